This design comes from an exercise in tuning for a short achievable clock period and few clock cycles on the open sky130 flow, not from production work.
In this exercise RTL edits were held to simulation tests only and were not proved equivalent to the original.
Runs are listed by start time; runs that overlapped did not see each other's results, and the first one shown may already differ from the original design.
The series may have gaps, and a smaller design here may also do less where the tests do not look.
Power and IR drop assume default switching activity.

## run.sh

```bash
#!/bin/bash
# synth_recipe.tcl (not shown) runs the flow's synth.tcl, then flattens the netlist and writes it again
# the make line also repeats each setting of config.mk as NAME=value (left out here)
make -C /OpenROAD-flow-scripts/flow DESIGN_CONFIG=/design/flow/config.mk WORK_HOME=/design/flow/orfs CLKGATE_MAP_FILE= SYNTH_SCRIPT=/design/flow/synth_recipe.tcl finish
```

## config.mk

```make
export PLATFORM = sky130hd
export DESIGN_NAME = mips
export DESIGN_NICKNAME = mips
export VERILOG_FILES = /design/flow/design.v
export SDC_FILE = /design/flow/constraint.sdc
export NUM_CORES = 4
export LEC_CHECK = 0
export CAP_MARGIN = 20
export CORE_MARGIN = 2
export CORE_UTILIZATION = 35
export PLACE_DENSITY = 0.45
export SLEW_MARGIN = 20
```

## constraint.sdc

```tcl
create_clock -name core_clock -period 8.5 [get_ports {clk}]
set_input_delay 1.7000 -clock core_clock [delete_from_list [all_inputs] [get_ports {clk}]]
set_output_delay 1.7000 -clock core_clock [all_outputs]
set_load 0.01 [all_outputs]
```

## design.v

```verilog
`timescale 1ns / 1ps
module IFU(
    input [31:0] NPC,
	 input clk,
    input reset,
	 input PCWR,
	 input branch,
	 output [31:0] PCout,
	 output [31:0] PC4,
	 output [31:0] PC8,
    output [31:0] Instr,
	 output [11:2] IM_A,
	 input [31:0] IM_D
    );
	 reg [31:0] PC;
	 assign IM_A = PC[11:2];
	 assign Instr = IM_D;
	 assign PCout = PC;
	 assign PC4 = PC + 4;
	 assign PC8 = PC + 8;
	 always @(posedge clk) begin
		if (reset) begin
			PC <= 32'h00003000;
		end
		else begin
		   if (PCWR) begin
				PC <= branch ? NPC : PC+4;
			end
		end
	 end
endmodule
`timescale 1ns / 1ps
module D(
    input WR,
	 input clk,
	 input reset,
	 input [31:0] PC,
    input [31:0] PC8,
    input [31:0] IR,
    output reg [31:0] PC_D,
    output reg [31:0] PC8_D,
    output reg [31:0] IR_D
    );
	 always @(posedge clk) begin
		if (reset) begin
			PC_D <= 0;
			PC8_D <= 0;
			IR_D <= 0;
		end
		else begin
			if (WR) begin
				PC_D <= PC;
				PC8_D <= PC8;
				IR_D <= IR;
			end
		end
	 end
endmodule
`timescale 1ns / 1ps
module GRF(
    input clk,
    input reset,
    input WE,
    input [4:0] A1,
    input [4:0] A2,
    input [4:0] A3,
    input [31:0] WD,
    output [31:0] RD1,
    output [31:0] RD2
    );
	 reg [31:0] regs [31:0];
	 integer i;
	 assign RD1 = (A1 == A3 && WE && A1 != 0) ? WD : regs[A1];
	 assign RD2 = (A2 == A3 && WE && A2 != 0) ? WD : regs[A2];
	 always @(posedge clk) begin
		if (reset) begin
			for ( i = 0; i < 32; i = i + 1 )
				regs[i] <= 0;
		end
		else begin
			if (WE && A3 != 0) begin
				regs[A3] <= WD;
			end
		end
	 end
endmodule
`timescale 1ns / 1ps
module EXT(
    input [15:0] A,
    input [1:0] EXTOp,
    output reg [31:0] B
    );
	 always @(*) begin
		B = 32'b0;
		if (EXTOp == 2'b00) begin
			B = {16'b0,A};
		end
		if (EXTOp == 2'b01) begin
			B = {A,16'b0};
		end
		if (EXTOp == 2'b10) begin
			B = {{16{A[15]}},A};
		end
	 end
endmodule
`timescale 1ns / 1ps
module CMP(
    input [31:0] A,
    input [31:0] B,
    output C
    );
	 assign C = (A == B);
endmodule
`timescale 1ns / 1ps
module NPC(
    input [31:0] Instr,
    input [31:0] rs,
    input [1:0] Br,
    input [31:0] PC,
    output reg [31:0] NPC
    );
	 wire [15:0] Imm;
	 wire [25:0] Jal;
	 assign Imm = Instr[15:0];
	 assign Jal = Instr[25:0];
	 always @(*) begin
		NPC = 32'b0;
		if (Br == 2'b00) begin
			NPC = PC + 4 + {{14{Imm[15]}},Imm,2'b0};
		end
		if (Br == 2'b01) begin
			NPC = {PC[31:28] ,Jal,2'b0};
		end
		if (Br == 2'b10) begin
			NPC = rs;
		end
	 end
endmodule
`timescale 1ns / 1ps
module Dpipe(
    input clk,
	 input reset,
	 input RegWr,
	 input [1:0] Br,
	 input [1:0] EXTOp,
	 input [31:0] PC_D,
    input [31:0] IR_D,
    input [31:0] PC8_D,
	 input [4:0] A3_W,
	 input [31:0] M_WD_src,
	 input [31:0] MF_RD1_D,
	 input [31:0] MF_RD2_D,
    output [31:0] RD1,
    output [31:0] RD2,
    output [31:0] EXTout,
    output CMPout,
    output [31:0] NPCout
    );
	 wire [31:0] NPC;
	 GRF grf(.clk(clk),.reset(reset),.WE(RegWr),.A1(IR_D[25:21]),.A2(IR_D[20:16]),.A3(A3_W),.WD(M_WD_src),.RD1(RD1),.RD2(RD2));
	 EXT ext(.A(IR_D[15:0]),.EXTOp(EXTOp),.B(EXTout));
	 CMP cmp(.A(MF_RD1_D),.B(MF_RD2_D),.C(CMPout));
	 NPC npc(.Instr(IR_D),.rs(MF_RD1_D),.Br(Br),.PC(PC_D),.NPC(NPCout));
endmodule
`timescale 1ns / 1ps
module E(
    input clk,
	 input reset,
	 input clr,
	 input [31:0] IR_D,
    input [31:0] PC8_D,
    input [31:0] MF_RD1_D,
    input [31:0] MF_RD2_D,
    input [31:0] EXT,
	 input [4:0] M_RF_A3,
	 input [2:0] RES,
    output reg [31:0] IR_E,
    output reg [31:0] PC8_E,
    output reg [4:0] A1_E,
    output reg [4:0] A2_E,
    output reg [4:0] A3_E,
    output reg [31:0] RD1_E,
    output reg [31:0] RD2_E,
    output reg [31:0] EXT_E,
	 output reg [2:0] RES_E
    );
	 always @(posedge clk) begin
		if (reset || clr) begin
			IR_E <= 0;
			PC8_E <= 0;
			A1_E <= 0;
			A2_E <= 0;
			A3_E <= 0;
			RD1_E <= 0;
			RD2_E <= 0;
			EXT_E <= 0;
			RES_E <= 0;
		end
		else begin
			IR_E <= IR_D;
			PC8_E <= PC8_D;
			A1_E <= IR_D[25:21];
			A2_E <= IR_D[20:16];
			A3_E <= M_RF_A3;
			RD1_E <= MF_RD1_D;
			RD2_E <= MF_RD2_D;
			EXT_E <= EXT;
			RES_E <= RES;
		end
	 end
endmodule
`timescale 1ns / 1ps
module ALU(
    input [31:0] A,
    input [31:0] B,
    input [2:0] ALUOp,
    output reg [31:0] C
    );
	 always @(*) begin
		C = 32'b0;
		if (ALUOp == 3'b000) begin
			C = A + B;
		end
		if (ALUOp == 3'b001) begin
			C = A - B;
		end
		if (ALUOp == 3'b010) begin
			C = A | B;
		end
	 end
endmodule
`timescale 1ns / 1ps
module M(
    input clk,
	 input reset,
	 input [31:0] IR_E,
    input [31:0] PC8_E,
    input [4:0] A2_E,
    input [4:0] A3_E,
    input [31:0] RD2_E,
    input [31:0] ALUout,
	 input [2:0] RES_E,
    output reg [31:0] IR_M,
    output reg [31:0] PC8_M,
    output reg [4:0] A2_M,
    output reg [4:0] A3_M,
    output reg [31:0] RD2_M,
    output reg [31:0] AO_M,
	 output reg [2:0] RES_M
    );
	 always @(posedge clk) begin
		if (reset) begin
			IR_M <= 0;
			PC8_M <= 0;
			A2_M <= 0;
			A3_M <= 0;
			RD2_M <= 0;
			AO_M <= 0;
			RES_M <= 0;
		end
		else begin
			IR_M <= IR_E;
			PC8_M <= PC8_E;
			A2_M <= A2_E;
			A3_M <= A3_E;
			RD2_M <= RD2_E;
			AO_M <= ALUout;
			RES_M <= RES_E;
		end
	 end
endmodule
`timescale 1ns / 1ps
module W(
    input clk,
	 input reset,
	 input [31:0] IR_M,
    input [31:0] PC8_M,
    input [4:0] A3_M,
    input [31:0] AO_M,
    input [31:0] DMout,
	 input [2:0] RES_M,
    output reg [31:0] IR_W,
    output reg [31:0] PC8_W,
    output reg [4:0] A3_W,
    output reg [31:0] AO_W,
    output reg [31:0] DR_W,
	 output reg [2:0] RES_W
    );
	 always @(posedge clk) begin
		if (reset) begin
			IR_W <= 0;
			PC8_W <= 0;
			A3_W <= 0;
			AO_W <= 0;
			DR_W <= 0;
			RES_W <= 0;
		end
		else begin
			IR_W <= IR_M;
			PC8_W <= PC8_M;
			A3_W <= A3_M;
			AO_W <= AO_M;
			DR_W <= DMout;
			RES_W <= RES_M;
		end
	 end
endmodule
`timescale 1ns / 1ps
module datapath(
    input clk,
    input reset,
	 input [1:0] Br,
	 input branch,
	 input RegWr,
	 input [1:0] RegIn,
	 input [1:0] EXTOp,
	 input ALUsrc,
	 input [2:0] ALUOp,
	 input MemWr,
	 input [1:0] ToReg,
	 input [2:0] RES,
	 input stall,
	 input [2:0] MRD1_D,
	 input [2:0] MRD2_D,
	 input [2:0] MRD1_E,
	 input [2:0] MRD2_E,
	 input [2:0] MRD2_M,
	 output [31:0] IR_D,
	 output [31:0] IR_E,
	 output [31:0] IR_M,
	 output [31:0] IR_W,
	 output [2:0] RES_E,
	 output [2:0] RES_M,
	 output [2:0] RES_W,
	 output [4:0] A1_E,
	 output [4:0] A2_E,
	 output [4:0] A2_M,
	 output [4:0] A3_E,
	 output [4:0] A3_M,
	 output [4:0] A3_W,
	 output [11:2] IM_A,
	 input [31:0] IM_D,
	 output [11:2] DM_A,
	 output [31:0] DM_WD,
	 output DM_WE,
	 input [31:0] DM_RD,
	 output W_EN,
	 output [4:0] W_REG,
	 output [31:0] W_DATA,
	 output [31:0] W_PC
    );
	 wire [31:0] PC,PC4,PC8,IR,GRFout1,GRFout2,EXTout,NPCout,ALUout,DMout;
	 wire [31:0] M_WD_src,MF_RD1_D,MF_RD2_D,MF_RD1_E,MF_RD2_E,MF_RD2_M,M_ALU_B;
	 wire [31:0] PC_D,PC8_D,RD1_E,RD2_E,PC8_E,EXT_E,PC8_M,AO_M,PC8_W,AO_W,DR_W,RD2_M;
	 wire [4:0] M_RF_A3;
	 IFU ifu(.NPC(NPCout),.clk(clk),.reset(reset),.PCWR(!stall),.branch(branchPC),.PCout(PC),.PC4(PC4),.PC8(PC8),.Instr(IR),.IM_A(IM_A),.IM_D(IM_D));
	 D d(.WR(!stall),.clk(clk),.reset(reset),.PC(PC),.PC8(PC8),.IR(IR),.PC_D(PC_D),.PC8_D(PC8_D),.IR_D(IR_D));
	 Dpipe dpiple(.clk(clk),.reset(reset),.RegWr(RegWr),.Br(Br),.EXTOp(EXTOp),.PC_D(PC_D),.IR_D(IR_D),.PC8_D(PC8_D),.A3_W(A3_W),.M_WD_src(M_WD_src),
					  .MF_RD1_D(MF_RD1_D),.MF_RD2_D(MF_RD2_D),.RD1(GRFout1),.RD2(GRFout2),.EXTout(EXTout),.CMPout(CMPout),.NPCout(NPCout));
	 E e(.clk(clk),.reset(reset),.clr(stall),.IR_D(IR_D),.PC8_D(PC8_D),.MF_RD1_D(MF_RD1_D),.MF_RD2_D(MF_RD2_D),.EXT(EXTout),.M_RF_A3(M_RF_A3),.RES(RES),
		  .IR_E(IR_E),.PC8_E(PC8_E),.A1_E(A1_E),.A2_E(A2_E),.A3_E(A3_E),.RD1_E(RD1_E),.RD2_E(RD2_E),.EXT_E(EXT_E),.RES_E(RES_E));
	 ALU epipe(.A(MF_RD1_E),.B(M_ALU_B),.ALUOp(ALUOp),.C(ALUout));
	 M m(.clk(clk),.reset(reset),.IR_E(IR_E),.PC8_E(PC8_E),.A2_E(A2_E),.A3_E(A3_E),.RD2_E(MF_RD2_E),.ALUout(ALUout),.RES_E(RES_E),
		  .IR_M(IR_M),.PC8_M(PC8_M),.A2_M(A2_M),.A3_M(A3_M),.RD2_M(RD2_M),.AO_M(AO_M),.RES_M(RES_M));
	 assign DM_A = AO_M[11:2];
	 assign DM_WD = MF_RD2_M;
	 assign DM_WE = MemWr;
	 assign DMout = DM_RD;
	 assign W_EN = RegWr && (A3_W != 0);
	 assign W_REG = A3_W;
	 assign W_DATA = M_WD_src;
	 assign W_PC = PC8_W - 8;
	 W w(.clk(clk),.reset(reset),.IR_M(IR_M),.PC8_M(PC8_M),.A3_M(A3_M),.AO_M(AO_M),.DMout(DMout),.RES_M(RES_M),
		  .IR_W(IR_W),.PC8_W(PC8_W),.A3_W(A3_W),.AO_W(AO_W),.DR_W(DR_W),.RES_W(RES_W));
	 assign branchPC = (Br == 2'b00) ? (CMPout ? branch : 0) : branch;
	 assign M_WD_src = (ToReg == 2'b00) ? AO_W :
							 (ToReg == 2'b01)  ? DR_W :
							 (ToReg == 2'b10) ? PC8_W : 32'b0 ;
	 assign M_ALU_B = ALUsrc ? EXT_E : MF_RD2_E;
	 assign M_RF_A3 = (RegIn == 2'b00) ? IR_D[20:16] :
							(RegIn == 2'b01) ? IR_D[15:11] :
							(RegIn == 2'b10) ? 5'b11111 : 5'b00000;
	 assign MF_RD1_D = (MRD1_D == 3'b000) ? PC8_E :
							 (MRD1_D == 3'b001) ? PC8_M :
							 (MRD1_D == 3'b010) ? AO_M : GRFout1;
	 assign MF_RD2_D = (MRD2_D == 3'b000) ? PC8_E :
							 (MRD2_D == 3'b001) ? PC8_M :
							 (MRD2_D == 3'b010) ? AO_M : GRFout2;
	 assign MF_RD1_E = (MRD1_E == 3'b001) ? PC8_M :
							 (MRD1_E == 3'b010) ? AO_M :
							 (MRD1_E == 3'b011) ? M_WD_src : RD1_E;
	 assign MF_RD2_E = (MRD2_E == 3'b001) ? PC8_M :
							 (MRD2_E == 3'b010) ? AO_M :
							 (MRD2_E == 3'b011) ? M_WD_src : RD2_E;
	 assign MF_RD2_M = (MRD2_M == 3'b011) ? M_WD_src : RD2_M;
endmodule
`timescale 1ns / 1ps
module control(
    input [31:0] Instr,
    output branch,
    output [1:0] Br,
    output [1:0] RegIn,
    output RegWr,
    output [1:0] EXTOp,
    output ALUsrc,
    output [2:0] ALUOp,
    output MemWr,
    output [1:0] ToReg
    );
	 wire [5:0] op = Instr[31:26];
	 wire [5:0] fun = Instr[5:0];
	 assign branch = (op == 6'b000100 || op == 6'b000010 || op == 6'b000011 || (op == 6'b000000 && fun == 6'b001000)) ? 1 : 0;
	 assign Br = (op == 6'b000010 || op == 6'b000011) ? 2'b01 :
					 (op == 6'b000000 && fun == 6'b001000) ? 2'b10 : 2'b00;
	 assign RegIn = (op == 6'b000000) ? 2'b01 :
						 (op == 6'b000011) ? 2'b10 : 2'b00;
	 assign RegWr = (op == 6'b000000) ?
											(fun == 6'b001000 || fun == 6'b000000) ? 0 : 1 :
						 (op == 6'b001101 || op == 6'b100011 || op == 6'b001111 || op == 6'b000011) ? 1 : 0;
	 assign EXTOp = (op == 6'b001111) ? 2'b01 :
						 (op == 6'b100011 || op == 6'b101011) ? 2'b10 : 2'b00;
	 assign ALUsrc = (op == 6'b001101 || op == 6'b100011 || op == 6'b001111 || op == 6'b101011) ? 1 : 0;
	 assign ALUOp = (op == 6'b000000 && fun == 6'b100011) ? 3'b001 :
						 (op == 6'b001101) ? 3'b010 : 3'b000;
	 assign MemWr = (op == 6'b101011) ? 1 : 0;
	 assign ToReg = (op == 6'b100011) ? 2'b01 :
						 (op == 6'b000011) ? 2'b10 : 2'b00;							
endmodule
`timescale 1ns / 1ps
module AT(
    input [31:0] Instr,
    output [1:0] Tuse_rs,
	 output [1:0] Tuse_rt,
    output [2:0] RES
    );
	 wire [5:0] op = Instr[31:26];
	 wire [5:0] fun = Instr[5:0];
	 assign Tuse_rs = (op == 6'b000000) ?
												(fun == 6'b001000) ? 2'b00 :
												(fun == 6'b000000) ? 2'b11 :2'b01 :
							(op == 6'b001101 || op == 6'b100011 || op == 6'b101011) ? 2'b01 :
							(op == 6'b000100) ? 2'b00 : 2'b11;
	 assign Tuse_rt = (op == 6'b000000 && (fun == 6'b100001 || fun == 6'b100011)) ? 2'b01 :
						   (op == 6'b101011) ? 2'b10 :
							(op == 6'b000100) ? 2'b00 : 2'b11;
	 assign RES = (op == 6'b000000 && (fun == 6'b100001 || fun == 6'b100011)) ? 3'b001 :
					  (op == 6'b001101 || op == 6'b001111) ? 3'b001 :
					  (op == 6'b100011) ? 3'b010 :
					  (op == 6'b000011) ? 3'b011 : 3'b000;
endmodule
`timescale 1ns / 1ps
module STALL(
    input [31:0] Instr,
	 input [1:0] Tuse_rs,
	 input [1:0] Tuse_rt,
	 input [2:0] RES_E,
	 input [2:0] RES_M,
	 input [2:0] RES_W,
	 input [4:0] A3_E,
	 input [4:0] A3_M,
	 input [4:0] A3_W,
    output stall
    );
	 wire [4:0] A1 = Instr[25:21];
	 wire [4:0] A2 = Instr[20:16];
	 wire stall_rs0_E1 = ((Tuse_rs == 2'b00) && (RES_E == 3'b001) && (A1 == A3_E) && (A1 != 0));
	 wire stall_rs0_E2 = ((Tuse_rs == 2'b00) && (RES_E == 3'b010) && (A1 == A3_E) && (A1 != 0));
	 wire stall_rs0_M2 = ((Tuse_rs == 2'b00) && (RES_M == 3'b010) && (A1 == A3_M) && (A1 != 0));
	 wire stall_rs1_E2 = ((Tuse_rs == 2'b01) && (RES_E == 3'b010) && (A1 == A3_E) && (A1 != 0));
	 wire stall_rt0_E1 = ((Tuse_rt == 2'b00) && (RES_E == 3'b001) && (A2 == A3_E) && (A2 != 0));
	 wire stall_rt0_E2 = ((Tuse_rt == 2'b00) && (RES_E == 3'b010) && (A2 == A3_E) && (A2 != 0));
	 wire stall_rt0_M2 = ((Tuse_rt == 2'b00) && (RES_M == 3'b010) && (A2 == A3_M) && (A2 != 0));
	 wire stall_rt1_E2 = ((Tuse_rt == 2'b01) && (RES_E == 3'b010) && (A2 == A3_E) && (A2 != 0));
	 wire stall_rs = (stall_rs0_E1 || stall_rs0_E2 || stall_rs0_M2 || stall_rs1_E2);
	 wire stall_rt = (stall_rt0_E1 || stall_rt0_E2 || stall_rt0_M2 || stall_rt1_E2);
	 assign stall = (stall_rs || stall_rt);
endmodule
`timescale 1ns / 1ps
module FORWARD(
	 input [31:0] Instr,
	 input [2:0] RES_E,
	 input [2:0] RES_M,
	 input [2:0] RES_W,
	 input [4:0] A1_E,
	 input [4:0] A2_E,
	 input [4:0] A2_M,
	 input [4:0] A3_E,
	 input [4:0] A3_M,
	 input [4:0] A3_W,
    output [2:0] RD1_D,
	 output [2:0] RD2_D,
	 output [2:0] RD1_E,
	 output [2:0] RD2_E,
	 output [2:0] RD2_M
    );
	 wire [4:0] A1_D = Instr[25:21];
	 wire [4:0] A2_D = Instr[20:16]; 
	 assign RD1_D = (A1_D == A3_E && RES_E == 3'b011 && A1_D != 0) ? 3'b000 :
						 (A1_D == A3_M && RES_M == 3'b011 && A1_D != 0) ? 3'b001 :
						 (A1_D == A3_M && RES_M == 3'b001 && A1_D != 0) ? 3'b010 : 3'b100;
	 assign RD2_D = (A2_D == A3_E && RES_E == 3'b011 && A2_D != 0) ? 3'b000 :
						 (A2_D == A3_M && RES_M == 3'b011 && A2_D != 0) ? 3'b001 :
						 (A2_D == A3_M && RES_M == 3'b001 && A2_D != 0) ? 3'b010 : 3'b100;
	 assign RD1_E = (A1_E == A3_M && RES_M == 3'b011 && A1_E != 0) ? 3'b001 :
						 (A1_E == A3_M && RES_M == 3'b001 && A1_E != 0) ? 3'b010 :
						 (A1_E == A3_W && RES_W != 3'b000 && A1_E != 0) ? 3'b011 :3'b100;
	 assign RD2_E = (A2_E == A3_M && RES_M == 3'b011 && A2_E != 0) ? 3'b001 :
						 (A2_E == A3_M && RES_M == 3'b001 && A2_E != 0) ? 3'b010 :
						 (A2_E == A3_W && RES_W != 3'b000 && A2_E != 0) ? 3'b011 :3'b100;
	 assign RD2_M = (A2_M == A3_W && RES_W != 3'b000 && A2_M != 0) ? 3'b011 :3'b100;
endmodule
`timescale 1ns / 1ps
module CPUUUUU(
    input clk,
    input reset,
	 output [11:2] IM_A,
	 input [31:0] IM_D,
	 output [11:2] DM_A,
	 output [31:0] DM_WD,
	 output DM_WE,
	 input [31:0] DM_RD,
	 output W_EN,
	 output [4:0] W_REG,
	 output [31:0] W_DATA,
	 output [31:0] W_PC
    );
	 wire [1:0] Br,RegIn,EXTOp,ToReg,Tuse_rs,Tuse_rt;
	 wire [2:0] ALUOp,RES,MRD1_D,MRD2_D,MRD1_E,MRD2_E,MRD2_M,RES_E,RES_M,RES_W;
	 wire [4:0] A3_E,A3_M,A3_W,A1_E,A2_E,A2_M;
	 wire [31:0] IR_D,IR_E,IR_M,IR_W;
	 datapath path(.clk(clk),.reset(reset),.Br(Br),.branch(branch),.RegWr(RegWr),.RegIn(RegIn),.EXTOp(EXTOp),
						.ALUsrc(ALUsrc),.ALUOp(ALUOp),.MemWr(MemWr),.ToReg(ToReg),.RES(RES),.stall(stall),
						.MRD1_D(MRD1_D),.MRD2_D(MRD2_D),.MRD1_E(MRD1_E),.MRD2_E(MRD2_E),.MRD2_M(MRD2_M),.IR_D(IR_D),.IR_E(IR_E),
						.IR_M(IR_M),.IR_W(IR_W),.RES_E(RES_E),.RES_M(RES_M),.RES_W(RES_W),.A1_E(A1_E),.A2_E(A2_E),
						.A2_M(A2_M),.A3_E(A3_E),.A3_M(A3_M),.A3_W(A3_W),
						.IM_A(IM_A),.IM_D(IM_D),.DM_A(DM_A),.DM_WD(DM_WD),.DM_WE(DM_WE),.DM_RD(DM_RD),
						.W_EN(W_EN),.W_REG(W_REG),.W_DATA(W_DATA),.W_PC(W_PC));
	 control ctrlD(.Instr(IR_D),.branch(branch),.Br(Br),.RegIn(RegIn),.EXTOp(EXTOp));
	 control ctrlE(.Instr(IR_E),.ALUsrc(ALUsrc),.ALUOp(ALUOp));
	 control ctrlM(.Instr(IR_M),.MemWr(MemWr));
	 control ctrlW(.Instr(IR_W),.RegWr(RegWr),.ToReg(ToReg));
	 AT at(.Instr(IR_D),.Tuse_rs(Tuse_rs),.Tuse_rt(Tuse_rt),.RES(RES));
	 STALL Stall(.Instr(IR_D),.Tuse_rs(Tuse_rs),.Tuse_rt(Tuse_rt),.RES_E(RES_E),.RES_M(RES_M),.RES_W(RES_W),.A3_E(A3_E),.A3_M(A3_M),.A3_W(A3_W),.stall(stall));
	 FORWARD forward(.Instr(IR_D),.RES_E(RES_E),.RES_M(RES_M),.RES_W(RES_W),.A1_E(A1_E),.A2_E(A2_E),.A2_M(A2_M),.A3_E(A3_E),.A3_M(A3_M),.A3_W(A3_W),
						  .RD1_D(MRD1_D),.RD2_D(MRD2_D),.RD1_E(MRD1_E),.RD2_E(MRD2_E),.RD2_M(MRD2_M));
endmodule
`timescale 1ns / 1ps
module mips(
    input clk,
    input reset,
    output [11:2] im_addr,
    input [31:0] im_rdata,
    output [11:2] dm_addr,
    output [31:0] dm_wdata,
    output dm_we,
    input [31:0] dm_rdata,
    output wb_en,
    output [4:0] wb_reg,
    output [31:0] wb_data,
    output [31:0] wb_pc
    );
	 CPUUUUU cpu(.clk(clk),.reset(reset),
	             .IM_A(im_addr),.IM_D(im_rdata),
	             .DM_A(dm_addr),.DM_WD(dm_wdata),.DM_WE(dm_we),.DM_RD(dm_rdata),
	             .W_EN(wb_en),.W_REG(wb_reg),.W_DATA(wb_data),.W_PC(wb_pc));
endmodule
```

==> results.cfg, run 1 <==
[floorplan]
die_w_um = 489
io_pins = 189
die-area_um2 = 239000
rows = 178
design.core.area_um2 = 235000
die_y_um = 489
start_util_pct = 35.1

[timing]
layout_min_cycle_time_ps = 7330
tightest_slew_ps = 1280
finalHoldViolations = 0
relSlewSlack_pct = 14.6
slew_viol_final = 0
timing.hold.ws_ps = 435
fin_skew_ps = 34.3
rsz0062_at_grt = no
setup_tns_ps = 0
setup_viol = 0
fmax_ghz = 0.136
timing.final.crit_share_pct = 86.2

[yosys]
synthMuxAreaShare_pct = 17.6
ys.flop_type = edfxtp_1
synth_compound_area_share_pct = 9.30
syn-instance-count = 7409
syn_area_per_cell_um2 = 11.1
synth-xor-area-share_pct = 1.83
yosysWarningCount = 16
ys_async_sr_fraction_pct = 0
syn-cell-area_um2 = 82400
synth-simple-area-share_pct = 14.5
synth_top_family_by_area = multiplexers
yosysSeqAreaShare_pct = 50.1
synth_edf_count = 1024
synth_fa_ha_area_share_pct = 2.41
synth_cell_types = 101
ys_ff_latch = 1549

[power]
p_leak_nw = 33.7
p_sw_share_pct = 29.5
vdd_drop_max_mv = 0.194
power-per-cell-area_nw_per_um2 = 207
p_comb_share_pct = 15.6
p_sw_w = 0.00575
pwr-share-seq_pct = 44.4
clkPwrFrac_pct = 40.0
internal_power_w = 0.0138

[critical_path]
timing.critical_path.slowest_stage_cell = a21oi_1
critPathArrivalTime_ps = 8140
endpoint_kind = flop
path_class = reg -> reg
r2r_end = cpu.path.ifu.PC[24]
reg2reg_from = cpu.path.d.IR_D[23]
crit_chain = xor2_1, nor3_1, nand2_1, a21oi_1, a221oi_1, a222oi_1, buf_4, xnor2_1, or4_1, or4_4, or3_1, buf_4, o41ai_1, a31oi_1, a21oi_1
regToRegSetupSlack_ps = 1170
cp.required_ps = 9310
cp_slowest_stage_delay_ps = 1210
worst-path-max-fanout = 17
start_kind = flop
r2r_cells = 15

[global_route]
grtUsageTotal_pct = 33.2
grt_pass1_wl_um = 546000
grt_max_degree = 197
grt_pass1_vias = 63100
antenna_found_initial = 42
grt_overflow = 0

[finish]
layout-drive-gt1-share_pct = 16.7
largest_reg_flops = 1024
final_area_um2 = 94300
layout_common_cells = nor2_1, edfxtp_1, dfxtp_1
fillers = 22600
top_register = cpu.path.dpiple.grf.regs
final_common_cell = nor2_1
final_nets = 7654
syn_to_final_growth_pct = 14.5

[detailed_routing]
via_count = 67100
drt-total-wl_um = 405000
ant_nets = 0
dr.first_iter.drc_count = 10100
vias_per_cell = 6.24
first_pass_iters = 8
wl_per_cell_um = 37.7
drc = 0

[clock_network]
cts_tree = built
clock_latency_ps = 880
ctsResizeCount = 0
cts_root_buffer = clkbuf_16
cts_max_path_buffers = 3
htree_levels = 4
post_cts_buffers = 0
cts.sinks = 1549
numCtsBuffers = 180
cts_hold_repair.buffers = 0
clkTransAtPathRegs_ps = 60

[placement]
dp_hpwl_um = 268000
port_buffers = 188
place_area_um2 = 88500
gp_congestion = 0.976

[worst_hold_path]
hold_path_depth = 1
min_to = cpu.path.w.IR_W[0]
hold_class = reg -> reg
min-delay-start = cpu.path.m.IR_M[0]

[flow_run]
max-cap-violations = 0

[run_status]
status = finished clean
stage by stage:
| step | worst slack [ps] | std cells | total power, W | util (%) |
|---|---|---|---|---|
| 6_report | 1170 | 10800 | 0.0195 | 40.2 |
| 5_1_grt | 978 | 10700 | 0.0200 | 40.2 |
| 4_1_cts | 1490 | 10700 | 0.0195 | 40.2 |
| 3_5_place_dp | 1540 | 10400 | 0.0118 | 37.7 |
| 3_3_place_gp | 781 | 10400 | 0.0118 | 37.7 |
| 2_1_floorplan | 2700 | 7440 | 0.0103 | - |
worst max-delay path by stage:
stage / end / from / slack (ps)
floorplan: cpu.path.m.AO_M[30] / cpu.path.m.A3_M[0] / 2700
detailed placement: cpu.path.m.AO_M[28] / cpu.path.w.A3_W[2] / 1540
CTS: cpu.path.m.AO_M[28] / cpu.path.w.A3_W[2] / 1490
global placement: cpu.path.ifu.PC[24] / cpu.path.d.IR_D[23] / 780
global route: cpu.path.ifu.PC[24] / cpu.path.d.IR_D[23] / 980
finish: cpu.path.ifu.PC[24] / cpu.path.d.IR_D[23] / 1170
worst max-delay path, delay by kind of cell (launching register included):
family                    cells  cell delay, ps
AOI/OAI and AO/OA             6            2360
DFF                           1             650
and+or+nand+nor               5            3340
xor gates and xnor gates      2             230
buffers and inverters         2             640
layout make-up:
type	count	area (um2)	share of cell area [%]
clock buffer	233	4870	5.16
antenna	20	50.0	0.0531
inverter	175	659	0.699
clock inverter	100	937	0.993
tap	3150	3940	4.18
timing repair buffer	473	4230	4.49
sequential	1549	41300	43.8
multi-input combinational	5052	38400	40.7
synth_stat cells, types with 14 or more instances:
| cell | instances | area (um2) |
|---|---|---|
| a21o_1 | 42 | 315 |
| a221oi_1 | 43 | 377 |
| edfxtp_1 | 1024 | 30700 |
| o221ai_1 | 30 | 263 |
| xnor2_1 | 89 | 780 |
| xor2_1 | 83 | 727 |
| nand2_1 | 525 | 1970 |
| mux2_2 | 71 | 800 |
| nor4_1 | 25 | 156 |
| nand2b_1 | 26 | 163 |
| and3_1 | 111 | 694 |
| mux2i_1 | 267 | 2670 |
| a211oi_1 | 78 | 586 |
| nor2b_1 | 196 | 1230 |
| mux4_2 | 477 | 10700 |
| and2_1 | 19 | 119 |
| nor2_1 | 1473 | 5530 |
| o22ai_1 | 62 | 388 |
| or3_1 | 46 | 288 |
| a221o_1 | 14 | 140 |
| o31ai_1 | 21 | 158 |
| buf_6 | 15 | 169 |
| buf_1 | 48 | 180 |
| o21ai_0 | 154 | 771 |
| a22o_1 | 14 | 123 |
| o21a_1 | 46 | 345 |
| buf_4 | 43 | 323 |
| nor3_1 | 79 | 395 |
| o32ai_1 | 19 | 166 |
| ha_1 | 154 | 1930 |
| a21oi_1 | 351 | 1760 |
| inv_1 | 171 | 642 |
| a22oi_1 | 87 | 653 |
| clkbuf_1 | 482 | 1810 |
| buf_2 | 74 | 370 |
| o21bai_1 | 20 | 150 |
| dfxtp_1 | 525 | 10500 |
| nand4_1 | 34 | 213 |
| nand3_1 | 90 | 450 |
| a31oi_1 | 31 | 194 |
cells by family (layout without fill, tap and decap cells):
| logic type | count (synthesis) | count (layout) |
|---|---|---|
| multiplexers | 828 | 828 |
| AO/OA/AOI/OAI | 1155 | 1155 |
| other | 1 | 52 |
| AND/OR/NAND/NOR | 2708 | 2708 |
| XOR/XNOR | 172 | 172 |
| flip-flops | 1549 | 1549 |
| buffers and inverters | 839 | 981 |
| adder cells (fa/ha/maj) | 157 | 157 |
power by group through the flow:
| stage | Clock [W] | Sequential (W) | Combinational (W) |
|---|---|---|---|
| floorplan | 0 | 0.00858 | 0.00172 |
| global placement | 0 | 0.00880 | 0.00296 |
| detailed placement | 0 | 0.00880 | 0.00296 |
| CTS | 0.00789 | 0.00864 | 0.00298 |
| global route | 0.00816 | 0.00867 | 0.00315 |
| finish | 0.00781 | 0.00866 | 0.00305 |
routing by layer:
metal / vias to the layer above / part of all wire (%) / track usage [%]
li1: 27200 / - / -
met1: 34600 / 41 / 46.4
met2: 4442 / 42 / 48.5
met3: 824 / 11 / 8.01
met4: 34 / 5.2 / 14.8
met5: - / 0.090 / 0
Testbench counts, summed over its fixed seeds: cycles 65,723.
==> run 2, diff against run 1 <==
==> design.v (replaced) <==
`timescale 1ns / 1ps
module mips(
    input clk,
    input reset,
    output [11:2] im_addr,
    input [31:0] im_rdata,
    output [11:2] dm_addr,
    output [31:0] dm_wdata,
    output dm_we,
    input [31:0] dm_rdata,
    output wb_en,
    output [4:0] wb_reg,
    output [31:0] wb_data,
    output [31:0] wb_pc
    );
    reg [31:0] pc_f;
    reg        v_d;
    reg [31:0] pc_d;
    reg [4:0]  rs_d, rt_d;
    reg [15:0] imm_d;
    reg [25:0] jidx_d;
    reg [31:1] srs_d, srt_d;         
    reg        addu_d, subu_d, jr_d, j_d, jal_d, beq_d, ori_d, lui_d, lw_d, sw_d;
    reg [4:0]  dst_d;
    reg        wr_d, urs_d, urt_d, bpt_d, early_d;
    reg        v_e;
    reg [31:0] pc_e, a_e, b_e, sd_e, ev_e, alt_e;
    reg [4:0]  dst_e;
    reg        wr_e, early_e, lw_e, sw_e, mem_e, beq_e, sub_e, or_e, predt_e;
    reg        fa_e, fb_e, fs_alu_e, fs_lw_e;
    reg [31:0] pc_m, ao_m, sd_m;
    reg [11:2] da_m;
    reg [4:0]  dst_m;
    reg        wr_m, lw_m, we_m;
    reg [31:0] pc_w, wd_w;
    reg [4:0]  dst_w;
    reg        wr_w;
    reg [31:0] regs [1:31];
    wire [5:0]  f_op = im_rdata[31:26];
    wire [5:0]  f_fn = im_rdata[5:0];
    wire [4:0]  f_rs = im_rdata[25:21];
    wire [4:0]  f_rt = im_rdata[20:16];
    wire [4:0]  f_rd = im_rdata[15:11];
    wire f_isR  = (f_op == 6'h00);
    wire f_addu = f_isR && (f_fn == 6'h21);
    wire f_subu = f_isR && (f_fn == 6'h23);
    wire f_jr   = f_isR && (f_fn == 6'h08);
    wire f_j    = (f_op == 6'h02);
    wire f_jal  = (f_op == 6'h03);
    wire f_beq  = (f_op == 6'h04);
    wire f_ori  = (f_op == 6'h0d);
    wire f_lui  = (f_op == 6'h0f);
    wire f_lw   = (f_op == 6'h23);
    wire f_sw   = (f_op == 6'h2b);
    wire [4:0] f_dst = (f_addu || f_subu) ? f_rd :
                       (f_ori || f_lui || f_lw) ? f_rt :
                       f_jal ? 5'd31 : 5'd0;
    wire f_urs = f_addu || f_subu || f_ori || f_lw || f_sw || f_beq || f_jr;
    wire f_urt = f_addu || f_subu || f_beq;
    wire [31:1] f_srs, f_srt;
    genvar g;
    generate
        for (g = 1; g < 32; g = g + 1) begin : sel
            assign f_srs[g] = (f_rs == g);
            assign f_srt[g] = (f_rt == g);
        end
    endgenerate
    wire d_addu = v_d && addu_d;
    wire d_subu = v_d && subu_d;
    wire d_jr   = v_d && jr_d;
    wire d_j    = v_d && j_d;
    wire d_jal  = v_d && jal_d;
    wire d_beq  = v_d && beq_d;
    wire d_ori  = ori_d;
    wire d_lui  = lui_d;
    wire d_lw   = v_d && lw_d;
    wire d_sw   = v_d && sw_d;
    wire d_wr   = v_d && wr_d;
    wire d_urs  = v_d && urs_d;
    wire d_urt  = v_d && urt_d;
    reg [31:0] grf_rs, grf_rt;
    integer k;
    always @(*) begin
        grf_rs = 32'd0;
        grf_rt = 32'd0;
        for (k = 1; k < 32; k = k + 1) begin
            grf_rs = grf_rs | ({32{srs_d[k]}} & regs[k]);
            grf_rt = grf_rt | ({32{srt_d[k]}} & regs[k]);
        end
    end
    wire e_rs = v_e && wr_e && (dst_e == rs_d);
    wire m_rs = wr_m && (dst_m == rs_d);
    wire e_rt = v_e && wr_e && (dst_e == rt_d);
    wire m_rt = wr_m && (dst_m == rt_d);
    wire [31:0] res_m = lw_m ? dm_rdata : ao_m;
    wire [31:0] fv_rs = e_rs ? ev_e : m_rs ? res_m : grf_rs;
    wire [31:0] fv_rt = e_rt ? ev_e : m_rt ? res_m : grf_rt;
    wire [31:0] pc8_d = pc_d + 32'd8;
    wire [31:0] d_ev = jal_d ? pc8_d : lui_d ? {imm_d, 16'd0} : {16'd0, imm_d};
    wire stall = (v_e && lw_e && wr_e &&
                  ((dst_e == rs_d && d_urs) || (dst_e == rt_d && d_urt))) ||
                 (d_jr && e_rs && !early_e) ||
                 (d_jr && m_rs && lw_m);
    wire [31:0] btarget = pc_d + 32'd4 + {{14{imm_d[15]}}, imm_d, 2'b00};
    wire d_predt = d_j || d_jal || d_jr || (d_beq && bpt_d);
    wire [31:0] d_target = (j_d || jal_d) ? {pc_d[31:28], jidx_d, 2'b00} :
                           jr_d ? fv_rs : btarget;
    wire [31:0] d_alt = bpt_d ? pc8_d : btarget;
    wire [31:0] ea = fa_e ? ao_m : a_e;
    wire [31:0] eb = fb_e ? ao_m : b_e;
    wire [31:0] esum = ea + (sub_e ? ~eb : eb) + {31'd0, sub_e};
    wire [31:0] eres = or_e ? (ea | eb) : esum;
    wire eeq = (ea == eb);
    wire mispredict = v_e && beq_e && (eeq != predt_e);
    always @(posedge clk) begin
        if (reset)
            pc_f <= 32'h00003000;
        else if (mispredict)
            pc_f <= alt_e;
        else if (!stall)
            pc_f <= (d_predt) ? d_target : pc_f + 32'd4;
        if (reset)
            v_d <= 1'b0;
        else if (!stall)
            v_d <= !mispredict;
        if (!stall) begin
            pc_d    <= pc_f;
            rs_d    <= f_rs;
            rt_d    <= f_rt;
            imm_d   <= im_rdata[15:0];
            jidx_d  <= im_rdata[25:0];
            srs_d   <= f_srs;
            srt_d   <= f_srt;
            addu_d  <= f_addu;
            subu_d  <= f_subu;
            jr_d    <= f_jr;
            j_d     <= f_j;
            jal_d   <= f_jal;
            beq_d   <= f_beq;
            ori_d   <= f_ori;
            lui_d   <= f_lui;
            lw_d    <= f_lw;
            sw_d    <= f_sw;
            dst_d   <= f_dst;
            wr_d    <= (f_dst != 5'd0);
            urs_d   <= f_urs;
            urt_d   <= f_urt;
            bpt_d   <= (f_rs == f_rt) || im_rdata[15];
            early_d <= f_jal || f_lui || (f_ori && f_rs == 5'd0);
        end
        if (reset)
            v_e <= 1'b0;
        else
            v_e <= !stall && v_d;
        pc_e    <= pc_d;
        a_e     <= jal_d ? pc8_d : fv_rs;
        b_e     <= (addu_d || subu_d || beq_d) ? fv_rt :
                   lui_d ? {imm_d, 16'd0} :
                   ori_d ? {16'd0, imm_d} :
                   jal_d ? 32'd0 : {{16{imm_d[15]}}, imm_d};
        sd_e    <= fv_rt;
        ev_e    <= d_ev;
        alt_e   <= d_alt;
        dst_e   <= dst_d;
        wr_e    <= d_wr;
        early_e <= early_d;
        lw_e    <= lw_d;
        sw_e    <= sw_d;
        mem_e   <= d_lw || d_sw;
        beq_e   <= beq_d;
        sub_e   <= subu_d;
        or_e    <= ori_d;
        predt_e <= bpt_d;
        fa_e    <= e_rs && d_urs && !lw_e && !early_e;
        fb_e    <= e_rt && d_urt && !lw_e && !early_e;
        fs_alu_e <= e_rt && d_sw && !lw_e && !early_e;
        fs_lw_e  <= e_rt && d_sw && lw_e;
        if (reset) begin
            wr_m <= 1'b0;
            we_m <= 1'b0;
        end else begin
            wr_m <= v_e && wr_e;
            we_m <= v_e && sw_e;
        end
        pc_m  <= pc_e;
        ao_m  <= eres;
        if (v_e && mem_e)
            da_m <= esum[11:2];
        sd_m  <= fs_lw_e ? dm_rdata : fs_alu_e ? ao_m : sd_e;
        dst_m <= dst_e;
        lw_m  <= lw_e;
        if (reset)
            wr_w <= 1'b0;
        else
            wr_w <= wr_m;
        if (wr_m) begin
            pc_w  <= pc_m;
            wd_w  <= res_m;
            dst_w <= dst_m;
        end
    end
    integer i;
    always @(posedge clk) begin
        if (reset) begin
            for (i = 1; i < 32; i = i + 1)
                regs[i] <= 32'd0;
        end else if (wr_m) begin
            regs[dst_m] <= res_m;
        end
    end
    assign im_addr  = pc_f[11:2];
    assign dm_addr  = da_m;
    assign dm_wdata = sd_m;
    assign dm_we    = we_m;
    assign wb_en    = wr_w;
    assign wb_reg   = dst_w;
    assign wb_data  = wd_w;
    assign wb_pc    = pc_w;
endmodule
--- a/config.mk
+++ b/config.mk
@@ -10,3 +10,4 @@
 export CORE_UTILIZATION = 35
 export PLACE_DENSITY = 0.45
+export SETUP_SLACK_MARGIN = 5
 export SLEW_MARGIN = 20
==> results.cfg, run 2 <==
[critical_path]
path_class = reg -> reg
critPathArrivalTime_ps = 4540
cp.required_ps = 9260
worst-path-max-fanout = 8
start_kind = flop
endpoint_kind = flop

[yosys]
synth_top_area_cell = edfxtp_1
synth_fa_ha_area_share_pct = 2.18
yosysWarningCount = 1
synth_edf_count = 1211
ys_ff_latch = 1558
ys.flop_type = edfxtp_1
netlist_top_cells_count = edfxtp_1, nor2_1, a22o_1, clkbuf_1, a221oi_1
synth_cell_types = 84
synth_compound_area_share_pct = 17.1
synth-simple-area-share_pct = 11.6
synth_top_family_by_area = compound AO/OA/AOI/OAI gates
ys_async_sr_fraction_pct = 0
synth.area.top_cells = edfxtp_1, dfxtp_1, nor2_1, a22o_1, a221oi_1
synth-xor-area-share_pct = 1.66
syn_area_per_cell_um2 = 11.6
synth_top_area_share_pct = 51.1
yosysMostFrequentCell = edfxtp_1
syn-cell-area_um2 = 71200
syn-instance-count = 6131
synthMuxAreaShare_pct = 3.22
yosysSeqAreaShare_pct = 60.8

[run_status]
status = finished clean

[floorplan]
die-area_um2 = 207000
die_w_um = 455
die_y_um = 455
start_util_pct = 35.2
design.core.area_um2 = 202000
rows = 165
io_pins = 189

[placement]
port_buffers = 188
place_area_um2 = 77100
dp_hpwl_um = 250000
gp_congestion = 0.999

[finish]
final_nets = 6546
largest_reg_flops = 992
layout_common_cells = edfxtp_1, nor2_1, a22o_1
utilization_pct = 42.7
final_common_cell = edfxtp_1
syn_to_final_growth_pct = 21.4
layout-drive-gt1-share_pct = 15.5
top_register = regs
fillers = 18900
final_area_um2 = 86500

[timing]
layout_min_cycle_time_ps = 3780
setup_viol = 0
timing.final.crit_share_pct = 44.4
slew_viol_final = 0
tightest_slew_ps = 1270
timing.hold.ws_ps = 324
fmax_ghz = 0.265
fin_skew_ps = 54.0
rsz0062_at_grt = yes
setup_tns_ps = 0
finalHoldViolations = 0
relSlewSlack_pct = 14.5

[clock_network]
cts_max_path_buffers = 3
cts_root_buffer = clkbuf_16
numCtsBuffers = 176
cts_tree = built
clkTransAtPathRegs_ps = 70
cts.sinks = 1558
htree_levels = 4
clock_latency_ps = 880

[detailed_routing]
dr.first_iter.drc_count = 12600
via_count = 62900
ant_nets = 0
wl_per_cell_um = 43.4
drc = 0
vias_per_cell = 6.84
first_pass_iters = 17
drt-total-wl_um = 399000

[global_route]
grt_pass1_vias = 58200
grtUsageTotal_pct = 37.3
grt_max_degree = 91
grt_overflow = 0
antenna_found_initial = 22
grt_pass1_wl_um = 523000

[power]
vdd_drop_max_mv = 0.241
p_leak_nw = 32.1
power-per-cell-area_nw_per_um2 = 233
p_total_w = 0.0201

[flow_run]
max-cap-violations = 0

[worst_hold_path]
hold_class = reg -> reg
-- run 2: cell types whose count changed after synthesis, moves of 190 or more --
cell / previous run / this run
nor2_1: 1473 / 1203
mux4_2: 477 / 0
nor2b_1: 196 / 6
a221oi_1: 43 / 452
nand2_1: 525 / 250
a22o_1: 14 / 466
-- run 2: worst paths after layout --
path             from        to  slack (ps)  cells after the start
max reg2reg      fb_e  pc_f[20]        4720                     16
min          pc_e[23]  pc_m[23]         320                      0
max              fb_e  pc_f[20]        4720                     16
min reg2reg  pc_e[23]  pc_m[23]         320                      0
-- run 2: timing repair --
| item | 4_1_cts | 5_1_grt |
|---|---|---|
| cloned | 9 | 4 |
| hold buffers | 0 | 0 |
| pin swaps | 44 | 55 |
| setup endpoints to repair | 1857 | 465 |
| setup buffers | 78 | 36 |
| resized for setup | 303 | 146 |
-- run 2: kinds of logic after synthesis --
group           after synthesis
mux                         224
xor+xnor                    135
flops                      1558
fa+ha+maj                   123
compound gates             1544
buf+inv                     629
simple gates               1918
-- run 2: routing by layer --
layer  wire, um  vias up  share of wire [%]  global-route usage, %
li1           -    24100                  -                      -
met4      37000       33                9.3                   26.1
met5        470        -               0.12                   1.29
met1     146000    31100                 36                   45.8
met3      54500     1882                 14                   14.8
met2     162000     5832                 40                   53.1
-- run 2: final cells by class --
| type | instances | area [um2] | area share [%] |
|---|---|---|---|
| diodes | 20 | 50.0 | 0.0579 |
| well taps | 2672 | 3340 | 3.87 |
| flip-flops and latches | 1558 | 43400 | 50.2 |
| multi-input cells | 3951 | 27800 | 32.2 |
| clock inverters | 97 | 1230 | 1.42 |
| inverters | 103 | 397 | 0.459 |
| repair buffers | 567 | 5470 | 6.33 |
| clock buffers | 232 | 4800 | 5.55 |
-- run 2: metrics by stage --
stage,setup WS (ps),std cells
floorplan,4580,6131
global placement,2460,8722
detailed placement,2520,8723
CTS,4730,9139
global route,4590,9187
finish,4720,9200
-- run 2: worst max-delay path: stages (launching register included) --
cell and delay (ps):
dfxtp_4 430, buf_12 150, buf_12 100, buf_12 100
buf_12 140, mux2i_4 270, ha_4 240, nor4_4 310
nand4_1 350, nor2_4 310, xor2_4 230, nand2_2 100
buf_12 150, nand2_8 120, o31ai_1 100, a311o_1 320
o32ai_1 230
-- run 2: where the power goes --
part	total, W	switching [W]	leakage (nW)	internal (W)
clock network	0.00812	0.00344	2.93	0.00468
registers	0.00900	0.000421	15.5	0.00858
logic	0.00302	0.00222	13.7	0.000797
Testbench counts for the RTL of run 2, summed over its fixed seeds: cycles 61,848.
==> run 3, diff against run 2 <==
==> design.v (replaced) <==
`timescale 1ns / 1ps
module mips(
    input clk,
    input reset,
    output [11:2] im_addr,
    input [31:0] im_rdata,
    output [11:2] dm_addr,
    output [31:0] dm_wdata,
    output dm_we,
    input [31:0] dm_rdata,
    output wb_en,
    output [4:0] wb_reg,
    output [31:0] wb_data,
    output [31:0] wb_pc
    );
    function [32:0] kadd;
        input [31:0] a;
        input [31:0] b;
        input        cin;
        reg [31:0] p, g, pp, gg;
        integer lv, i;
        begin
            p = a ^ b;
            g = a & b;
            pp = p;
            gg = g;
            for (lv = 1; lv < 32; lv = lv * 2)
                for (i = 31; i >= 0; i = i - 1)
                    if (i & lv) begin
                        gg[i] = gg[i] | (pp[i] & gg[(i & ~(lv - 1)) - 1]);
                        pp[i] = pp[i] & pp[(i & ~(lv - 1)) - 1];
                    end
            gg = gg | (pp & {32{cin}});
            kadd = {gg[31], p ^ {gg[30:0], cin}};
        end
    endfunction
    reg [31:0] pc_f;
    reg        v_d;
    reg [31:0] pc_d, pc8_d;
    reg [15:0] blo_d;
    reg        bc_d;
    reg [15:0] imm_d;
    reg [25:0] jidx_d;
    reg [31:0] rsv_d, rtv_d;         
    reg        addu_d, subu_d, jr_d, j_d, jal_d, beq_d, ori_d, lui_d, lw_d, sw_d;
    reg [4:0]  dst_d;
    reg        wr_d, urs_d, urt_d, bpt_d, early_d;
    reg        em_rs, em_rt;         
    reg        mm_rs, mm_rt;         
    reg        v_e;
    reg [31:0] pc_e, a_e, b_e, sd_e, ev_e, alt_e;
    reg [4:0]  dst_e;
    reg        wr_e, early_e, lw_e, sw_e, mem_e, sub_e;
    reg        chk_t_e, chk_n_e;
    reg        fs_lw_e;
    reg [31:0] ao_m, sd_m, pc_m;
    reg [31:1] wen_m;
    reg [11:2] da_m;
    reg [4:0]  dst_m;
    reg        wr_m, lw_m, we_m;
    reg [31:0] pc_w, wd_w;
    reg [4:0]  dst_w;
    reg        wr_w;
    reg [31:0] regs [1:31];
    integer i;
    wire [31:0] res_m = lw_m ? dm_rdata : ao_m;
    wire [5:0]  f_op = im_rdata[31:26];
    wire [5:0]  f_fn = im_rdata[5:0];
    wire [4:0]  f_rs = im_rdata[25:21];
    wire [4:0]  f_rt = im_rdata[20:16];
    wire [4:0]  f_rd = im_rdata[15:11];
    wire [15:0] f_imm = im_rdata[15:0];
    wire f_isR  = (f_op == 6'h00);
    wire f_addu = f_isR && (f_fn == 6'h21);
    wire f_subu = f_isR && (f_fn == 6'h23);
    wire f_jr   = f_isR && (f_fn == 6'h08);
    wire f_j    = (f_op == 6'h02);
    wire f_jal  = (f_op == 6'h03);
    wire f_beq  = (f_op == 6'h04);
    wire f_ori  = (f_op == 6'h0d);
    wire f_lui  = (f_op == 6'h0f);
    wire f_lw   = (f_op == 6'h23);
    wire f_sw   = (f_op == 6'h2b);
    wire [4:0] f_dst = (f_addu || f_subu) ? f_rd :
                       (f_ori || f_lui || f_lw) ? f_rt :
                       f_jal ? 5'd31 : 5'd0;
    wire f_urs = f_addu || f_subu || f_ori || f_lw || f_sw || f_beq || f_jr;
    wire f_urt = f_addu || f_subu || f_beq;
    wire [31:0] f_grs = (f_rs == 5'd0) ? 32'd0 : regs[f_rs];
    wire [31:0] f_grt = (f_rt == 5'd0) ? 32'd0 : regs[f_rt];
    wire [31:0] f_vrs = (wr_m && dst_m == f_rs) ? res_m : f_grs;
    wire [31:0] f_vrt = (wr_m && dst_m == f_rt) ? res_m : f_grt;
    wire [32:0] pc4_s = kadd({2'b00, pc_f[31:2]}, 32'd0, 1'b1);
    wire [32:0] pc8_s = kadd({3'b000, pc_f[31:3]}, 32'd0, 1'b1);
    wire [32:0] blo_s = kadd({16'd0, pc_f[17:2]}, {16'd0, f_imm}, 1'b1);
    wire [31:0] pc4_f = {pc4_s[29:0], pc_f[1:0]};
    wire [31:0] pc8_f = {pc8_s[28:0], pc_f[2:0]};
    wire d_jr   = v_d && jr_d;
    wire d_beq  = v_d && beq_d;
    wire d_lw   = v_d && lw_d;
    wire d_sw   = v_d && sw_d;
    wire d_wr   = v_d && wr_d;
    wire d_urs  = v_d && urs_d;
    wire d_urt  = v_d && urt_d;
    wire d_predt = v_d && (j_d || jal_d || jr_d || (beq_d && bpt_d));
    wire [31:0] fv_rs = em_rs ? eres : mm_rs ? res_m : rsv_d;
    wire [31:0] fv_rt = em_rt ? eres : mm_rt ? res_m : rtv_d;
    wire [31:0] fj_rs = em_rs ? ev_e : mm_rs ? res_m : rsv_d;
    wire [31:0] d_ev = jal_d ? pc8_d : lui_d ? {imm_d, 16'd0} : {16'd0, imm_d};
    wire stall = (lw_e && ((em_rs && d_urs) || (em_rt && d_urt))) ||
                 (d_jr && em_rs && !early_e) ||
                 (d_jr && mm_rs && lw_m);
    wire [13:0] phi = pc_d[31:18];
    wire [32:0] phi_p = kadd({18'd0, phi}, 32'd0, 1'b1);
    wire [32:0] phi_m = kadd({18'd0, phi}, 32'hffffffff, 1'b0);
    wire [13:0] bhi = (imm_d[15] == bc_d) ? phi :
                      imm_d[15] ? phi_m[13:0] : phi_p[13:0];
    wire [31:0] btgt_d = {bhi, blo_d, pc_d[1:0]};
    wire [31:0] d_target = (j_d || jal_d) ? {pc_d[31:28], jidx_d, 2'b00} :
                           jr_d ? fj_rs : btgt_d;
    wire [31:0] d_alt = bpt_d ? pc8_d : btgt_d;
    wire [31:0] esum = kadd(a_e, b_e, sub_e);
    wire [31:0] eres = esum;
    wire eeq = (a_e == b_e);
    wire mispredict = (chk_t_e && !eeq) || (chk_n_e && eeq);
    always @(posedge clk) begin
        if (reset)
            pc_f <= 32'h00003000;
        else if (mispredict)
            pc_f <= alt_e;
        else if (!stall)
            pc_f <= d_predt ? d_target : pc4_f;
        if (reset)
            v_d <= 1'b0;
        else if (!stall)
            v_d <= !mispredict;
        if (!stall) begin
            pc_d    <= pc_f;
            pc8_d   <= pc8_f;
            blo_d   <= blo_s[15:0];
            bc_d    <= blo_s[16];
            imm_d   <= f_imm;
            jidx_d  <= im_rdata[25:0];
            rsv_d   <= f_vrs;
            rtv_d   <= f_vrt;
            addu_d  <= f_addu;
            subu_d  <= f_subu;
            jr_d    <= f_jr;
            j_d     <= f_j;
            jal_d   <= f_jal;
            beq_d   <= f_beq;
            ori_d   <= f_ori;
            lui_d   <= f_lui;
            lw_d    <= f_lw;
            sw_d    <= f_sw;
            dst_d   <= f_dst;
            wr_d    <= (f_dst != 5'd0);
            urs_d   <= f_urs;
            urt_d   <= f_urt;
            bpt_d   <= (f_rs == f_rt) || f_imm[15];
            early_d <= f_jal || f_lui || (f_ori && f_rs == 5'd0);
            em_rs   <= d_wr && (dst_d == f_rs);
            em_rt   <= d_wr && (dst_d == f_rt);
            mm_rs   <= v_e && wr_e && (dst_e == f_rs);
            mm_rt   <= v_e && wr_e && (dst_e == f_rt);
        end else begin
            if (mm_rs) rsv_d <= res_m;
            if (mm_rt) rtv_d <= res_m;
            em_rs   <= 1'b0;
            em_rt   <= 1'b0;
            mm_rs   <= em_rs;
            mm_rt   <= em_rt;
        end
        if (reset)
            v_e <= 1'b0;
        else
            v_e <= !stall && v_d;
        pc_e    <= pc_d;
        a_e     <= jal_d ? pc8_d : fv_rs;
        b_e     <= (addu_d || beq_d) ? fv_rt :
                   subu_d ? ~fv_rt :
                   lui_d ? {imm_d, 16'd0} :
                   ori_d ? {16'd0, imm_d & ~fv_rs[15:0]} :
                   jal_d ? 32'd0 : {{16{imm_d[15]}}, imm_d};
        sd_e    <= fv_rt;
        ev_e    <= d_ev;
        alt_e   <= d_alt;
        dst_e   <= dst_d;
        wr_e    <= d_wr;
        early_e <= early_d;
        lw_e    <= lw_d;
        sw_e    <= sw_d;
        mem_e   <= d_lw || d_sw;
        sub_e   <= subu_d;
        chk_t_e <= !stall && d_beq && bpt_d && !mispredict;
        chk_n_e <= !stall && d_beq && !bpt_d && !mispredict;
        fs_lw_e  <= em_rt && d_sw && lw_e;
        if (reset) begin
            wr_m <= 1'b0;
            we_m <= 1'b0;
        end else begin
            wr_m <= v_e && wr_e;
            we_m <= v_e && sw_e;
        end
        pc_m  <= pc_e;
        ao_m  <= eres;
        da_m  <= esum[11:2];
        sd_m  <= fs_lw_e ? dm_rdata : sd_e;
        for (i = 1; i < 32; i = i + 1)
            wen_m[i] <= v_e && wr_e && (dst_e == i);
        dst_m <= dst_e;
        lw_m  <= lw_e;
        if (reset)
            wr_w <= 1'b0;
        else
            wr_w <= wr_m;
        pc_w  <= pc_m;
        wd_w  <= res_m;
        dst_w <= dst_m;
    end
    integer j;
    always @(posedge clk) begin
        for (j = 1; j < 32; j = j + 1)
            if (reset)
                regs[j] <= 32'd0;
            else if (wen_m[j])
                regs[j] <= res_m;
    end
    assign im_addr  = pc_f[11:2];
    assign dm_addr  = da_m;
    assign dm_wdata = sd_m;
    assign dm_we    = we_m;
    assign wb_en    = wr_w;
    assign wb_reg   = dst_w;
    assign wb_data  = wd_w;
    assign wb_pc    = pc_w;
endmodule
==> flow/run.sh (new file) <==
#!/bin/bash
set -euo pipefail
bash standard.sh SETUP_SLACK_MARGIN=6 finish > standard.log 2>&1
==> standard.sh (new file) <==
#!/bin/bash
# synth_recipe.tcl (not shown) runs the flow's synth.tcl, then flattens the netlist and writes it again
# the make line also repeats each setting of config.mk as NAME=value (left out here)
make -C /OpenROAD-flow-scripts/flow DESIGN_CONFIG=/design/flow/config.mk WORK_HOME=/design/flow/orfs CLKGATE_MAP_FILE= SYNTH_SCRIPT=/design/flow/synth_recipe.tcl "${@:-finish}"
--- a/config.mk
+++ b/config.mk
@@ -10,4 +10,3 @@
 export CORE_UTILIZATION = 35
 export PLACE_DENSITY = 0.45
-export SETUP_SLACK_MARGIN = 5
 export SLEW_MARGIN = 20
removed: run.sh
==> results.cfg, run 3 <==
[yosys]
synth_top_family_by_area = compound AO/OA/AOI/OAI gates
synth-simple-area-share_pct = 12.4
yosysMostFrequentCell = dfxtp_1
synth_compound_area_share_pct = 29.0
yosysSeqAreaShare_pct = 49.3
ys_ff_latch = 1628
yosysWarningCount = 34
syn-instance-count = 7482
synth_top_area_cell = dfxtp_1
netlist_top_cells_count = dfxtp_1, nor2_1, a211oi_1, clkbuf_1, a22oi_1
synth_fa_ha_area_share_pct = 1.23
synth_top_area_share_pct = 43.8
synth_edf_count = 124
synth.area.top_cells = dfxtp_1, a211oi_1, nor2_1, edfxtp_1, a22oi_1
syn_area_per_cell_um2 = 9.18
synthMuxAreaShare_pct = 1.83
ys_async_sr_fraction_pct = 0
synth-xor-area-share_pct = 1.35
ys.flop_type = dfxtp_1
syn-cell-area_um2 = 68700
synth_cell_types = 79

[clock_network]
htree_levels = 4
cts_max_path_buffers = 3
clock_latency_ps = 890
cts.sinks = 1628
cts_tree = built
numCtsBuffers = 184
cts_hold_repair.buffers = 0
clkTransAtPathRegs_ps = 60
cts_root_buffer = clkbuf_16

[floorplan]
io_pins = 189
design.core.area_um2 = 195000
die_w_um = 447
rows = 162
die_y_um = 447
start_util_pct = 35.2
die-area_um2 = 200000

[finish]
syn_to_final_growth_pct = 40.7
layout-drive-gt1-share_pct = 30.3
final_nets = 8182
final_common_cell = dfxtp_1
final_area_um2 = 96600
largest_reg_flops = 992
layout_common_cells = dfxtp_1, nor2_1, a211oi_1
fillers = 17900
stdcell_count = 10900
top_register = regs

[detailed_routing]
drc = 0
via_count = 73400
vias_per_cell = 6.75
ant_nets = 0
wl_per_cell_um = 39.8
first_pass_iters = 17
drt-total-wl_um = 432000
dr.first_iter.drc_count = 14100

[critical_path]
r2r_cells = 14
path_class = in -> reg
endpoint_kind = flop
reg2reg_from = pc_f[2]
critical-path-top-delay-family = simple AND/OR/NAND/NOR gates
cp_common_cell = buf_6
critPathArrivalTime_ps = 4220
crit_chain = buf_6, buf_12, nand2b_4, buf_6, buf_6, nor2_4, buf_12, bufbuf_16, a221oi_2, nand4_1, nor3_4, o22ai_1, nand2_1, o21ai_1
regToRegSetupSlack_ps = 5500
start_kind = primary input
cp_slowest_stage_delay_ps = 660
cp_num_buf_inv = 6
r2r_end = bc_d
worst-path-max-fanout = 7
timing.critical_path.slowest_stage_cell = nor3_4
cp.required_ps = 9270

[timing]
relSlewSlack_pct = 20.2
timing.final.crit_share_pct = 40.6
layout_min_cycle_time_ps = 3450
setup_viol = 0
slew_viol_final = 0
finalHoldViolations = 0
setup_tns_ps = 0
fin_skew_ps = 50.7
tightest_slew_ps = 1200
rsz0062_at_grt = yes
fmax_ghz = 0.290

[run_status]
status = finished clean

[power]
internal_power_w = 0.0137
p_sw_w = 0.00501
vdd_drop_max_mv = 0.265
p_comb_share_pct = 11.9
power-per-cell-area_nw_per_um2 = 193
clkPwrFrac_pct = 45.2
p_sw_share_pct = 26.8
p_leak_nw = 34.1
pwr-share-seq_pct = 42.9

[global_route]
grt_pass1_vias = 66900
grt_max_degree = 179
antenna_found_initial = 38
grt_overflow = 0
grt_pass1_wl_um = 579000
grtUsageTotal_pct = 41.9

[worst_hold_path]
hold_class = reg -> reg
min-delay-start = pc_m[3]
min_to = pc_w[3]
hold_path_depth = 0

[placement]
port_buffers = 188
dp_hpwl_um = 232000
dp_cells = 9715
gp_congestion = 0.961
place_area_um2 = 74800

[flow_run]
max-cap-violations = 0
-- run 3: cell count changes in the layout (fill, tap and decap cells not counted), moves of 228 or more --
cell / before / now
a22oi_1: 4 / 380
dfxtp_1: 324 / 1371
a211oi_1: 38 / 1028
edfxtp_1: 1211 / 124
a22o_1: 466 / 238
a221oi_1: 449 / 51
-- run 3: routing by layer --
metal / track usage, % / up-vias / wire, um / share of wire [%]
li1: - / 29500 / - / -
met1: 53.0 / 35700 / 165000 / 38
met2: 56.4 / 6271 / 167000 / 39
met3: 19.2 / 1898 / 62800 / 15
met4: 28.0 / 18 / 37300 / 8.6
met5: 0 / - / 275 / 0.064
-- run 3: power by group through the flow --
stage / clock network [W] / logic (W) / registers (W)
after detailed placement: 0 / 0.00126 / 0.00816
final: 0.00843 / 0.00223 / 0.00800
after global routing: 0.00878 / 0.00224 / 0.00801
after global placement: 0 / 0.00126 / 0.00816
after CTS: 0.00846 / 0.00205 / 0.00799
after floorplan: 0 / 0.000703 / 0.00812
-- run 3: worst max path at each step --
| stage | start | to | slack, ps | depth (start not counted) |
|---|---|---|---|---|
| floorplan | im_rdata[0] | bc_d | 4430 | 12 |
| global placement | im_rdata[17] | rtv_d[12] | 1930 | 9 |
| detailed placement | im_rdata[23] | rsv_d[30] | 2750 | 11 |
| CTS | im_rdata[0] | bc_d | 5240 | 14 |
| global route | im_rdata[25] | rsv_d[21] | 5010 | 14 |
| finish | im_rdata[25] | rsv_d[21] | 5050 | 14 |
-- run 3: repair_timing --
item	4_1_cts	5_1_grt
cloned	97	0
gates resized for setup	2086	347
buffers inserted	550	125
setup endpoints to repair	780	409
pin swaps	508	218
hold endpoints to repair	0	0
-- run 3: final cells by class --
| class | count | area [um2] | share of cell area (%) |
|---|---|---|---|
| sequential | 1628 | 34100 | 35.3 |
| timing repair buffer | 1174 | 14900 | 15.4 |
| tap | 2624 | 3280 | 3.40 |
| clock inverter | 69 | 912 | 0.944 |
| clock buffer | 272 | 5390 | 5.58 |
| inverter | 89 | 362 | 0.374 |
| antenna | 33 | 82.6 | 0.0855 |
| multi-input combinational | 4972 | 37600 | 38.9 |
-- run 3: cell families (layout without fill, tap and decap cells) --
group | after synthesis | after routing
AO/OA/AOI/OAI | 2688 | 2688
AND/OR/NAND/NOR | 1986 | 1989
flip-flops | 1628 | 1628
buffers and inverters | 889 | 1604
multiplexers | 118 | 122
XOR/XNOR | 106 | 106
adder cells (fa/ha/maj) | 67 | 67
other | 0 | 33
-- run 3: stage by stage --
stage / hold WS (ps) / total power, W / util (%) / worst slack, ps
final: 318 / 0.0187 / 49.6 / 5050
after global routing: 319 / 0.0190 / 49.5 / 5010
after detailed placement: 312 / 0.00941 / 38.4 / 2750
after global placement: 312 / 0.00941 / 38.3 / 1930
after floorplan: 310 / 0.00882 / - / 4430
after CTS: 319 / 0.0185 / 48.3 / 5240
Testbench counts for the RTL of run 3, summed over its fixed seeds: cycles 61,848.
==> run 4, diff against run 3 <==
--- a/design.v
+++ b/design.v
@@ -38,9 +38,9 @@
     reg        v_d;
     reg [31:0] pc_d, pc8_d;
-    reg [15:0] blo_d;
-    reg        bc_d;
     reg [15:0] imm_d;
     reg [25:0] jidx_d;
-    reg [31:0] rsv_d, rtv_d;         
+    reg [31:0] rsg0_d, rsg1_d, rsg2_d, rsg3_d;
+    reg [31:0] rtg0_d, rtg1_d, rtg2_d, rtg3_d;
+    reg [1:0]  rsh_d, rth_d;
     reg        addu_d, subu_d, jr_d, j_d, jal_d, beq_d, ori_d, lui_d, lw_d, sw_d;
     reg [4:0]  dst_d;
@@ -48,4 +48,8 @@
     reg        em_rs, em_rt;         
     reg        mm_rs, mm_rt;         
+    reg        ww_rs, ww_rt;         
+    reg [15:0] bs0_d, bs1_d;         
+    reg [3:0]  bg_d, bp_d;           
+    reg [13:0] phip_d, phim_d;       
     reg        v_e;
     reg [31:0] pc_e, a_e, b_e, sd_e, ev_e, alt_e;
@@ -59,5 +63,5 @@
     reg [4:0]  dst_m;
     reg        wr_m, lw_m, we_m;
-    reg [31:0] pc_w, wd_w;
+    reg [31:0] pc_w, wd_w, wv_w;
     reg [4:0]  dst_w;
     reg        wr_w;
@@ -65,4 +69,5 @@
     integer i;
     wire [31:0] res_m = lw_m ? dm_rdata : ao_m;
+    genvar g;
     wire [5:0]  f_op = im_rdata[31:26];
     wire [5:0]  f_fn = im_rdata[5:0];
@@ -87,11 +92,24 @@
     wire f_urs = f_addu || f_subu || f_ori || f_lw || f_sw || f_beq || f_jr;
     wire f_urt = f_addu || f_subu || f_beq;
-    wire [31:0] f_grs = (f_rs == 5'd0) ? 32'd0 : regs[f_rs];
-    wire [31:0] f_grt = (f_rt == 5'd0) ? 32'd0 : regs[f_rt];
-    wire [31:0] f_vrs = (wr_m && dst_m == f_rs) ? res_m : f_grs;
-    wire [31:0] f_vrt = (wr_m && dst_m == f_rt) ? res_m : f_grt;
+    wire [31:0] f_rsg0 = (f_rs[2:0] == 3'd0) ? 32'd0 : regs[{2'd0, f_rs[2:0]}];
+    wire [31:0] f_rsg1 = regs[{2'd1, f_rs[2:0]}];
+    wire [31:0] f_rsg2 = regs[{2'd2, f_rs[2:0]}];
+    wire [31:0] f_rsg3 = regs[{2'd3, f_rs[2:0]}];
+    wire [31:0] f_rtg0 = (f_rt[2:0] == 3'd0) ? 32'd0 : regs[{2'd0, f_rt[2:0]}];
+    wire [31:0] f_rtg1 = regs[{2'd1, f_rt[2:0]}];
+    wire [31:0] f_rtg2 = regs[{2'd2, f_rt[2:0]}];
+    wire [31:0] f_rtg3 = regs[{2'd3, f_rt[2:0]}];
+    wire [4:0] f_b0 [0:3];
+    wire [4:0] f_b1 [0:3];
+    generate
+        for (g = 0; g < 4; g = g + 1) begin : bblk
+            assign f_b0[g] = {1'b0, pc_f[4*g+5:4*g+2]} + {1'b0, f_imm[4*g+3:4*g]};
+            assign f_b1[g] = {1'b0, pc_f[4*g+5:4*g+2]} + {1'b0, f_imm[4*g+3:4*g]} + 5'd1;
+        end
+    endgenerate
+    wire [32:0] f_phip = kadd({18'd0, pc_f[31:18]}, 32'd0, 1'b1);
+    wire [32:0] f_phim = kadd({18'd0, pc_f[31:18]}, 32'hffffffff, 1'b0);
     wire [32:0] pc4_s = kadd({2'b00, pc_f[31:2]}, 32'd0, 1'b1);
     wire [32:0] pc8_s = kadd({3'b000, pc_f[31:3]}, 32'd0, 1'b1);
-    wire [32:0] blo_s = kadd({16'd0, pc_f[17:2]}, {16'd0, f_imm}, 1'b1);
     wire [31:0] pc4_f = {pc4_s[29:0], pc_f[1:0]};
     wire [31:0] pc8_f = {pc8_s[28:0], pc_f[2:0]};
@@ -104,19 +122,42 @@
     wire d_urt  = v_d && urt_d;
     wire d_predt = v_d && (j_d || jal_d || jr_d || (beq_d && bpt_d));
-    wire [31:0] fv_rs = em_rs ? eres : mm_rs ? res_m : rsv_d;
-    wire [31:0] fv_rt = em_rt ? eres : mm_rt ? res_m : rtv_d;
-    wire [31:0] fj_rs = em_rs ? ev_e : mm_rs ? res_m : rsv_d;
+    wire [31:0] rsv_d = rsh_d[1] ? (rsh_d[0] ? rsg3_d : rsg2_d) : (rsh_d[0] ? rsg1_d : rsg0_d);
+    wire [31:0] rtv_d = rth_d[1] ? (rth_d[0] ? rtg3_d : rtg2_d) : (rth_d[0] ? rtg1_d : rtg0_d);
+    wire [31:0] bv_rs = ww_rs ? wv_w : rsv_d;
+    wire [31:0] bv_rt = ww_rt ? wv_w : rtv_d;
+    wire [31:0] fv_rs = em_rs ? eres : mm_rs ? res_m : bv_rs;
+    wire [31:0] fv_rt = em_rt ? eres : mm_rt ? res_m : bv_rt;
+    wire [31:0] fj_rs = em_rs ? ev_e : mm_rs ? res_m : bv_rs;
     wire [31:0] d_ev = jal_d ? pc8_d : lui_d ? {imm_d, 16'd0} : {16'd0, imm_d};
     wire stall = (lw_e && ((em_rs && d_urs) || (em_rt && d_urt))) ||
                  (d_jr && em_rs && !early_e) ||
                  (d_jr && mm_rs && lw_m);
+    wire [31:0] fx_rs = mm_rs ? res_m : bv_rs;
+    wire [31:0] fx_rt = mm_rt ? res_m : bv_rt;
+    wire ea_sel = em_rs && !jal_d;
+    wire eb_pos = em_rt && (addu_d || beq_d);
+    wire [31:0] eb_neg = {32{em_rt && subu_d}} | {16'd0, imm_d & {16{em_rs && ori_d}}};
+    wire [31:0] a_oth = ea_sel ? 32'd0 : jal_d ? pc8_d : fx_rs;
+    wire [31:0] b_oth = (addu_d || beq_d) ? (em_rt ? 32'd0 : fx_rt) :
+                        subu_d ? (em_rt ? 32'd0 : ~fx_rt) :
+                        lui_d ? {imm_d, 16'd0} :
+                        ori_d ? (em_rs ? 32'd0 : {16'd0, imm_d & ~fx_rs[15:0]}) :
+                        jal_d ? 32'd0 : {{16{imm_d[15]}}, imm_d};
+    wire [31:0] sd_oth = em_rt ? 32'd0 : fx_rt;
+    wire bk1 = bp_d[0];
+    wire bk2 = bk1 ? bp_d[1] : bg_d[1];
+    wire bk3 = bk2 ? bp_d[2] : bg_d[2];
+    wire bc_d = bk3 ? bp_d[3] : bg_d[3];
+    wire [15:0] blo_d = {bk3 ? bs1_d[15:12] : bs0_d[15:12],
+                         bk2 ? bs1_d[11:8]  : bs0_d[11:8],
+                         bk1 ? bs1_d[7:4]   : bs0_d[7:4],
+                         bs1_d[3:0]};
     wire [13:0] phi = pc_d[31:18];
-    wire [32:0] phi_p = kadd({18'd0, phi}, 32'd0, 1'b1);
-    wire [32:0] phi_m = kadd({18'd0, phi}, 32'hffffffff, 1'b0);
     wire [13:0] bhi = (imm_d[15] == bc_d) ? phi :
-                      imm_d[15] ? phi_m[13:0] : phi_p[13:0];
+                      imm_d[15] ? phim_d : phip_d;
     wire [31:0] btgt_d = {bhi, blo_d, pc_d[1:0]};
     wire [31:0] d_target = (j_d || jal_d) ? {pc_d[31:28], jidx_d, 2'b00} :
                            jr_d ? fj_rs : btgt_d;
+    wire [31:0] pc_nm = stall ? pc_f : d_predt ? d_target : pc4_f;
     wire [31:0] d_alt = bpt_d ? pc8_d : btgt_d;
     wire [31:0] esum = kadd(a_e, b_e, sub_e);
@@ -127,8 +168,6 @@
         if (reset)
             pc_f <= 32'h00003000;
-        else if (mispredict)
-            pc_f <= alt_e;
-        else if (!stall)
-            pc_f <= d_predt ? d_target : pc4_f;
+        else
+            pc_f <= mispredict ? alt_e : pc_nm;
         if (reset)
             v_d <= 1'b0;
@@ -138,10 +177,22 @@
             pc_d    <= pc_f;
             pc8_d   <= pc8_f;
-            blo_d   <= blo_s[15:0];
-            bc_d    <= blo_s[16];
             imm_d   <= f_imm;
             jidx_d  <= im_rdata[25:0];
-            rsv_d   <= f_vrs;
-            rtv_d   <= f_vrt;
+            rsg0_d  <= f_rsg0;
+            rsg1_d  <= f_rsg1;
+            rsg2_d  <= f_rsg2;
+            rsg3_d  <= f_rsg3;
+            rtg0_d  <= f_rtg0;
+            rtg1_d  <= f_rtg1;
+            rtg2_d  <= f_rtg2;
+            rtg3_d  <= f_rtg3;
+            rsh_d   <= f_rs[4:3];
+            rth_d   <= f_rt[4:3];
+            bs0_d   <= {f_b0[3][3:0], f_b0[2][3:0], f_b0[1][3:0], f_b0[0][3:0]};
+            bs1_d   <= {f_b1[3][3:0], f_b1[2][3:0], f_b1[1][3:0], f_b1[0][3:0]};
+            bg_d    <= {f_b0[3][4], f_b0[2][4], f_b0[1][4], f_b0[0][4]};
+            bp_d    <= {f_b1[3][4], f_b1[2][4], f_b1[1][4], f_b1[0][4]};
+            phip_d  <= f_phip[13:0];
+            phim_d  <= f_phim[13:0];
             addu_d  <= f_addu;
             subu_d  <= f_subu;
@@ -164,11 +215,25 @@
             mm_rs   <= v_e && wr_e && (dst_e == f_rs);
             mm_rt   <= v_e && wr_e && (dst_e == f_rt);
+            ww_rs   <= wr_m && (dst_m == f_rs);
+            ww_rt   <= wr_m && (dst_m == f_rt);
         end else begin
-            if (mm_rs) rsv_d <= res_m;
-            if (mm_rt) rtv_d <= res_m;
+            if (ww_rs) begin
+                rsg0_d <= wv_w;
+                rsg1_d <= wv_w;
+                rsg2_d <= wv_w;
+                rsg3_d <= wv_w;
+            end
+            if (ww_rt) begin
+                rtg0_d <= wv_w;
+                rtg1_d <= wv_w;
+                rtg2_d <= wv_w;
+                rtg3_d <= wv_w;
+            end
             em_rs   <= 1'b0;
             em_rt   <= 1'b0;
             mm_rs   <= em_rs;
             mm_rt   <= em_rt;
+            ww_rs   <= mm_rs;
+            ww_rt   <= mm_rt;
         end
         if (reset)
@@ -177,11 +242,7 @@
             v_e <= !stall && v_d;
         pc_e    <= pc_d;
-        a_e     <= jal_d ? pc8_d : fv_rs;
-        b_e     <= (addu_d || beq_d) ? fv_rt :
-                   subu_d ? ~fv_rt :
-                   lui_d ? {imm_d, 16'd0} :
-                   ori_d ? {16'd0, imm_d & ~fv_rs[15:0]} :
-                   jal_d ? 32'd0 : {{16{imm_d[15]}}, imm_d};
-        sd_e    <= fv_rt;
+        a_e     <= ({32{ea_sel}} & eres) | a_oth;
+        b_e     <= ({32{eb_pos}} & eres) | (eb_neg & ~eres) | b_oth;
+        sd_e    <= ({32{em_rt}} & eres) | sd_oth;
         ev_e    <= d_ev;
         alt_e   <= d_alt;
@@ -217,4 +278,6 @@
         pc_w  <= pc_m;
         wd_w  <= res_m;
+        if (wr_m)
+            wv_w <= res_m;
         dst_w <= dst_m;
     end
--- a/config.mk
+++ b/config.mk
@@ -8,5 +8,7 @@
 export CAP_MARGIN = 20
 export CORE_MARGIN = 2
-export CORE_UTILIZATION = 35
-export PLACE_DENSITY = 0.45
+export CORE_UTILIZATION = 45
+export CTS_CLUSTER_DIAMETER = 100
+export CTS_CLUSTER_SIZE = 20
+export PLACE_DENSITY = 0.55
 export SLEW_MARGIN = 20
==> results.cfg, run 4 <==
[yosys]
netlist_top_cells_count = dfxtp_1, nor2_1, a211oi_1, clkbuf_1, o21ai_0
syn-instance-count = 8854
synth_top_area_cell = dfxtp_1
ys.flop_type = dfxtp_1
yosysSeqAreaShare_pct = 50.4
syn_area_per_cell_um2 = 9.54
synth.area.top_cells = dfxtp_1, edfxtp_1, a211oi_1, nor2_1, o21ai_0
synth_top_area_share_pct = 34.2
syn-cell-area_um2 = 84500
synth_cell_types = 76
ys_async_sr_fraction_pct = 0
yosysMostFrequentCell = dfxtp_1
yosysWarningCount = 34
synth_edf_count = 457
ys_ff_latch = 1899

[finish]
top_register = regs
layout-drive-gt1-share_pct = 31.7
stdcell_count = 12000
largest_reg_flops = 992
final_common_cell = dfxtp_1
layout_common_cells = dfxtp_1, nor2_1, a211oi_1
fillers = 15200
final_nets = 9515
syn_to_final_growth_pct = 35.2

[detailed_routing]
ant_nets = 0
dr.first_iter.drc_count = 14900
drt-total-wl_um = 476000
drc = 0
wl_per_cell_um = 39.7
vias_per_cell = 7.10
first_pass_iters = 11
via_count = 85100

[timing]
layout_min_cycle_time_ps = 3150
tightest_slew_ps = 1380
timing.final.crit_share_pct = 37.1
finalHoldViolations = 0
slew_viol_final = 0
setup_tns_ps = 0
fmax_ghz = 0.317
fin_skew_ps = 46.8
rsz0062_at_grt = yes
fin_ws_ps = 5350
setup_viol = 0
relSlewSlack_pct = 8.04

[floorplan]
die_w_um = 437
start_util_pct = 45.1
die_y_um = 437
design.core.area_um2 = 187000
rows = 159
die-area_um2 = 191000
io_pins = 189

[power]
p_sw_w = 0.00636
power-per-cell-area_nw_per_um2 = 177
p_sw_share_pct = 31.5
clkPwrFrac_pct = 28.3
p_comb_share_pct = 23.4
internal_power_w = 0.0139
p_total_w = 0.0202
p_leak_nw = 41.0
vdd_drop_max_mv = 0.198
pwr-share-seq_pct = 48.3

[critical_path]
regToRegSetupSlack_ps = 5550
r2r_end = pc_f[27]
path_class = in -> reg
cp.required_ps = 9080
endpoint_kind = flop
critPathArrivalTime_ps = 3730
reg2reg_from = b_e[28]
start_kind = primary input
r2r_cells = 10
worst-path-max-fanout = 5

[global_route]
antenna_found_initial = 47
grt_pass1_wl_um = 631000
grt_pass1_vias = 75800
grt_max_degree = 212
grt_overflow = 0
grtUsageTotal_pct = 47.0

[placement]
gp_congestion = 0.997
dp_cells = 10800
port_buffers = 188
place_ws_ps = 2880
dp_hpwl_um = 233000

[clock_network]
cts_max_path_buffers = 3
htree_levels = 3
cts_root_buffer = clkbuf_16
clock_latency_ps = 850
clkTransAtPathRegs_ps = 90
cts_hold_repair.buffers = 0
numCtsBuffers = 105
cts_tree = built
cts.sinks = 1899

[worst_hold_path]
min_to = pc_w[19]
hold_class = reg -> reg
min-delay-start = pc_m[19]
hold_path_depth = 0

[flow_run]
max-cap-violations = 0

[run_status]
status = finished clean
run 4: changes by cell type after synthesis, sizes merged, moves of 108 or more:
cell,change
a22oi,-249
a22o,-172
nand2,+337
mux2,+108
mux2i,+239
o21ai,+375
nand4,-138
a21oi,+287
edfxtp,+333
run 4: worst max-delay path by stage:
stage / cells after the start / slack (ps) / start / to
finish: 14 / 5350 / im_rdata[17] / rtg3_d[24]
global route: 15 / 5370 / im_rdata[17] / rtg3_d[29]
CTS: 2 / 5370 / pc_f[3] / im_addr[3]
detailed placement: 10 / 2880 / im_rdata[17] / rtg0_d[13]
global placement: 10 / 2970 / im_rdata[17] / rtg0_d[19]
floorplan: 9 / 5380 / im_rdata[18] / rtg1_d[22]
run 4: final cells by class:
class / instances / area, um2 / area share (%)
clock inverter: 5 / 37.5 / 0.0329
timing repair buffer: 1305 / 18100 / 15.8
inverter: 113 / 602 / 0.527
tap: 2495 / 3120 / 2.73
multi-input combinational: 5939 / 46300 / 40.5
antenna: 28 / 70.1 / 0.0613
sequential: 1899 / 42800 / 37.5
clock buffer: 191 / 3070 / 2.68
timing repair inverter: 12 / 128 / 0.112
run 4: per-stage QoR:
| step | instance area (um2) | util, % | hold WS [ps] |
|---|---|---|---|
| final | 114000 | 61.0 | 326 |
| after global routing | 114000 | 61.0 | 334 |
| after CTS | 110000 | 58.5 | 330 |
| after detailed placement | 90100 | 48.1 | 312 |
| after global placement | 90100 | 48.1 | 310 |
| after floorplan | 88900 | - | 310 |
run 4: timing repair:
item,CTS,global route
endpoints found under the setup margin,2063,1073
endpoints found under the hold margin,0,0
pin swaps,497,382
resized for setup,2362,679
cloned,165,23
setup buffers,599,157
run 4: power groups by stage:
stage          clock (W)  combinational, W  sequential (W)
6_report         0.00572           0.00473         0.00977
3_3_place_gp           0           0.00259         0.00994
5_1_grt          0.00600           0.00468         0.00978
3_5_place_dp           0           0.00260         0.00994
2_1_floorplan          0           0.00151         0.00988
4_1_cts          0.00569           0.00414         0.00974
run 4: worst max-delay path, cell delays in order:
cell        delay [ps]
buf_16             130
clkinvlp_4         120
buf_12             130
buf_16             130
buf_6              110
nor3_4              40
buf_6              130
buf_12             150
buf_4              160
buf_16             150
a22o_1             230
a221o_1            280
o221ai_2           130
nand2_1             70
run 4: metal layers:
metal / share of wire [%] / global-route usage [%]
met1: 34 / 56.5
met2: 39 / 64.5
met3: 16 / 20.9
met4: 10 / 37.3
met5: 0.15 / 1.29
run 4: logic make-up after synthesis:
family | count (synthesis) | synth area share (%)
AND/OR/NAND/NOR | 2077 | 9.89
adder cells (fa/ha/maj) | 74 | 1.14
multiplexers | 543 | 7.88
AO/OA/AOI/OAI | 3090 | 24.5
flip-flops | 1899 | 50.4
buffers and inverters | 1041 | 4.79
XOR/XNOR | 130 | 1.35
Testbench counts for the RTL of run 4, summed over its fixed seeds: cycles 61,848.
==> run 5, diff against run 4 <==
--- a/config.mk
+++ b/config.mk
@@ -8,7 +8,7 @@
 export CAP_MARGIN = 20
 export CORE_MARGIN = 2
-export CORE_UTILIZATION = 45
+export CORE_UTILIZATION = 35
 export CTS_CLUSTER_DIAMETER = 100
 export CTS_CLUSTER_SIZE = 20
-export PLACE_DENSITY = 0.55
+export PLACE_DENSITY = 0.45
 export SLEW_MARGIN = 20
==> results.cfg, run 5 <==
[detailed_routing]
vias_per_cell = 6.56
ant_nets = 0
wl_met1_um = 187000
drt-total-wl_um = 517000
met3_length_um = 67500
first_pass_iters = 8
via_count = 84200
wl_per_cell_um = 40.3
dr.first_iter.drc_count = 13200
top_layer_used = met5
wl_met2_um = 210000
drc = 0

[floorplan]
rows = 180
die-area_um2 = 245000
design.core.area_um2 = 240000
die_y_um = 495
start_util_pct = 35.1
io_pins = 189
die_w_um = 495

[critical_path]
r2r_end = pc_f[8]
regToRegSetupSlack_ps = 5460
path_class = reg -> out
start_kind = flop
worst-path-max-fanout = 2
reg2reg_from = jidx_d[24]
endpoint_kind = output port
r2r_cells = 11
critPathArrivalTime_ps = 1440
endpoint = im_addr[9]
cp.required_ps = 6800
startpoint = pc_f[9]

[finish]
layout_common_cells = dfxtp_1, nor2_1, a211oi_1
top_register = regs
seq_area_um2 = 42900
final_common_cell = dfxtp_1
fillers = 21900
largest_reg_flops = 992
layout-drive-gt1-share_pct = 33.2
multiInputGateArea_um2 = 46100
stdcell_count = 12800
final_area_um2 = 118000
final_nets = 9658
syn_to_final_growth_pct = 39.6

[placement]
port_buffers = 188
dp_cells = 11500
dp_hpwl_um = 250000
place_ws_ps = 3390
place_area_um2 = 91100
gp_congestion = 0.968

[clock_network]
htree_levels = 3
cts.sinks = 1899
cts_hold_repair.buffers = 0
cts_tree = built
numCtsBuffers = 110
clock_latency_ps = 850
clkTransAtPathRegs_ps = 90
cts_root_buffer = clkbuf_16
cts_max_path_buffers = 3

[yosys]
ys.flop_type = dfxtp_1
synth_fa_ha_area_share_pct = 1.14
synth-simple-area-share_pct = 9.89
synth_top_area_cell = dfxtp_1
synth_compound_area_share_pct = 24.5
synthMuxAreaShare_pct = 7.88
synth_edf_count = 457
synth.area.top_cells = dfxtp_1, edfxtp_1, a211oi_1, nor2_1, o21ai_0
ys_async_sr_fraction_pct = 0
synth_cell_types = 76
syn-instance-count = 8854
synth-xor-area-share_pct = 1.35
synth_top_family_by_area = compound AO/OA/AOI/OAI gates
yosysWarningCount = 34
yosysMostFrequentCell = dfxtp_1
netlist_top_cells_count = dfxtp_1, nor2_1, a211oi_1, clkbuf_1, o21ai_0
synth_top_area_share_pct = 34.2
syn-cell-area_um2 = 84500
ys_ff_latch = 1899
syn_area_per_cell_um2 = 9.54
yosysSeqAreaShare_pct = 50.4

[timing]
rsz0062_at_grt = yes
timing.final.crit_share_pct = 37.0
tightest_slew_ps = 1270
relSlewSlack_pct = 15.5
finalHoldViolations = 0
setup_tns_ps = 0
slew_viol_final = 0
layout_min_cycle_time_ps = 3140
fmax_ghz = 0.318
fin_ws_ps = 5360
fin_skew_ps = 41.2
setup_viol = 0

[worst_hold_path]
hold_class = reg -> reg

[flow_run]
max-cap-violations = 0

[global_route]
grt_max_degree = 155
grt_overflow = 0
grt_pass1_wl_um = 675000
grtUsageTotal_pct = 39.9
antenna_found_initial = 46
grt_pass1_vias = 75300

[power]
power-per-cell-area_nw_per_um2 = 175
vdd_drop_max_mv = 0.191
p_leak_nw = 42.5

[run_status]
status = finished clean
[run 5: worst min path at each step]
stage                     to  cells after the start  startpoint
global placement     pc_m[3]                      0     pc_e[3]
CTS                 pc_w[25]                      0    pc_m[25]
detailed placement  pc_m[24]                      0    pc_e[24]
floorplan            pc_m[0]                      0     pc_e[0]
finish              pc_w[25]                      0    pc_m[25]
global route        pc_w[25]                      0    pc_m[25]
[run 5: report_power, final]
group | internal (W) | switching (W) | total, W | leakage (nW)
Clock | 0.00259 | 0.00347 | 0.00607 | 1.62
Combinational | 0.00187 | 0.00287 | 0.00474 | 23.9
Sequential | 0.00955 | 0.000234 | 0.00979 | 17.0
[run 5: cell type report]
type	instances	share of cell area [%]
repair buffers	1443	17.6
well taps	3185	3.38
flip-flops and latches	1899	36.4
inverters	113	0.492
clock inverters	20	0.145
repair inverters	13	0.171
diodes	41	0.0870
multi-input cells	5938	39.1
clock buffers	184	2.70
[run 5: critical path, cell delays in order, from the launching register on]
cell     delay (ps)
dfxtp_2         360
buf_12          140
buf_6           110
[run 5: metrics by stage]
stage | hold slack, ps | utilization [%] | power (W)
final | 321 | 49.1 | 0.0206
after global routing | 328 | 49.0 | 0.0209
after CTS | 320 | 46.6 | 0.0200
after detailed placement | 312 | 37.9 | 0.0126
after global placement | 310 | 37.9 | 0.0126
after floorplan | 310 | - | 0.0114
[run 5: layer usage]
| metal | vias to the layer above | global-route usage, % |
|---|---|---|
| li1 | 34200 | - |
| met1 | 41500 | 48.9 |
| met2 | 6519 | 57.1 |
| met3 | 1956 | 13.9 |
| met4 | 32 | 31.0 |
| met5 | - | 0.313 |
[run 5: cell families after synthesis]
| group | Yosys count |
|---|---|
| buffers and inverters | 1041 |
| muxes | 543 |
| adders and majority gates | 74 |
| and+or+nand+nor | 2077 |
| xor gates and xnor gates | 130 |
| DFF | 1899 |
| AOI/OAI and AO/OA | 3090 |
[run 5: repair_timing]
action,in CTS,in global routing
cloned,190,24
setup endpoints to repair,1784,832
buffers inserted,660,217
gates resized for setup,2243,780
pin swaps,526,487
==> run 6, diff against run 5 <==
--- a/config.mk
+++ b/config.mk
@@ -8,7 +8,5 @@
 export CAP_MARGIN = 20
 export CORE_MARGIN = 2
-export CORE_UTILIZATION = 35
-export CTS_CLUSTER_DIAMETER = 100
-export CTS_CLUSTER_SIZE = 20
-export PLACE_DENSITY = 0.45
+export CORE_UTILIZATION = 45
+export PLACE_DENSITY = 0.55
 export SLEW_MARGIN = 20
==> results.cfg, run 6 <==
[clock_network]
cts.sinks = 1899
numCtsBuffers = 202
clkTransAtPathRegs_ps = 60
cts_root_buffer = clkbuf_16
htree_levels = 4
clock_latency_ps = 940
cts_tree = built
cts_max_path_buffers = 3

[floorplan]
die-area_um2 = 191000
rows = 159
start_util_pct = 45.1
io_pins = 189
die_y_um = 437
die_w_um = 437
design.core.area_um2 = 187000

[yosys]
synth.area.top_cells = dfxtp_1, edfxtp_1, a211oi_1, nor2_1, o21ai_0
ys_async_sr_fraction_pct = 0
ys_ff_latch = 1899
synth_compound_area_share_pct = 24.5
synthMuxAreaShare_pct = 7.88
synth_top_area_cell = dfxtp_1
ys.flop_type = dfxtp_1
synth_top_family_by_area = compound AO/OA/AOI/OAI gates
synth_edf_count = 457
yosysMostFrequentCell = dfxtp_1
synth-xor-area-share_pct = 1.35
syn-instance-count = 8854
yosysWarningCount = 34
yosysSeqAreaShare_pct = 50.4
synth_cell_types = 76
syn_area_per_cell_um2 = 9.54
netlist_top_cells_count = dfxtp_1, nor2_1, a211oi_1, clkbuf_1, o21ai_0
syn-cell-area_um2 = 84500
synth-simple-area-share_pct = 9.89
synth_fa_ha_area_share_pct = 1.14
synth_top_area_share_pct = 34.2

[placement]
dp_hpwl_um = 233000
place_ws_ps = 2880
gp_congestion = 0.997
port_buffers = 188

[timing]
finalHoldViolations = 0
relSlewSlack_pct = 16.4
fmax_ghz = 0.314
tightest_slew_ps = 1250
layout_min_cycle_time_ps = 3180
fin_skew_ps = 44.6
timing.final.crit_share_pct = 37.5
fin_ws_ps = 5320
rsz0062_at_grt = yes
setup_viol = 0
setup_tns_ps = 0
slew_viol_final = 0

[flow_run]
max-cap-violations = 0

[critical_path]
critical-path-top-delay-family = flip-flops
cp_num_buf_inv = 2
critPathArrivalTime_ps = 1480
start_kind = flop
worst-path-max-fanout = 2
crit_chain = buf_8, buf_6
cp_slowest_stage_delay_ps = 320
cp.required_ps = 6800
endpoint_kind = output port
path_class = reg -> out
timing.critical_path.slowest_stage_cell = dfxtp_2

[finish]
layout_common_cells = dfxtp_1, nor2_1, a211oi_1
fillers = 14700
final_common_cell = dfxtp_1
layout-drive-gt1-share_pct = 33.5
syn_to_final_growth_pct = 40.5
top_register = regs
final_nets = 9674
largest_reg_flops = 992

[detailed_routing]
drc = 0
first_pass_iters = 16
dr.first_iter.drc_count = 15600
ant_nets = 0
via_count = 86300
vias_per_cell = 7.05
wl_per_cell_um = 39.1
drt-total-wl_um = 478000

[power]
p_leak_nw = 43.4
vdd_drop_max_mv = 0.207
power-per-cell-area_nw_per_um2 = 199

[global_route]
grt_overflow = 0
grt_pass1_vias = 76300
grt_max_degree = 212
grtUsageTotal_pct = 46.4
antenna_found_initial = 48
grt_pass1_wl_um = 625000

[run_status]
status = finished clean

[worst_hold_path]
hold_class = reg -> reg
run 6: cell types whose count changed in the layout (fill, tap and decap cells not counted), moves of 17 or more:
cell | before | now
a21oi_1 | 293 | 315
a21oi_2 | 171 | 126
a21oi_4 | 21 | 44
buf_12 | 261 | 231
buf_16 | 163 | 133
buf_2 | 56 | 78
buf_6 | 286 | 236
clkbuf_16 | 130 | 251
clkbuf_8 | 2 | 37
clkinv_2 | 3 | 37
dfxtp_1 | 1306 | 1334
dfxtp_2 | 90 | 73
o21ai_0 | 254 | 214
o21ai_2 | 99 | 124
run 6: power by group:
part           total, W  internal (W)  switching [W]  leakage, nW
combinational   0.00468       0.00184        0.00284         23.1
clock           0.00917       0.00518        0.00399         3.35
sequential      0.00978       0.00956       0.000217         17.0
total            0.0236        0.0166        0.00705         43.4
run 6: kinds of logic after synthesis:
| group | Yosys count |
|---|---|
| compound gates | 3090 |
| simple gates | 2077 |
| flops | 1899 |
| buf+inv | 1041 |
| mux | 543 |
| xor+xnor | 130 |
| fa+ha+maj | 74 |
run 6: area by class of cell:
cell class              count  area [um2]  area share (%)
diodes                     36        90.1          0.0759
clock buffers             314        6120            5.16
clock inverters            69         651           0.548
inverters                 113         589           0.496
multi-input cells        5942       46100            38.9
flip-flops and latches   1899       42800            36.1
well taps                2495        3120            2.63
repair buffers           1365       19100            16.1
repair inverters           11        97.6          0.0822
run 6: worst paths after layout:
check / from / endpoint / slack [ps] / cells after the start
worst min register to register: pc_e[6] / pc_m[6] / 320 / 0
worst max register to register: jidx_d[24] / pc_f[9] / 5510 / 14
worst min-delay path: pc_e[6] / pc_m[6] / 320 / 0
worst max-delay path: pc_f[3] / im_addr[3] / 5320 / 2
run 6: what timing repair did:
action / 4_1_cts / 5_1_grt
cloned: 159 / 43
pin swaps: 396 / 495
resized for setup: 2050 / 931
hold buffers: 0 / 0
setup buffers: 534 / 270
setup endpoints to repair: 1877 / 932
run 6: worst register-to-register path: cells and delay by family, from the launching register on:
family | cells | cell delay (ps)
flip-flops | 1 | 380
buffers and inverters | 5 | 740
AND/OR/NAND/NOR | 2 | 140
AO/OA/AOI/OAI | 5 | 680
multiplexers | 2 | 910
run 6: per-stage QoR:
stage               instances  util [%]  total power, W  hold slack (ps)  instance area (um2)
floorplan                8854         -          0.0114              310                88900
global placement        10800      48.1          0.0125              310                90100
detailed placement      10800      48.1          0.0125              312                90100
CTS                     11900      59.5          0.0229              321               111000
global route            12200      63.4          0.0239              326               119000
finish                  12200      63.4          0.0236              322               119000
run 6: metal layers:
| metal | global-route usage (%) | vias up | share of wire [%] |
|---|---|---|---|
| met5 | 0 | - | 0.16 |
| met4 | 37.3 | 32 | 11 |
| met3 | 20.1 | 2519 | 16 |
| met2 | 64.0 | 8012 | 39 |
| met1 | 55.8 | 41500 | 34 |
| li1 | - | 34300 | - |

## separate check: timing with driven ports
In the flow no input, the clock included, has a driving cell. The finished layouts below were timed again as built, in two steps. Step 1 sets driving cells, clkbuf_16 on the clock port and buf_2 on the other inputs (assumed; they add their load-dependent delay and slew). Step 2 moves the port delays by t, midway between the first and last clock arrival at a register: inputs arrive t later, outputs are due t later. That takes back most of the time a late clock gives input paths. a / b / c = ideal ports / drivers / drivers and shift; a / b = the first two.
| run | t, ns | setup slack, ns | worst setup path at the end | clock arrival spread, ns | worst data-port slew with drivers (ns) |
|---|---|---|---|---|---|
| run 1 | 0.974 | 1.170 / 1.170 / 1.170 | register to register | 0.039 / 0.039 | 0.10 |
| run 2 | 0.949 | 4.724 / 4.724 / 4.005 | input to register | 0.055 / 0.055 | 0.06 |
| run 3 | 0.965 | 5.049 / 5.104 / 4.140 | input to register | 0.056 / 0.057 | 0.09 |
| run 4 | 0.915 | 5.346 / 5.124 / 4.209 | input to register | 0.059 / 0.060 | 0.74 |
| run 5 | 0.923 | 5.356 / 5.259 / 4.352 | input to register | 0.045 / 0.045 | 0.43 |
| run 6 | 1.004 | 5.316 / 5.226 / 4.226 | input to register | 0.044 / 0.045 | 0.78 |
After both steps every run listed still meets setup and hold. For run 4, which loses most, drivers alone change the setup slack by -0.222 ns; drivers and shift together by -1.137 ns.
